What follows belongs to an exercise in optimizing a design on an open flow for small area; a production flow would make more cautious choices. In this exercise RTL edits were held to simulation tests only and were not proved equivalent to the original. Order is by start time. A run may have started before the one above it ended, and the first run may already hold edits. Not every run is shown, and edits may drop behaviour that the tests do not exercise. No activity file was given, so power comes from the tool's default toggle rates.

$ cat flow/design.v
package utils_top;
parameter bit [7-1:0] OP_LUI    = 7'b0110111 ;  
parameter bit [7-1:0] OP_AUIPC  = 7'b0010111 ;  
parameter bit [7-1:0] OP_IMM    = 7'b0010011 ;  
parameter bit [7-1:0] OP_RR     = 7'b0110011 ;  
parameter bit [7-1:0] OP_FENCE  = 7'b0001111 ;  
parameter bit [7-1:0] OP_CSR    = 7'b1110011 ;  
parameter bit [7-1:0] OP_LOAD   = 7'b0000011 ;  
parameter bit [7-1:0] OP_STORE  = 7'b0100011 ;  
parameter bit [7-1:0] OP_JAL    = 7'b1101111 ;  
parameter bit [7-1:0] OP_JALR   = 7'b1100111 ;  
parameter bit [7-1:0] OP_BRANCH = 7'b1100011 ;  
parameter bit [4-1:0] ALU_ADD   = 4'b0000 ;  
parameter bit [4-1:0] ALU_SUB   = 4'b1000 ;  
parameter bit [4-1:0] ALU_AND   = 4'b0111 ;  
parameter bit [4-1:0] ALU_OR    = 4'b0110 ;  
parameter bit [4-1:0] ALU_XOR   = 4'b0100 ;  
parameter bit [4-1:0] ALU_SLT   = 4'b0010 ;  
parameter bit [4-1:0] ALU_SLTU  = 4'b0011 ;  
parameter bit [4-1:0] ALU_SRL   = 4'b0101 ;  
parameter bit [4-1:0] ALU_SRA   = 4'b1101 ;  
parameter bit [4-1:0] ALU_SLL   = 4'b0001 ;  
parameter bit [3-1:0] ALU_BEQ   =  3'b000 ;  
parameter bit [3-1:0] ALU_BNE   =  3'b001 ;  
parameter bit [3-1:0] ALU_BLT   =  3'b100 ;  
parameter bit [3-1:0] ALU_BGE   =  3'b101 ;  
parameter bit [3-1:0] ALU_BGEU  =  3'b111 ;  
parameter bit [3-1:0] ALU_ADDI  =  3'b000 ;  
parameter bit [4-1:0] ALU_SLLI  = 4'b0001 ;  
parameter bit [3-1:0] ALU_SLTI  =  3'b010 ;  
parameter bit [3-1:0] ALU_SLTIU =  3'b011 ;  
parameter bit [3-1:0] ALU_XORI  =  3'b100 ;  
parameter bit [4-1:0] ALU_SRLI  = 4'b0101 ;  
parameter bit [4-1:0] ALU_SRAI  = 4'b1101 ;  
parameter bit [3-1:0] ALU_ORI   =  3'b110 ;  
parameter bit [3-1:0] ALU_ANDI  =  3'b111 ;  
parameter bit [32-1:0] BUBBLE = 32'h33 ;  
endpackage
import utils_top::* ;  
module fetch_top #(
   parameter int INST_MEM_BYTE_ADD_W = 8  
)(
   input  logic [32-1:0] cfg_trap_hdlr_addr ,  
   input  logic [32-1:0] pc                 ,  
   output logic [32-1:0] pc_next            ,  
   output logic [32-1:0] id_inst            ,  
   input  logic          intrlock_bubble    ,  
   output logic          id_branch_taken    ,  
   output logic [32-1:0] id_branch_nt_pc    ,  
   input  logic          ex_branch_flush    ,  
   input  logic [32-1:0] ex_branch_pc       ,  
   input  logic          exc_main_addr_mis  ,  
   input  logic          exc_main_addr_oob  ,  
   output logic          exc_inst_addr_mis  ,  
   output logic          exc_inst_addr_oob  ,  
   output logic [32-1:0] mem_addr   ,  
   input  logic [32-1:0] mem_dat_out   
);
logic [07-1:0] opcode            ; 
logic [32-1:0] int_inst          ; 
logic [32-1:0] b_imm             ; 
logic [32-1:0] j_imm             ; 
logic [32-1:0] pc_p4             ; 
logic [32-1:0] pc_pb             ; 
logic [32-1:0] pc_pj             ; 
logic          jump2trap_cond    ; 
logic [32-1:0] pc_next_unmasked  ; 
assign opcode = int_inst[6:0] ; 
assign b_imm = { {20{int_inst[31]}} , int_inst[07] , int_inst[30:25] , int_inst[11:08] ,                           1'b0 } ; 
assign j_imm = { {12{int_inst[31]}} , int_inst[19:12] , int_inst[20] , int_inst[30:25] , int_inst[24:21] ,         1'b0 } ; 
assign pc_p4 = pc + 4 ; 
assign pc_pb = pc + b_imm ; 
assign pc_pj = pc + j_imm ;
assign id_branch_taken = opcode==OP_BRANCH & b_imm[31] ; 
assign id_branch_nt_pc = id_branch_taken ? pc_p4 : pc_pb ; 
assign pc_next_unmasked = ex_branch_flush ? ex_branch_pc       :  
                          intrlock_bubble ? pc                 :  
                          opcode==OP_JAL  ? pc_pj              :  
                          id_branch_taken ? pc_pb              :  
                                            pc_p4              ;  
assign pc_next = jump2trap_cond ? cfg_trap_hdlr_addr :  
                                  pc_next_unmasked   ;  
assign exc_inst_addr_mis = |(pc_next_unmasked[1:0]) ; 
assign exc_inst_addr_oob = |(pc_next_unmasked[32-1:INST_MEM_BYTE_ADD_W]) ; 
assign jump2trap_cond = exc_inst_addr_mis | exc_inst_addr_oob | exc_main_addr_mis | exc_main_addr_oob ; 
assign mem_addr = pc ; 
assign int_inst = ex_branch_flush ? BUBBLE      :
                                    mem_dat_out ; 
assign id_inst = int_inst ; 
endmodule
module decode_regfile #(
   parameter REGS_PTR_W =  5 ,  
   parameter REGS_NUM   = 32 ,  
   parameter REG_SIZE   = 32    
)(
   input  logic                  clk   ,  
   input  logic                  rst_n ,  
   input  logic                  we    ,  
   input  logic [REGS_PTR_W-1:0] wa    ,  
   input  logic [REG_SIZE  -1:0] wd    ,  
   input  logic [REGS_PTR_W-1:0] rs1   ,  
   input  logic [REGS_PTR_W-1:0] rs2   ,  
   output logic [REG_SIZE  -1:0] rd1   ,  
   output logic [REG_SIZE  -1:0] rd2      
);
logic [REGS_NUM-1:0][REG_SIZE-1:0] reg_array  ;  
logic [REGS_NUM-1:0]               reg_we_vec ;  
genvar REG_IDX ; 
generate
   for (REG_IDX=0; REG_IDX<REGS_NUM; REG_IDX++) begin: gen_regfile_loop
      assign reg_we_vec[REG_IDX] = we & (wa == REG_IDX[REGS_PTR_W-1:0]) & (REG_IDX!=0) ;  
      always_ff @(posedge clk) 
         if (!rst_n)  
            reg_array[REG_IDX] <= REG_SIZE'(0) ; 
         else if (reg_we_vec[REG_IDX])  
            reg_array[REG_IDX] <= wd ; 
   end
endgenerate
assign rd1 = reg_array[rs1] ; 
assign rd2 = reg_array[rs2] ; 
endmodule
import utils_top::* ;  
module decode_top ( 
   input  logic          clk             ,  
   input  logic          rst_n           ,  
   input  logic          ex_fwd_we       ,  
   input  logic [ 5-1:0] ex_fwd_dst      ,  
   input  logic [32-1:0] ex_fwd_dat      ,  
   input  logic          ma_fwd_we       ,  
   input  logic [ 5-1:0] ma_fwd_dst      ,  
   input  logic [32-1:0] ma_fwd_dat      ,  
   input  logic          if_branch_taken ,  
   input  logic [32-1:0] if_branch_nt_pc ,  
   output logic          ex_branch_taken ,  
   output logic [32-1:0] ex_branch_nt_pc ,  
   input  logic          ex_branch_flush ,  
   input  logic [32-1:0] wb_pc           ,  
   input  logic [32-1:0] wb_inst         ,  
   input  logic [32-1:0] wb_dat          ,  
   input  logic [32-1:0] if_inst         ,  
   input  logic [32-1:0] if_pc           ,  
   input  logic          ex_load         ,  
   output logic          intrlock_bubble ,  
   output logic [32-1:0] ex_inst         ,  
   output logic [32-1:0] ex_pc           ,  
   output logic [32-1:0] ex_dat_a        ,  
   output logic [32-1:0] ex_dat_b        ,  
   output logic [32-1:0] ex_rd2             
);
logic [32-1:0] inst           ;  
logic [32-1:0] i_imm          ;  
logic [32-1:0] s_imm          ;  
logic [32-1:0] b_imm          ;  
logic [32-1:0] u_imm          ;  
logic [32-1:0] j_imm          ;  
logic [ 7-1:0] opcode         ;  
logic [32-1:0] imm            ;  
logic          rgf_we         ;  
logic [05-1:0] rgf_wa         ;  
logic [32-1:0] rgf_wd         ;  
logic          rd1_re         ;  
logic          rd2_re         ;  
logic [05-1:0] rgf_rs1        ;  
logic [05-1:0] rgf_rs2        ;  
logic [32-1:0] rgf_rd1        ;  
logic [32-1:0] rgf_rd2        ;  
logic [32-1:0] fwd_rd1        ;  
logic [32-1:0] fwd_rd2        ;  
logic [32-1:0] wb_fwd_dat     ; 
logic [05-1:0] wb_fwd_dst     ; 
logic          wb_fwd_we      ; 
logic          fwd_rd1_ex_sel ;
logic          fwd_rd1_ma_sel ;
logic          fwd_rd1_wb_sel ;
logic          fwd_rd1_no_fwd ;  
logic          fwd_rd2_ex_sel ;
logic          fwd_rd2_ma_sel ;
logic          fwd_rd2_wb_sel ;
logic          fwd_rd2_no_fwd ;  
assign inst  = if_inst ; 
assign i_imm = { {21{inst[31]}}            , inst[30:25] , inst[24:21] ,               inst[20] } ; 
assign s_imm = { {21{inst[31]}}            , inst[30:25] , inst[11:08] ,               inst[07] } ; 
assign b_imm = { {20{inst[31]}} , inst[07] , inst[30:25] , inst[11:08] ,                   1'b0 } ; 
assign u_imm = { inst[31]                  , inst[30:20] , inst[19:12] ,                  12'b0 } ; 
assign j_imm = { {12{inst[31]}} , inst[19:12] , inst[20] , inst[30:25] , inst[24:21] ,     1'b0 } ; 
assign opcode = inst[6:0] ; 
always_comb begin
   case (opcode) 
      OP_LUI    : imm = u_imm ; 
      OP_AUIPC  : imm = u_imm ; 
      OP_STORE  : imm = s_imm ; 
      OP_JAL    : imm = j_imm ; 
      OP_BRANCH : imm = b_imm ; 
      default   : imm = i_imm ; 
   endcase
end
assign rgf_we  = ~(wb_inst[6:0]==OP_STORE | wb_inst[6:0]==OP_BRANCH) ; 
assign rgf_wa  = wb_inst[11:7] ; 
assign rgf_wd  = wb_dat        ; 
assign rgf_rs1 = inst[19:15]   ; 
assign rgf_rs2 = inst[24:20]   ; 
decode_regfile i_regfile (
   .clk   (clk     ),  
   .rst_n (rst_n   ),  
   .we    (rgf_we  ),  
   .wa    (rgf_wa  ),  
   .wd    (rgf_wd  ),  
   .rs1   (rgf_rs1 ),  
   .rs2   (rgf_rs2 ),  
   .rd1   (rgf_rd1 ),  
   .rd2   (rgf_rd2 )   
);
assign wb_fwd_we  = rgf_we ; 
assign wb_fwd_dst = rgf_wa ; 
assign wb_fwd_dat = rgf_wd ; 
assign rd1_re = opcode==OP_IMM | opcode==OP_RR | opcode==OP_LOAD | opcode==OP_STORE | opcode==OP_JALR | opcode==OP_BRANCH ; 
assign rd2_re =                  opcode==OP_RR                   | opcode==OP_STORE                   | opcode==OP_BRANCH ; 
assign fwd_rd1_ex_sel = ex_fwd_we & ex_fwd_dst!=5'h0 & rd1_re & ex_fwd_dst==rgf_rs1 ; 
assign fwd_rd1_ma_sel = ma_fwd_we & ma_fwd_dst!=5'h0 & rd1_re & ma_fwd_dst==rgf_rs1 & ~fwd_rd1_ex_sel ; 
assign fwd_rd1_wb_sel = wb_fwd_we & wb_fwd_dst!=5'h0 & rd1_re & wb_fwd_dst==rgf_rs1 & ~fwd_rd1_ex_sel & ~fwd_rd1_ma_sel ; 
assign fwd_rd1_no_fwd = ~fwd_rd1_ex_sel & ~fwd_rd1_ma_sel & ~fwd_rd1_wb_sel ;  
assign fwd_rd2_ex_sel = ex_fwd_we & ex_fwd_dst!=5'h0 & rd2_re & ex_fwd_dst==rgf_rs2 ; 
assign fwd_rd2_ma_sel = ma_fwd_we & ma_fwd_dst!=5'h0 & rd2_re & ma_fwd_dst==rgf_rs2 & ~fwd_rd2_ex_sel ; 
assign fwd_rd2_wb_sel = wb_fwd_we & wb_fwd_dst!=5'h0 & rd2_re & wb_fwd_dst==rgf_rs2 & ~fwd_rd2_ex_sel & ~fwd_rd2_ma_sel ; 
assign fwd_rd2_no_fwd = ~fwd_rd2_ex_sel & ~fwd_rd2_ma_sel & ~fwd_rd2_wb_sel ;  
assign fwd_rd1 = ({32{fwd_rd1_ex_sel}} & ex_fwd_dat) | ({32{fwd_rd1_ma_sel}} & ma_fwd_dat) | ({32{fwd_rd1_wb_sel}} & wb_fwd_dat) | ({32{fwd_rd1_no_fwd}} & rgf_rd1) ; 
assign fwd_rd2 = ({32{fwd_rd2_ex_sel}} & ex_fwd_dat) | ({32{fwd_rd2_ma_sel}} & ma_fwd_dat) | ({32{fwd_rd2_wb_sel}} & wb_fwd_dat) | ({32{fwd_rd2_no_fwd}} & rgf_rd2) ; 
assign intrlock_bubble = ex_load & (ex_fwd_dst!=5'h0) & ((rd1_re & ex_fwd_dst==rgf_rs1) | (rd2_re & ex_fwd_dst==rgf_rs2)) ; 
assign ex_inst   = ex_branch_flush | intrlock_bubble ? BUBBLE : inst ; 
assign ex_pc     = if_pc   ; 
assign ex_dat_a  = (opcode==OP_AUIPC) ? ex_pc : fwd_rd1 ;  
assign ex_dat_b  = (opcode==OP_RR | opcode==OP_BRANCH) ? fwd_rd2 : imm ; 
assign ex_rd2    = fwd_rd2 ; 
assign ex_branch_taken = if_branch_taken ; 
assign ex_branch_nt_pc = if_branch_nt_pc ; 
endmodule
import utils_top::* ;  
module execute_alu (
   input  logic [ 7-1:0] opcode ,  
   input  logic [ 3-1:0] funct3 ,  
   input  logic [ 1-1:0] funct7 ,  
   input  logic [32-1:0] a      ,  
   input  logic [32-1:0] b      ,  
   output logic [32-1:0] y         
);
logic [32-1:0] mask_stype        ; 
logic [32-1:0] mask_jtype        ;
logic [32-1:0] mask_rtype_add    ; 
logic [32-1:0] mask_rtype_sub    ; 
logic [32-1:0] mask_rtype_and    ; 
logic [32-1:0] mask_rtype_or     ; 
logic [32-1:0] mask_rtype_xor    ; 
logic [32-1:0] mask_rtype_slt    ; 
logic [32-1:0] mask_rtype_sltu   ; 
logic [32-1:0] mask_rtype_srl    ; 
logic [32-1:0] mask_rtype_sra    ; 
logic [32-1:0] mask_rtype_sll    ; 
logic [32-1:0] mask_rtype        ; 
logic [32-1:0] mask_btype_eq     ; 
logic [32-1:0] mask_btype_lt     ; 
logic [32-1:0] mask_btype_ltu    ; 
logic [32-1:0] mask_btype        ;
logic [32-1:0] mask_itype_add    ; 
logic [32-1:0] mask_itype_sll    ; 
logic [32-1:0] mask_itype_slt    ; 
logic [32-1:0] mask_itype_sltu   ; 
logic [32-1:0] mask_itype_xor    ; 
logic [32-1:0] mask_itype_srl    ; 
logic [32-1:0] mask_itype_sra    ; 
logic [32-1:0] mask_itype_or     ; 
logic [32-1:0] mask_itype_and    ; 
logic [32-1:0] mask_itype        ;
logic [32-1:0] mask_utype        ; 
logic [32-1:0] res_add           ;
logic [32-1:0] res_sub           ;
logic [32-1:0] res_and           ;
logic [32-1:0] res_or            ;
logic [32-1:0] res_xor           ;
logic [32-1:0] res_slt           ; 
logic [32-1:0] res_sltu          ; 
logic [32-1:0] res_sll           ; 
logic [32-1:0] res_srl           ; 
logic [32-1:0] res_sra           ; 
logic [32-1:0] res_rtype         ; 
logic [32-1:0] res_btype         ; 
logic [32-1:0] res_itype         ; 
logic [32-1:0] res_stype         ; 
logic [32-1:0] res_jtype         ; 
logic [32-1:0] res_utype         ; 
assign res_add  = a + b ; 
assign res_sub  = a - b ; 
assign res_and  = a & b ; 
assign res_or   = a | b ; 
assign res_xor  = a ^ b ; 
assign res_slt  = a[31] != b[31] ? (a[31] ? 1 : 0) : (res_sub[31] ? 1 : 0) ; 
assign res_sltu = a < b ? 1 : 0 ; 
assign res_sll  = a << b[4:0] ; 
assign res_srl  = a >> b[4:0] ; 
assign res_sra  = $signed(a) >> b[4:0] ; 
assign mask_rtype_add  = {32{{funct7, funct3}==ALU_ADD  }} ; 
assign mask_rtype_sub  = {32{{funct7, funct3}==ALU_SUB  }} ; 
assign mask_rtype_and  = {32{{funct7, funct3}==ALU_AND  }} ; 
assign mask_rtype_or   = {32{{funct7, funct3}==ALU_OR   }} ; 
assign mask_rtype_xor  = {32{{funct7, funct3}==ALU_XOR  }} ; 
assign mask_rtype_slt  = {32{{funct7, funct3}==ALU_SLT  }} ; 
assign mask_rtype_sltu = {32{{funct7, funct3}==ALU_SLTU }} ; 
assign mask_rtype_srl  = {32{{funct7, funct3}==ALU_SRL  }} ; 
assign mask_rtype_sra  = {32{{funct7, funct3}==ALU_SRA  }} ; 
assign mask_rtype_sll  = {32{{funct7, funct3}==ALU_SLL  }} ; 
assign mask_btype_ltu  = {32{funct3==ALU_BGEU}} ; 
assign mask_btype_lt   = {32{(funct3==ALU_BLT)|(funct3==ALU_BGE)}} ; 
assign mask_btype_eq   = {32{(funct3==ALU_BEQ)|(funct3==ALU_BNE)}} ; 
assign mask_itype_add  = {32{funct3==ALU_ADDI  }} ;  
assign mask_itype_slt  = {32{funct3==ALU_SLTI  }} ;
assign mask_itype_sltu = {32{funct3==ALU_SLTIU }} ;
assign mask_itype_xor  = {32{funct3==ALU_XORI  }} ;
assign mask_itype_or   = {32{funct3==ALU_ORI   }} ;
assign mask_itype_and  = {32{funct3==ALU_ANDI  }} ;
assign mask_itype_sll  = {32{{funct7, funct3}==ALU_SLLI }} ;
assign mask_itype_srl  = {32{{funct7, funct3}==ALU_SRLI }} ;
assign mask_itype_sra  = {32{{funct7, funct3}==ALU_SRAI }} ;
assign res_rtype = ( mask_rtype_add  & res_add  ) | 
                   ( mask_rtype_sub  & res_sub  ) | 
                   ( mask_rtype_and  & res_and  ) |
                   ( mask_rtype_or   & res_or   ) |
                   ( mask_rtype_xor  & res_xor  ) |
                   ( mask_rtype_slt  & res_slt  ) |
                   ( mask_rtype_sltu & res_sltu ) |
                   ( mask_rtype_sll  & res_sll  ) |
                   ( mask_rtype_srl  & res_srl  ) |
                   ( mask_rtype_sra  & res_sra  ) ;
assign res_btype = ( mask_btype_ltu  & res_sltu ) | 
                   ( mask_btype_lt   & res_slt  ) | 
                   ( mask_btype_eq   & res_xor  ) ;
assign res_itype = ( mask_itype_add  & res_add  ) | 
                   ( mask_itype_slt  & res_slt  ) | 
                   ( mask_itype_sltu & res_sltu ) | 
                   ( mask_itype_xor  & res_xor  ) |
                   ( mask_itype_or   & res_or   ) |
                   ( mask_itype_and  & res_and  ) |
                   ( mask_itype_sll  & res_sll  ) |
                   ( mask_itype_srl  & res_srl  ) |
                   ( mask_itype_sra  & res_sra  ) ;
assign res_stype = ( res_add ) ; 
assign res_jtype = ( res_add ) ; 
assign res_utype = ( res_add ) ; 
assign mask_rtype = {32{opcode==OP_RR}} ;
assign mask_jtype = {32{opcode==OP_JAL | opcode==OP_JALR}} ; 
assign mask_btype = {32{opcode==OP_BRANCH}} ;
assign mask_stype = {32{opcode==OP_STORE | opcode==OP_LOAD}} ; 
assign mask_itype = {32{opcode==OP_IMM}} ;
assign mask_utype = {32{(opcode==OP_LUI | opcode==OP_AUIPC)}} ;
assign y = ( mask_rtype & res_rtype ) | 
           ( mask_btype & res_btype ) | 
           ( mask_stype & res_stype ) | 
           ( mask_jtype & res_jtype ) | 
           ( mask_utype & res_utype ) | 
           ( mask_itype & res_itype ) ; 
endmodule
import utils_top::* ;  
module execute_branch_flush (
   input  logic          inst_branch , 
   input  logic          inst_jalr , 
   input  logic [32-1:0] alu_dat_out , 
   input  logic [ 3-1:0] funct3 , 
   input  logic          br_pred , 
   output logic          flush 
);
logic br_act ; 
assign br_act = funct3==ALU_BGEU | funct3==ALU_BGE ?    ~alu_dat_out[0] :  
                funct3==ALU_BLT                    ?     alu_dat_out[0] :  
                funct3==ALU_BEQ                    ? ~(|(alu_dat_out))  :  
                                                       |(alu_dat_out)   ;  
assign flush = inst_jalr | (inst_branch & (br_pred ^ br_act)) ;
endmodule
import utils_top::* ;  
module execute_top (
   input  logic [32-1:0] id_pc           ,  
   input  logic [32-1:0] id_inst         ,  
   input  logic [32-1:0] id_dat_a        ,  
   input  logic [32-1:0] id_dat_b        ,  
   input  logic [32-1:0] id_rd2          ,  
   output logic          id_fwd_we       ,  
   output logic [ 5-1:0] id_fwd_dst      ,  
   output logic [32-1:0] id_fwd_dat      ,  
   output logic          ex_load         ,  
   input  logic          id_branch_taken ,  
   input  logic [32-1:0] id_branch_nt_pc ,  
   output logic          ex_branch_flush ,  
   output logic [32-1:0] ex_branch_pc    ,  
   output logic [32-1:0] ma_inst         ,  
   output logic [32-1:0] ma_pc           ,  
   output logic [32-1:0] ma_dat          ,  
   output logic [32-1:0] ma_rd2             
);
logic inst_branch ;  
logic inst_jalr ;  
execute_alu i_alu (
   .opcode ( id_inst[ 6: 0] ) , 
   .funct3 ( id_inst[14:12] ) , 
   .funct7 ( id_inst[   30] ) ,
   .a      ( id_dat_a       ) , 
   .b      ( id_dat_b       ) , 
   .y      ( ma_dat         )   
);
assign inst_branch = id_inst[6:0]==OP_BRANCH ; 
assign inst_jalr = id_inst[6:0]==OP_JALR ; 
execute_branch_flush i_execute_branch_flush (
   .inst_branch ( inst_branch     ),
   .inst_jalr   ( inst_jalr       ),
   .alu_dat_out ( ma_dat          ),
   .funct3      ( id_inst[14:12]  ),
   .br_pred     ( id_branch_taken ),
   .flush       ( ex_branch_flush )
);
assign ex_branch_pc = inst_jalr ? ma_dat : id_branch_nt_pc ; 
assign id_fwd_we = ~(id_inst[6:0]==OP_STORE | id_inst[6:0]==OP_BRANCH) ; 
assign id_fwd_dst = id_inst[11:7] ; 
assign id_fwd_dat = id_inst[6:0]==OP_JAL | id_inst[6:0]==OP_JALR ? id_pc + 4 : ma_dat ; 
assign ex_load = id_inst[6:0]==OP_LOAD ; 
assign ma_rd2  = id_rd2  ; 
assign ma_inst = ex_branch_flush & inst_branch ? BUBBLE : id_inst ; 
assign ma_pc   = id_pc ; 
endmodule
import utils_top::* ;  
module memory_access_top #(
   parameter MAIN_MEM_BYTE_ADD_W = 8  
)(
   input  logic [32-1:0] ex_pc              ,  
   input  logic [32-1:0] ex_inst            ,  
   input  logic [32-1:0] ex_dat             ,  
   input  logic [32-1:0] ex_rd2             ,  
   output logic          id_fwd_we          ,  
   output logic [ 5-1:0] id_fwd_dst         ,  
   output logic [32-1:0] id_fwd_dat         ,  
   output logic [32-1:0] wb_dat             ,  
   output logic [32-1:0] wb_inst            ,  
   output logic [32-1:0] wb_pc              ,  
   output logic          exc_main_addr_mis  ,  
   output logic          exc_main_addr_oob  ,  
   output logic          mem_cs      ,  
   output logic          mem_wen     ,  
   output logic [32-1:0] mem_addr    ,  
   output logic [32-1:0] mem_dat_in  ,  
   input  logic [32-1:0] mem_dat_out   
);
logic [ 7-1:0] opcode       ; 
logic [ 3-1:0] f3           ; 
logic          mem_wen_int  ; 
logic          wb_sel_mem   ; 
logic          wb_sel_pc    ; 
logic [ 4-1:0] mem_byte_en  ;  
logic [32-1:0] mem_dat_mask ;  
assign opcode = ex_inst[6:0] ;
assign mem_wen_int = opcode==OP_STORE ;  
assign f3 = ex_inst[14:12] ; 
assign mem_byte_en = (f3==3'h0 | f3==3'h4) ? 4'b0001 :  
                     (f3==3'h1 | f3==3'h5) ? 4'b0011 :  
                                             4'b1111 ;  
genvar BYTE_IDX ; 
generate
   for (BYTE_IDX=0; BYTE_IDX<4; BYTE_IDX++) begin: gen_mask_loop
      assign mem_dat_mask[BYTE_IDX*8 +: 8] = {8{mem_byte_en[BYTE_IDX]}} ; 
   end
endgenerate
assign wb_sel_mem = opcode==OP_LOAD ; 
assign wb_sel_pc = opcode==OP_JAL | opcode==OP_JALR ; 
assign wb_dat = wb_sel_mem ? (mem_dat_out & mem_dat_mask) : wb_sel_pc ? (wb_pc + 4) : ex_dat ; 
assign wb_inst = exc_main_addr_mis | exc_main_addr_oob ? BUBBLE : ex_inst ; 
assign wb_pc = ex_pc ; 
assign mem_cs      = 1'b1 ; 
assign mem_wen     = mem_wen_int & ~(exc_main_addr_mis | exc_main_addr_oob) ; 
assign mem_addr    = ex_dat ; 
assign mem_dat_in  = ex_rd2 & mem_dat_mask ; 
assign id_fwd_we = ~(wb_inst[6:0]==OP_STORE | wb_inst[6:0]==OP_BRANCH) ; 
assign id_fwd_dst = wb_inst[11:7] ; 
assign id_fwd_dat = wb_sel_pc ? (wb_pc + 4) : wb_dat ; 
assign exc_main_addr_mis = (mem_wen_int | wb_sel_mem) & (|(mem_addr[1:0])) ; 
assign exc_main_addr_oob = (mem_wen_int | wb_sel_mem) & (|(mem_addr[32-1:MAIN_MEM_BYTE_ADD_W])) ; 
endmodule
module etcpu_mng_regs #(
   parameter int APB_ADD_W = 4 ,  
   parameter int APB_DAT_W = 32   
)(
   input  logic                  clk   ,
   input  logic                  rst_n ,
   output logic [32-1:0]         etcpu_mng_regs_cfg_trap_hdlr_addr        ,
   input  logic                  etcpu_mng_regs_exc_inst_addr_mis_hw_next ,
   input  logic                  etcpu_mng_regs_exc_inst_addr_oob_hw_next ,
   input  logic                  etcpu_mng_regs_exc_main_addr_mis_hw_next ,
   input  logic                  etcpu_mng_regs_exc_main_addr_oob_hw_next ,
   input  logic [32-1:0]         etcpu_mng_regs_epc_val_hw_next           ,
   input  logic                  etcpu_mng_regs_epc_val_hw_we             ,
   output logic                  etcpu_mng_regs___intr                    ,
   input  logic [APB_ADD_W-1:0]  paddr   ,
   input  logic [3-1:0]          pprot   ,
   input  logic                  psel    ,
   input  logic                  penable ,
   input  logic                  pwrite  ,
   input  logic [APB_DAT_W-1:0]  pwdata  ,
   input  logic [APB_DAT_W/8-1:0] pstrb  ,
   input  logic                  pwakeup ,
   output logic                  pready  ,
   output logic [APB_DAT_W-1:0]  prdata  ,
   output logic                  pslverr
);
logic [32-1:0] cfg_trap_hdlr_addr ;
logic [ 4-1:0] exc                ;  
logic [32-1:0] epc_val            ;
logic          addr_ok  ;
logic          wr_acc   ;
logic          wr_cfg   ;
logic          wr_exc   ;
logic [ 4-1:0] exc_set  ;
logic [ 4-1:0] exc_clr  ;
assign addr_ok = (paddr[1:0]==2'b00) & (paddr[APB_ADD_W-1:2] < 3) ;
assign wr_acc  = psel & penable & pwrite & addr_ok ;
assign wr_cfg  = wr_acc & (paddr[APB_ADD_W-1:2]==0) ;
assign wr_exc  = wr_acc & (paddr[APB_ADD_W-1:2]==1) ;
genvar BYTE_IDX ;
generate
   for (BYTE_IDX=0; BYTE_IDX<4; BYTE_IDX++) begin: gen_cfg_loop
      always_ff @(posedge clk)
         if (!rst_n)
            cfg_trap_hdlr_addr[BYTE_IDX*8 +: 8] <= 8'h0 ;
         else if (wr_cfg & pstrb[BYTE_IDX])
            cfg_trap_hdlr_addr[BYTE_IDX*8 +: 8] <= pwdata[BYTE_IDX*8 +: 8] ;
      assign exc_clr[BYTE_IDX] = wr_exc & pstrb[BYTE_IDX] & pwdata[BYTE_IDX*8] ;
   end
endgenerate
assign exc_set = { etcpu_mng_regs_exc_main_addr_oob_hw_next ,
                   etcpu_mng_regs_exc_main_addr_mis_hw_next ,
                   etcpu_mng_regs_exc_inst_addr_oob_hw_next ,
                   etcpu_mng_regs_exc_inst_addr_mis_hw_next } ;
always_ff @(posedge clk) if (!rst_n) exc <= 4'h0 ; else exc <= exc_set | (exc & ~exc_clr) ;
always_ff @(posedge clk) if (!rst_n) epc_val <= 32'h0 ; else if (etcpu_mng_regs_epc_val_hw_we) epc_val <= etcpu_mng_regs_epc_val_hw_next ;
assign etcpu_mng_regs_cfg_trap_hdlr_addr = cfg_trap_hdlr_addr ;
assign etcpu_mng_regs___intr             = |exc_set ;  
assign pready  = 1'b1 ;
assign pslverr = psel & penable & ~addr_ok ;
always_comb begin
   prdata = '0 ;
   if (psel & ~pwrite & addr_ok) begin
      case (paddr[APB_ADD_W-1:2])
         0       : prdata = cfg_trap_hdlr_addr ;
         1       : prdata = {7'h0, exc[3], 7'h0, exc[2], 7'h0, exc[1], 7'h0, exc[0]} ;
         default : prdata = epc_val ;
      endcase
   end
end
endmodule
module etcpu_top #(
   parameter  int INST_MEM_BYTE_ADD_W =  8 ,  
   parameter  int MAIN_MEM_BYTE_ADD_W =  8 ,  
   parameter  int APB_ADD_W           =  4 ,  
   parameter  int APB_DAT_W           = 32 ,  
   localparam int APB_STRB_W     = int'(APB_DAT_W/8)    
)(
   input  logic                  clk                ,  
   input  logic                  rst_n              ,  
   input  logic [APB_ADD_W -1:0] mng_apb4_s_paddr   ,
   input  logic [3         -1:0] mng_apb4_s_pprot   , 
   input  logic                  mng_apb4_s_psel    ,
   input  logic                  mng_apb4_s_penable ,
   input  logic                  mng_apb4_s_pwrite  ,
   input  logic [APB_DAT_W -1:0] mng_apb4_s_pwdata  ,
   input  logic [APB_STRB_W-1:0] mng_apb4_s_pstrb   ,
   input  logic                  mng_apb4_s_pwakeup ,
   output logic                  mng_apb4_s_pready  ,
   output logic [APB_DAT_W -1:0] mng_apb4_s_prdata  ,
   output logic                  mng_apb4_s_pslverr ,
   output logic                  exc_evnt_agg       ,  
   output logic                  main_mem_cs        ,  
   output logic                  main_mem_wen       ,  
   output logic [32-1:0]         main_mem_addr      ,  
   output logic [32-1:0]         main_mem_dat_in    ,  
   input  logic [32-1:0]         main_mem_dat_out   ,  
   output logic [32-1:0]         inst_mem_addr      ,  
   input  logic [32-1:0]         inst_mem_dat_out      
);
logic [32-1:0] cfg_trap_hdlr_addr      ;
logic          exc_inst_addr_mis       ; 
logic          exc_inst_addr_oob       ;
logic          exc_main_addr_mis       ;
logic          exc_main_addr_oob       ;
logic [32-1:0] pc_next                 ; 
logic [32-1:0] if2id_inst_next         ; 
logic [32-1:0] ma2wb_pc_next           ; 
logic [32-1:0] ma2wb_inst_next         ;
logic [32-1:0] ma2wb_dat_next          ;
logic [32-1:0] id2ex_pc_next           ; 
logic [32-1:0] id2ex_inst_next         ; 
logic [32-1:0] id2ex_dat_a_next        ;
logic [32-1:0] id2ex_dat_b_next        ;
logic [32-1:0] id2ex_rd2_next          ;
logic [32-1:0] ex2ma_pc_next           ; 
logic [32-1:0] ex2ma_inst_next         ;
logic [32-1:0] ex2ma_rd2_next          ;
logic [32-1:0] ex2ma_dat_next          ;
logic [32-1:0] ex2id_fwd_dat           ;
logic [05-1:0] ex2id_fwd_dst           ;
logic          ex2id_fwd_we            ;
logic [32-1:0] ma2id_fwd_dat           ;
logic [05-1:0] ma2id_fwd_dst           ;
logic          ma2id_fwd_we            ;
logic          ex_load                 ;
logic          intrlock_bubble         ;
logic          branch_flush            ;
logic [32-1:0] branch_flush_pc         ;
logic          if2id_branch_taken_next ; 
logic [32-1:0] if2id_branch_nt_pc_next ; 
logic          id2ex_branch_taken_next ; 
logic [32-1:0] id2ex_branch_nt_pc_next ; 
logic [32-1:0] pc                 ; 
logic [32-1:0] if2id_pc           ; 
logic [32-1:0] if2id_inst         ; 
logic [32-1:0] ma2wb_pc           ; 
logic [32-1:0] ma2wb_inst         ;
logic [32-1:0] ma2wb_dat          ;
logic [32-1:0] id2ex_inst         ; 
logic [32-1:0] id2ex_dat_a        ;
logic [32-1:0] id2ex_dat_b        ;
logic [32-1:0] id2ex_rd2          ;
logic [32-1:0] id2ex_pc           ; 
logic [32-1:0] ex2ma_inst         ;
logic [32-1:0] ex2ma_rd2          ;
logic [32-1:0] ex2ma_dat          ;
logic [32-1:0] ex2ma_pc           ; 
logic          if2id_branch_taken ; 
logic [32-1:0] if2id_branch_nt_pc ; 
logic          id2ex_branch_taken ; 
logic [32-1:0] id2ex_branch_nt_pc ; 
fetch_top #(.INST_MEM_BYTE_ADD_W(INST_MEM_BYTE_ADD_W)) i_fetch_top (
   .cfg_trap_hdlr_addr (cfg_trap_hdlr_addr      ),  
   .pc                 (pc                      ),  
   .pc_next            (pc_next                 ),  
   .id_inst            (if2id_inst_next         ),  
   .intrlock_bubble    (intrlock_bubble         ),  
   .id_branch_taken    (if2id_branch_taken_next ),
   .id_branch_nt_pc    (if2id_branch_nt_pc_next ),
   .ex_branch_flush    (branch_flush            ),
   .ex_branch_pc       (branch_flush_pc         ),
   .exc_main_addr_mis  (exc_main_addr_mis       ),  
   .exc_main_addr_oob  (exc_main_addr_oob       ),  
   .exc_inst_addr_mis  (exc_inst_addr_mis       ),  
   .exc_inst_addr_oob  (exc_inst_addr_oob       ),  
   .mem_addr          (inst_mem_addr           ),  
   .mem_dat_out       (inst_mem_dat_out        )   
);
decode_top i_decode_top (
   .clk             (clk                     ),  
   .rst_n           (rst_n                   ),  
   .ex_fwd_we       (ex2id_fwd_we            ),  
   .ex_fwd_dst      (ex2id_fwd_dst           ),  
   .ex_fwd_dat      (ex2id_fwd_dat           ),  
   .ma_fwd_we       (ma2id_fwd_we            ),  
   .ma_fwd_dst      (ma2id_fwd_dst           ),  
   .ma_fwd_dat      (ma2id_fwd_dat           ),  
   .wb_pc           (ma2wb_pc                ),  
   .wb_inst         (ma2wb_inst              ),  
   .wb_dat          (ma2wb_dat               ),  
   .if_pc           (if2id_pc                ),  
   .if_inst         (if2id_inst              ),  
   .ex_load         (ex_load                 ),  
   .intrlock_bubble (intrlock_bubble         ),  
   .if_branch_taken (if2id_branch_taken      ),
   .if_branch_nt_pc (if2id_branch_nt_pc      ),
   .ex_branch_taken (id2ex_branch_taken_next ),
   .ex_branch_nt_pc (id2ex_branch_nt_pc_next ),
   .ex_branch_flush (branch_flush            ),
   .ex_pc           (id2ex_pc_next           ),  
   .ex_inst         (id2ex_inst_next         ),  
   .ex_dat_a        (id2ex_dat_a_next        ),  
   .ex_dat_b        (id2ex_dat_b_next        ),  
   .ex_rd2          (id2ex_rd2_next          )   
);
execute_top i_execute_top (
   .id_pc           (id2ex_pc           ),  
   .id_inst         (id2ex_inst         ),  
   .id_dat_a        (id2ex_dat_a        ),  
   .id_dat_b        (id2ex_dat_b        ),  
   .id_rd2          (id2ex_rd2          ),  
   .id_fwd_we       (ex2id_fwd_we       ),  
   .id_fwd_dst      (ex2id_fwd_dst      ),  
   .id_fwd_dat      (ex2id_fwd_dat      ),  
   .ex_load         (ex_load            ),  
   .id_branch_taken (id2ex_branch_taken ),
   .id_branch_nt_pc (id2ex_branch_nt_pc ),
   .ex_branch_flush (branch_flush       ),
   .ex_branch_pc    (branch_flush_pc    ),
   .ma_pc           (ex2ma_pc_next      ),  
   .ma_inst         (ex2ma_inst_next    ),  
   .ma_dat          (ex2ma_dat_next     ),  
   .ma_rd2          (ex2ma_rd2_next     )   
);
memory_access_top #(.MAIN_MEM_BYTE_ADD_W(MAIN_MEM_BYTE_ADD_W)) i_memory_access_top (
   .ex_pc             (ex2ma_pc         ),  
   .ex_inst           (ex2ma_inst       ),  
   .ex_dat            (ex2ma_dat        ),  
   .ex_rd2            (ex2ma_rd2        ),  
   .wb_dat            (ma2wb_dat_next   ),  
   .wb_inst           (ma2wb_inst_next  ),  
   .wb_pc             (ma2wb_pc_next    ),  
   .id_fwd_we         (ma2id_fwd_we     ),  
   .id_fwd_dst        (ma2id_fwd_dst    ),  
   .id_fwd_dat        (ma2id_fwd_dat    ),  
   .exc_main_addr_mis (exc_main_addr_mis),  
   .exc_main_addr_oob (exc_main_addr_oob),  
   .mem_cs            (main_mem_cs      ),  
   .mem_wen           (main_mem_wen     ),  
   .mem_addr          (main_mem_addr    ),  
   .mem_dat_in        (main_mem_dat_in  ),  
   .mem_dat_out       (main_mem_dat_out )   
);
always_ff @(posedge clk) if (!rst_n) pc                 <=    0 ;                                                       else pc <= 32'(pc_next[INST_MEM_BYTE_ADD_W-1:0])   ; 
always_ff @(posedge clk) if (!rst_n) if2id_pc           <=    0 ;                                                       else if2id_pc           <= pc                      ; 
always_ff @(posedge clk) if (!rst_n) if2id_inst         <=    0 ;  else if (intrlock_bubble) if2id_inst <= if2id_inst ; else if2id_inst         <= if2id_inst_next         ; 
always_ff @(posedge clk) if (!rst_n) if2id_branch_taken <= 1'b0 ;                                                       else if2id_branch_taken <= if2id_branch_taken_next ; 
always_ff @(posedge clk) if (!rst_n) if2id_branch_nt_pc <=    0 ;                                                       else if2id_branch_nt_pc <= if2id_branch_nt_pc_next ; 
always_ff @(posedge clk) if (!rst_n) id2ex_inst         <=    0 ;                                                       else id2ex_inst         <= id2ex_inst_next         ; 
always_ff @(posedge clk) if (!rst_n) id2ex_dat_a        <=    0 ;                                                       else id2ex_dat_a        <= id2ex_dat_a_next        ; 
always_ff @(posedge clk) if (!rst_n) id2ex_dat_b        <=    0 ;                                                       else id2ex_dat_b        <= id2ex_dat_b_next        ; 
always_ff @(posedge clk) if (!rst_n) id2ex_rd2          <=    0 ;                                                       else id2ex_rd2          <= id2ex_rd2_next          ; 
always_ff @(posedge clk) if (!rst_n) id2ex_pc           <=    0 ;                                                       else id2ex_pc           <= id2ex_pc_next           ; 
always_ff @(posedge clk) if (!rst_n) id2ex_branch_taken <= 1'b0 ;                                                       else id2ex_branch_taken <= id2ex_branch_taken_next ; 
always_ff @(posedge clk) if (!rst_n) id2ex_branch_nt_pc <=    0 ;                                                       else id2ex_branch_nt_pc <= id2ex_branch_nt_pc_next ; 
always_ff @(posedge clk) if (!rst_n) ex2ma_pc           <=    0 ;                                                       else ex2ma_pc           <= ex2ma_pc_next           ; 
always_ff @(posedge clk) if (!rst_n) ex2ma_inst         <=    0 ;                                                       else ex2ma_inst         <= ex2ma_inst_next         ; 
always_ff @(posedge clk) if (!rst_n) ex2ma_rd2          <=    0 ;                                                       else ex2ma_rd2          <= ex2ma_rd2_next          ; 
always_ff @(posedge clk) if (!rst_n) ex2ma_dat          <=    0 ;                                                       else ex2ma_dat          <= ex2ma_dat_next          ; 
always_ff @(posedge clk) if (!rst_n) ma2wb_pc           <=    0 ;                                                       else ma2wb_pc           <= ma2wb_pc_next           ; 
always_ff @(posedge clk) if (!rst_n) ma2wb_inst         <=    0 ;                                                       else ma2wb_inst         <= ma2wb_inst_next         ; 
always_ff @(posedge clk) if (!rst_n) ma2wb_dat          <=    0 ;                                                       else ma2wb_dat          <= ma2wb_dat_next          ; 
etcpu_mng_regs i_etcpu_mng_regs ( 
   .clk   (clk   ),
   .rst_n (rst_n ),
   .etcpu_mng_regs_cfg_trap_hdlr_addr        (cfg_trap_hdlr_addr ),  
   .etcpu_mng_regs_exc_inst_addr_mis_hw_next (exc_inst_addr_mis  ),  
   .etcpu_mng_regs_exc_inst_addr_oob_hw_next (exc_inst_addr_oob  ),  
   .etcpu_mng_regs_exc_main_addr_mis_hw_next (exc_main_addr_mis  ),  
   .etcpu_mng_regs_exc_main_addr_oob_hw_next (exc_main_addr_oob  ),  
   .etcpu_mng_regs_epc_val_hw_next           (pc                 ),  
   .etcpu_mng_regs_epc_val_hw_we             (exc_evnt_agg       ),  
   .etcpu_mng_regs___intr                    (exc_evnt_agg       ),  
   .paddr   (mng_apb4_s_paddr   ),
   .pprot   (mng_apb4_s_pprot   ),
   .psel    (mng_apb4_s_psel    ),
   .penable (mng_apb4_s_penable ),
   .pwrite  (mng_apb4_s_pwrite  ),
   .pwdata  (mng_apb4_s_pwdata  ),
   .pstrb   (mng_apb4_s_pstrb   ),
   .pwakeup (mng_apb4_s_pwakeup ),
   .pready  (mng_apb4_s_pready  ),
   .prdata  (mng_apb4_s_prdata  ),
   .pslverr (mng_apb4_s_pslverr )
);
endmodule
$ cat flow/run.sh
#!/bin/bash
# synth_recipe.tcl (not shown) runs the flow's synth.tcl, then flattens the netlist and writes it again
# the make line also repeats each setting of config.mk as NAME=value (left out here)
make -C /OpenROAD-flow-scripts/flow DESIGN_CONFIG=/design/flow/config.mk WORK_HOME=/design/flow/orfs CLKGATE_MAP_FILE= SYNTH_SCRIPT=/design/flow/synth_recipe.tcl finish
$ cat flow/config.mk
export PLATFORM = sky130hd
export DESIGN_NAME = etcpu_top
export DESIGN_NICKNAME = etcpu_top
export VERILOG_FILES = /design/flow/design.v
export SDC_FILE = /design/flow/constraint.sdc
export NUM_CORES = 4
export LEC_CHECK = 0
export CAP_MARGIN = 20
export CORE_MARGIN = 2
export CORE_UTILIZATION = 40
export SLEW_MARGIN = 20
$ cat flow/constraint.sdc
create_clock -name core_clock -period 15.0 [get_ports {clk}]
set_input_delay 3.0000 -clock core_clock [delete_from_list [all_inputs] [get_ports {clk}]]
set_output_delay 3.0000 -clock core_clock [all_outputs]
set_load 0.01 [all_outputs]
==> results.ini, run 1 <==
[synth]
synth_ff_type=dfxtp_1
synth_xor_area_frac=0.009318
synthArstFlopShare=0
ys_types=109
muxShareOfSynthArea=0.2116
synth_edf_count=0
synth_compound_area_frac=0.1580
synth_top_family_by_area=multiplexers
ys_seq_area_frac=0.3574
syn_area_um2=78020
ys_warn_count=4
synth-simple-area-share=0.1907
synthAdderAreaFrac=0.01973
synth_cells=9108
synth_seq_cells=1393
postSynthAreaPerCell_um2=8.566

[flow_run]
max_cap_viol_count=0

[final_layout]
nets=9068
areaGrowthSynthToFinish_pct=11.99
nFillCells=18570
drive_gt1_frac=0.1527

[timing]
period_share=0.9696
setup_slack_ns=0.4562
setup_violations=0
grt_setup_unrepaired=false
maxSlewHeadroom=0.1504
fin_setup_tns_ns=0
clock_skew_ns=0.05598
layout_min_cycle_time_ns=14.54
slew_violations=0
fin_hold_ws_ns=0.4175
worstMarginPinSlew_ns=1.261
fmax_ghz=0.06876
finalHoldViolCount=0

[clock_network]
clock-root-buffer=clkbuf_16
path_clk_slew_ns=0.06
cts_buffer_depth=3
cts_made_buffers=154
cts_tree=yes
htreeDepth=4
ctsHoldBuffers=0
numClockSinks=1393
clk_latency_ns=0.87

[detailed_routing]
drc_errors=0
wl_per_cell_um=27.92
drtPass1Iterations=9
drt-initial-drc-count=9332
routed_wl_um=321200
vias=71620
drtAntennaViolNets=0
viasPerCell=6.225

[global_routing]
grt_antenna_before_repair=15
gr-total-overflow=0
grt_pass1_vias=68880
grt_pass1_wl_um=466600
grt_max_degree=212
grt_usage=0.3151

[hold_path]
holdPathStages=1
min_path_type=reg -> reg
min-delay-start=if2id_branch_nt_pc[22]
hold_end=id2ex_branch_nt_pc[22]

[floorplan]
row_count=162
die_h_um=445.6
num_io_pins=246
initial_core_util=0.4014
die_area_um2=198600
design.core.area_um2=194400
die_w_um=445.6

[critical_path]
critPathRequiredTime_ns=12.00
crit_type=reg -> out
rrSetupSlack_ns=4.23
critPathArrivalTime_ns=11.54
start_kind=flip-flop
r2r_cells=42
end_kind=output pin
timing.rr.start=id2ex_dat_a[9]
cp_max_fo=10
rr_endpoint=pc[0]
cpMaxStageDelayCell=dfxtp_1
crit_top_cell=ha_1
cpPeakStageDelay_ns=0.65

[power_and_ir_drop]
p_per_area_nw_per_um2=94.25
irDropWorstVdd_uv=137.4
p_leak_uw=0.02915

[run_status]
outcome=timing/DRC/antenna clean

[placement]
gp_congestion=1.002
place_ws_ns=0.8379
dp.final_hpwl_um=206800
port_buffers=215

placed cells by master (no fill, tap or decap), types with 29 or more instances in the layout:
cell,n
nand2_1,2300
dfxtp_1,1360
a21oi_1,1311
mux4_2,604
nor2_1,453
buf_4,223
clkdlybuf4s50_1,214
and2_1,178
clkbuf_16,156
mux2i_1,148
o21ai_0,140
inv_1,123
mux2_2,113
ha_1,112
nand3_1,97
nor3_1,85
and3_1,85
o22ai_1,79
a22o_1,72
a211oi_1,67
a31oi_1,55
xnor2_1,54
a22oi_1,47
nor4_1,43
clkbuf_1,43
nand4_1,38
nand2b_1,37
nor2_4,32
a21o_1,29
xor2_1,29
flip-flops by register name (all words and copies together), names as in the netlist, 29 cells and up:
signal / count
ex2ma_dat: 32
ex2ma_rd2: 32
i_decode_top.i_regfile.reg_array: 992
i_etcpu_mng_regs.cfg_trap_hdlr_addr: 32
id2ex_branch_nt_pc: 30
id2ex_dat_a: 32
id2ex_dat_b: 32
id2ex_rd2: 32
if2id_branch_nt_pc: 29
if2id_inst: 32
ma2wb_dat: 32
power breakdown:
group | leakage, uW | switching (uW) | total (uW) | internal, uW
logic | 0.0154 | 377 | 570 | 192
registers | 0.0113 | 42.7 | 3770 | 3720
clock network | 0.00253 | 1670 | 3900 | 2230
cell type report:
class                      count  area [um2]  area share
antenna                        5       12.51   0.0001432
clock buffer                 226        4437     0.05078
multi-input combinational   6712       46580      0.5332
clock inverter                52       711.9    0.008149
sequential                  1393       27960      0.3200
tap                         2542        3181     0.03640
timing repair buffer         446        3995     0.04573
inverter                     128       488.0    0.005585
cells in the mapped netlist, drive strengths merged, types with 38 or more instances:
master  instances  area (um2)
xnor2          54       473.0
a211oi         72       555.5
nand2        2329        8745
and3           85       531.8
mux2          123        1400
o21ai         155       779.5
a21oi        1316        6590
ha            115        1439
a22o           72       630.6
nand3         102       520.5
nor2          487        1828
clkbuf        651        2464
nor3           92       465.5
and2          182        1139
inv           125       469.2
a31oi          56       356.6
mux4          605       13630
mux2i         148        1481
o22ai          79       494.2
a22oi          47       352.8
nor4           52       331.6
dfxtp        1393       27890
buf           248        1202
nand4          38       237.7
logic make-up (layout without fill, tap and decap cells):
group                    Yosys count  after routing
multiplexers                     876            876
flip-flops                      1393           1393
AND/OR/NAND/NOR                 3515           3515
AO/OA/AOI/OAI                   2092           2092
buffers and inverters           1027            852
XOR/XNOR                          83             83
adder cells (fa/ha/maj)          120            120
other                              2             31
metrics by stage:
step	std cells	power, uW	utilization	area, um2
after CTS	11500	8252	0.4488	87250
after global routing	11500	8447	0.4494	87370
after global placement	11220	4398	0.4221	82050
final	11500	8234	0.4495	87370
after detailed placement	11220	4399	0.4223	82080
after floorplan	9132	4197	-	78110
per-layer routing:
| layer | vias to the layer above | track usage | part of all wire | wire length [um] |
|---|---|---|---|---|
| li1 | 31600 | - | - | - |
| met1 | 34900 | 0.3931 | 0.37 | 120200 |
| met2 | 4029 | 0.5011 | 0.46 | 147400 |
| met3 | 1084 | 0.06250 | 0.096 | 30830 |
| met4 | 6 | 0.1948 | 0.071 | 22690 |
| met5 | - | 0 | 0.00011 | 36 |
worst max path at each step:
stage | from | depth (start not counted) | end
finish | id2ex_dat_a[9] | 41 | exc_evnt_agg
global placement | id2ex_dat_a[5] | 36 | exc_evnt_agg
CTS | id2ex_dat_a[8] | 42 | exc_evnt_agg
detailed placement | id2ex_dat_a[11] | 41 | exc_evnt_agg
global route | id2ex_dat_a[2] | 42 | exc_evnt_agg
floorplan | id2ex_dat_b[3] | 46 | exc_evnt_agg
what timing repair did:
action	CTS	global route
setup endpoints to repair	1	1
pin swaps	0	1
resized for setup	4	34
gates cloned	0	0
buffers inserted	0	1
worst max-delay path, delay by kind of cell, from the launching register on:
family	cells	cell delay, ns
DFF	1	0.65
adders and majority gates	5	1.63
buffers and inverters	4	0.89
AOI/OAI and AO/OA	18	4.18
and+or+nand+nor	14	3.33
==> run 2, diff against run 1 <==
==> flow/design.v (replaced) <==
module decode_regfile (
   input  logic          clk    ,
   input  logic          rst_n  ,
   input  logic [ 5-1:0] wa     ,
   input  logic [32-1:0] wd     ,
   input  logic [ 5-1:0] rs1    ,
   input  logic          rf1_en ,  
   input  logic [ 3-1:0] fw1    ,  
   input  logic [ 5-1:0] rs2    ,
   input  logic          rf2_en ,
   input  logic [ 3-1:0] fw2    ,
   input  logic [32-1:0] ex_dat ,
   input  logic [32-1:0] ma_dat ,
   output logic [32-1:0] rd1    ,
   output logic [32-1:0] rd2
);
logic [31:1][32-1:0] rf ;
logic [32-1:0]       wdr ;
logic [31:1]         we ;
logic [31:1]         s1, s2 ;
assign wdr = wd & {32{rst_n}} ;
genvar i ;
generate
   for (i=1; i<32; i++) begin: gen_rf
      assign we[i] = ~rst_n | (wa == i[4:0]) ;
      assign s1[i] = rf1_en & (rs1 == i[4:0]) ;
      assign s2[i] = rf2_en & (rs2 == i[4:0]) ;
      always_ff @(posedge clk)
         if (we[i]) rf[i] <= wdr ;
   end
endgenerate
always_comb begin
   rd1 = ({32{fw1[0]}} & ex_dat) | ({32{fw1[1]}} & ma_dat) | ({32{fw1[2]}} & wd) ;
   rd2 = ({32{fw2[0]}} & ex_dat) | ({32{fw2[1]}} & ma_dat) | ({32{fw2[2]}} & wd) ;
   for (int k=1; k<32; k++) begin
      rd1 = rd1 | ({32{s1[k]}} & rf[k]) ;
      rd2 = rd2 | ({32{s2[k]}} & rf[k]) ;
   end
end
endmodule
module execute_alu (
   input  logic [ 4-1:0] op ,
   input  logic [32-1:0] a  ,
   input  logic [32-1:0] b  ,
   output logic [32-1:0] y
);
logic          op_add, op_sub, op_and, op_or, op_xor, op_slt, op_sltu, op_sll, op_srl ;
logic          sub_mode ;
logic [34-1:0] sum ;
logic          lt_u, lt_s ;
logic [32-1:0] sh_in, sh_out, sh_res ;
assign op_add  = op == 4'd1 ;
assign op_sub  = op == 4'd2 ;
assign op_and  = op == 4'd3 ;
assign op_or   = op == 4'd4 ;
assign op_xor  = op == 4'd5 ;
assign op_slt  = op == 4'd6 ;
assign op_sltu = op == 4'd7 ;
assign op_sll  = op == 4'd8 ;
assign op_srl  = op == 4'd9 ;
assign sub_mode = op_sub | op_slt | op_sltu ;
assign sum  = {1'b0, a, 1'b1} + {1'b0, b ^ {32{sub_mode}}, sub_mode} ;
assign lt_u = ~sum[33] ;
assign lt_s = (a[31] ^ b[31]) ? a[31] : sum[32] ;
genvar i ;
generate
   for (i=0; i<32; i++) begin: gen_rev
      assign sh_in[i]  = op_sll ? a[31-i] : a[i] ;
      assign sh_res[i] = op_sll ? sh_out[31-i] : sh_out[i] ;
   end
endgenerate
assign sh_out = sh_in >> b[4:0] ;
assign y = ({32{op_add | op_sub}} & sum[32:1])          |
           ({32{op_and}}          & (a & b))            |
           ({32{op_or }}          & (a | b))            |
           ({32{op_xor}}          & (a ^ b))            |
           ({32{op_sll | op_srl}} & sh_res)             |
           {31'b0, (op_slt & lt_s) | (op_sltu & lt_u)} ;
endmodule
module etcpu_mng_regs #(
   parameter int APB_ADD_W = 4 ,  
   parameter int APB_DAT_W = 32   
)(
   input  logic                  clk   ,
   input  logic                  rst_n ,
   output logic [32-1:0]         etcpu_mng_regs_cfg_trap_hdlr_addr        ,
   input  logic                  etcpu_mng_regs_exc_inst_addr_mis_hw_next ,
   input  logic                  etcpu_mng_regs_exc_inst_addr_oob_hw_next ,
   input  logic                  etcpu_mng_regs_exc_main_addr_mis_hw_next ,
   input  logic                  etcpu_mng_regs_exc_main_addr_oob_hw_next ,
   input  logic [ 8-1:0]         etcpu_mng_regs_epc_val_hw_next           ,
   input  logic                  etcpu_mng_regs_epc_val_hw_we             ,
   output logic                  etcpu_mng_regs___intr                    ,
   input  logic [APB_ADD_W-1:0]  paddr   ,
   input  logic [3-1:0]          pprot   ,
   input  logic                  psel    ,
   input  logic                  penable ,
   input  logic                  pwrite  ,
   input  logic [APB_DAT_W-1:0]  pwdata  ,
   input  logic [APB_DAT_W/8-1:0] pstrb  ,
   input  logic                  pwakeup ,
   output logic                  pready  ,
   output logic [APB_DAT_W-1:0]  prdata  ,
   output logic                  pslverr
);
logic [32-1:0] cfg_trap_hdlr_addr ;
logic [ 4-1:0] exc                ;  
logic [ 8-1:0] epc_val            ;  
logic          addr_ok  ;
logic          wr_acc   ;
logic          wr_cfg   ;
logic          wr_exc   ;
logic [ 4-1:0] exc_set  ;
logic [ 4-1:0] exc_clr  ;
assign addr_ok = (paddr[1:0]==2'b00) & (paddr[APB_ADD_W-1:2] < 3) ;
assign wr_acc  = psel & penable & pwrite & addr_ok ;
assign wr_cfg  = wr_acc & (paddr[APB_ADD_W-1:2]==0) ;
assign wr_exc  = wr_acc & (paddr[APB_ADD_W-1:2]==1) ;
genvar BYTE_IDX ;
generate
   for (BYTE_IDX=0; BYTE_IDX<4; BYTE_IDX++) begin: gen_cfg_loop
      always_ff @(posedge clk)
         if (!rst_n)
            cfg_trap_hdlr_addr[BYTE_IDX*8 +: 8] <= 8'h0 ;
         else if (wr_cfg & pstrb[BYTE_IDX])
            cfg_trap_hdlr_addr[BYTE_IDX*8 +: 8] <= pwdata[BYTE_IDX*8 +: 8] ;
      assign exc_clr[BYTE_IDX] = wr_exc & pstrb[BYTE_IDX] & pwdata[BYTE_IDX*8] ;
   end
endgenerate
assign exc_set = { etcpu_mng_regs_exc_main_addr_oob_hw_next ,
                   etcpu_mng_regs_exc_main_addr_mis_hw_next ,
                   etcpu_mng_regs_exc_inst_addr_oob_hw_next ,
                   etcpu_mng_regs_exc_inst_addr_mis_hw_next } ;
always_ff @(posedge clk) if (!rst_n) exc <= 4'h0 ; else exc <= exc_set | (exc & ~exc_clr) ;
always_ff @(posedge clk) if (!rst_n) epc_val <= 8'h0 ; else if (etcpu_mng_regs_epc_val_hw_we) epc_val <= etcpu_mng_regs_epc_val_hw_next ;
assign etcpu_mng_regs_cfg_trap_hdlr_addr = cfg_trap_hdlr_addr ;
assign etcpu_mng_regs___intr             = |exc_set ;  
assign pready  = 1'b1 ;
assign pslverr = psel & penable & ~addr_ok ;
always_comb begin
   prdata = '0 ;
   if (psel & ~pwrite & addr_ok) begin
      case (paddr[APB_ADD_W-1:2])
         0       : prdata = cfg_trap_hdlr_addr ;
         1       : prdata = {7'h0, exc[3], 7'h0, exc[2], 7'h0, exc[1], 7'h0, exc[0]} ;
         default : prdata = {24'h0, epc_val} ;
      endcase
   end
end
endmodule
module etcpu_top #(
   parameter  int INST_MEM_BYTE_ADD_W =  8 ,  
   parameter  int MAIN_MEM_BYTE_ADD_W =  8 ,  
   parameter  int APB_ADD_W           =  4 ,  
   parameter  int APB_DAT_W           = 32 ,  
   localparam int APB_STRB_W     = int'(APB_DAT_W/8)    
)(
   input  logic                  clk                ,  
   input  logic                  rst_n              ,  
   input  logic [APB_ADD_W -1:0] mng_apb4_s_paddr   ,
   input  logic [3         -1:0] mng_apb4_s_pprot   ,
   input  logic                  mng_apb4_s_psel    ,
   input  logic                  mng_apb4_s_penable ,
   input  logic                  mng_apb4_s_pwrite  ,
   input  logic [APB_DAT_W -1:0] mng_apb4_s_pwdata  ,
   input  logic [APB_STRB_W-1:0] mng_apb4_s_pstrb   ,
   input  logic                  mng_apb4_s_pwakeup ,
   output logic                  mng_apb4_s_pready  ,
   output logic [APB_DAT_W -1:0] mng_apb4_s_prdata  ,
   output logic                  mng_apb4_s_pslverr ,
   output logic                  exc_evnt_agg       ,  
   output logic                  main_mem_cs        ,  
   output logic                  main_mem_wen       ,  
   output logic [32-1:0]         main_mem_addr      ,  
   output logic [32-1:0]         main_mem_dat_in    ,  
   input  logic [32-1:0]         main_mem_dat_out   ,  
   output logic [32-1:0]         inst_mem_addr      ,  
   input  logic [32-1:0]         inst_mem_dat_out      
);
localparam logic [6:0] OP_LUI    = 7'b0110111 ;
localparam logic [6:0] OP_AUIPC  = 7'b0010111 ;
localparam logic [6:0] OP_IMM    = 7'b0010011 ;
localparam logic [6:0] OP_RR     = 7'b0110011 ;
localparam logic [6:0] OP_LOAD   = 7'b0000011 ;
localparam logic [6:0] OP_STORE  = 7'b0100011 ;
localparam logic [6:0] OP_JAL    = 7'b1101111 ;
localparam logic [6:0] OP_JALR   = 7'b1100111 ;
localparam logic [6:0] OP_BRANCH = 7'b1100011 ;
localparam logic [3:0] A_ZERO = 4'd0 , A_ADD = 4'd1 , A_SUB = 4'd2 , A_AND = 4'd3 , A_OR  = 4'd4 ,
                       A_XOR  = 4'd5 , A_SLT = 4'd6 , A_SLTU = 4'd7, A_SLL = 4'd8 , A_SRL = 4'd9 ;
logic [ 8-1:0] pc          ;
logic [32-1:0] if2id_inst  ;
logic [ 8-1:0] if2id_pc    ;
logic          if2id_taken ;
logic [ 9-1:0] if2id_ntpc  ;  
logic [ 4-1:0] id2ex_op    ;  
logic          id2ex_br    ;  
logic          id2ex_pinv  ;  
logic          id2ex_jalr  ;
logic          id2ex_jal   ;  
logic          id2ex_ld    ;
logic          id2ex_st    ;
logic [ 2-1:0] id2ex_msk   ;  
logic [ 5-1:0] id2ex_dst   ;  
logic [ 9-1:0] id2ex_pc4   ;
logic [ 9-1:0] id2ex_ntpc  ;
logic [32-1:0] id2ex_a     ;
logic [32-1:0] id2ex_b     ;
logic [32-1:0] id2ex_rd2   ;
logic [32-1:0] ex2ma_dat   ;
logic [32-1:0] ex2ma_rd2   ;
logic [ 9-1:0] ex2ma_pc4   ;
logic          ex2ma_ld    ;
logic          ex2ma_st    ;
logic          ex2ma_jal   ;
logic [ 2-1:0] ex2ma_msk   ;
logic [ 5-1:0] ex2ma_dst   ;
logic [32-1:0] ma2wb_dat   ;
logic [ 5-1:0] ma2wb_dst   ;
logic [32-1:0] cfg_trap_hdlr_addr ;
logic          exc_inst_addr_mis , exc_inst_addr_oob ;
logic          exc_main_addr_mis , exc_main_addr_oob ;
logic          flush      ;
logic [ 9-1:0] flush_pc   ;  
logic          bubble     ;
logic [32-1:0] y          ;  
logic [32-1:0] ex_fwd_dat ;
logic [32-1:0] wb_dat     ;
logic [ 5-1:0] wb_dst     ;
logic [32-1:0] finst ;
logic          f_jal, f_taken ;
logic [ 9-1:0] p4, pb, pj ;     
logic [ 9-1:0] pb_sum, pj_sum ;
logic [ 5-1:0] bhi ;
logic [13-1:0] jhi ;
logic [ 9-1:0] pcnu ;
logic          trap ;
assign finst   = flush ? 32'h00000033 : inst_mem_dat_out ;
assign f_jal   = finst[6:0] == OP_JAL ;
assign f_taken = finst[6:0] == OP_BRANCH & finst[31] ;
assign p4 = {1'b0, pc} + 9'd4 ;
assign bhi    = {finst[31], finst[7], finst[30:28]} ;
assign pb_sum = {1'b0, pc} + {1'b0, finst[27:25], finst[11:8], 1'b0} ;
assign pb     = {~((bhi == 5'h00 & ~pb_sum[8]) | (bhi == 5'h1f & pb_sum[8])), pb_sum[7:0]} ;
assign jhi    = {finst[31], finst[19:12], finst[20], finst[30:28]} ;
assign pj_sum = {1'b0, pc} + {1'b0, finst[27:21], 1'b0} ;
assign pj     = {~((jhi == 13'h0000 & ~pj_sum[8]) | (jhi == 13'h1fff & pj_sum[8])), pj_sum[7:0]} ;
assign pcnu = flush   ? flush_pc      :
              bubble  ? {1'b0, pc}    :
              f_jal   ? pj            :
              f_taken ? pb            :
                        p4            ;
assign exc_inst_addr_mis = |pcnu[1:0] ;
assign exc_inst_addr_oob = pcnu[8] ;
assign trap = exc_inst_addr_mis | exc_inst_addr_oob | exc_main_addr_mis | exc_main_addr_oob ;
assign inst_mem_addr = {24'h0, pc} ;
always_ff @(posedge clk)
   if (!rst_n) begin
      pc          <= 8'h0 ;
      if2id_inst  <= 32'h0 ;
      if2id_pc    <= 8'h0 ;
      if2id_taken <= 1'b0 ;
      if2id_ntpc  <= 9'h0 ;
   end else begin
      pc          <= trap ? cfg_trap_hdlr_addr[7:0] : pcnu[7:0] ;
      if (!bubble) if2id_inst <= finst ;
      if2id_pc    <= pc ;
      if2id_taken <= f_taken ;
      if2id_ntpc  <= f_taken ? p4 : pb ;
   end
logic [32-1:0] inst ;
logic [ 7-1:0] opcode ;
logic [ 3-1:0] f3 ;
logic          is_lui, is_auipc, is_imm, is_rr, is_load, is_store, is_jal, is_jalr, is_branch ;
logic          rd1_re, rd2_re ;
logic [ 5-1:0] rs1, rs2 ;
logic [ 5-1:0] ex_dst, ma_dst ;
logic          ex1, ma1, wb1, ex2, ma2, wb2 ;
logic [32-1:0] imm ;
logic [32-1:0] rd1, rd2 ;
logic [ 4-1:0] alu_op ;
logic          kill ;
assign inst   = if2id_inst ;
assign opcode = inst[6:0] ;
assign f3     = inst[14:12] ;
assign rs1    = inst[19:15] ;
assign rs2    = inst[24:20] ;
assign is_lui    = opcode == OP_LUI    ;
assign is_auipc  = opcode == OP_AUIPC  ;
assign is_imm    = opcode == OP_IMM    ;
assign is_rr     = opcode == OP_RR     ;
assign is_load   = opcode == OP_LOAD   ;
assign is_store  = opcode == OP_STORE  ;
assign is_jal    = opcode == OP_JAL    ;
assign is_jalr   = opcode == OP_JALR   ;
assign is_branch = opcode == OP_BRANCH ;
assign rd1_re = is_imm | is_rr | is_load | is_store | is_jalr | is_branch ;
assign rd2_re =          is_rr           | is_store           | is_branch ;
assign ex_dst = id2ex_dst ;
assign ma_dst = wb_dst    ;
assign ex1 = rd1_re & (ex_dst    != 5'h0) & (ex_dst    == rs1) ;
assign ma1 = rd1_re & (ma_dst    != 5'h0) & (ma_dst    == rs1) & ~ex1 ;
assign wb1 = rd1_re & (ma2wb_dst != 5'h0) & (ma2wb_dst == rs1) & ~ex1 & ~ma1 ;
assign ex2 = rd2_re & (ex_dst    != 5'h0) & (ex_dst    == rs2) ;
assign ma2 = rd2_re & (ma_dst    != 5'h0) & (ma_dst    == rs2) & ~ex2 ;
assign wb2 = rd2_re & (ma2wb_dst != 5'h0) & (ma2wb_dst == rs2) & ~ex2 & ~ma2 ;
assign bubble = id2ex_ld & (ex1 | ex2) ;
assign kill   = flush | bubble ;
decode_regfile i_regfile (
   .clk    (clk                                  ),
   .rst_n  (rst_n                                ),
   .wa     (ma2wb_dst                            ),
   .wd     (ma2wb_dat                            ),
   .rs1    (rs1                                  ),
   .rf1_en (~(ex1 | ma1 | wb1) & ~is_auipc       ),
   .fw1    ({wb1, ma1, ex1}                      ),
   .rs2    (rs2                                  ),
   .rf2_en (~(ex2 | ma2 | wb2)                   ),
   .fw2    ({wb2, ma2, ex2}                      ),
   .ex_dat (ex_fwd_dat                           ),
   .ma_dat (wb_dat                               ),
   .rd1    (rd1                                  ),
   .rd2    (rd2                                  )
);
always_comb begin
   case (opcode)
      OP_LUI, OP_AUIPC : imm = {inst[31:12], 12'b0} ;
      OP_STORE         : imm = {{21{inst[31]}}, inst[30:25], inst[11:7]} ;
      OP_JAL           : imm = {{12{inst[31]}}, inst[19:12], inst[20], inst[30:21], 1'b0} ;
      OP_BRANCH        : imm = {{20{inst[31]}}, inst[7], inst[30:25], inst[11:8], 1'b0} ;
      default          : imm = {{21{inst[31]}}, inst[30:20]} ;
   endcase
end
always_comb begin
   alu_op = A_ZERO ;
   if (is_rr) begin
      case ({inst[30], f3})
         4'b0000 : alu_op = A_ADD  ;
         4'b1000 : alu_op = A_SUB  ;
         4'b0111 : alu_op = A_AND  ;
         4'b0110 : alu_op = A_OR   ;
         4'b0100 : alu_op = A_XOR  ;
         4'b0010 : alu_op = A_SLT  ;
         4'b0011 : alu_op = A_SLTU ;
         4'b0101 : alu_op = A_SRL  ;
         4'b1101 : alu_op = A_SRL  ;  
         4'b0001 : alu_op = A_SLL  ;
         default : alu_op = A_ZERO ;
      endcase
   end else if (is_imm) begin
      case (f3)
         3'b000  : alu_op = A_ADD  ;
         3'b010  : alu_op = A_SLT  ;
         3'b011  : alu_op = A_SLTU ;
         3'b100  : alu_op = A_XOR  ;
         3'b110  : alu_op = A_OR   ;
         3'b111  : alu_op = A_AND  ;
         3'b001  : alu_op = inst[30] ? A_ZERO : A_SLL ;
         default : alu_op = A_SRL  ;
      endcase
   end else if (is_branch) begin
      case (f3)
         3'b111         : alu_op = A_SLTU ;
         3'b100, 3'b101 : alu_op = A_SLT  ;
         3'b000, 3'b001 : alu_op = A_XOR  ;
         default        : alu_op = A_ZERO ;
      endcase
   end else if (is_load | is_store | is_jal | is_jalr | is_lui | is_auipc) begin
      alu_op = A_ADD ;
   end
end
always_ff @(posedge clk)
   if (!rst_n) begin
      id2ex_op   <= A_ZERO ;
      id2ex_br   <= 1'b0 ;
      id2ex_pinv <= 1'b0 ;
      id2ex_jalr <= 1'b0 ;
      id2ex_jal  <= 1'b0 ;
      id2ex_ld   <= 1'b0 ;
      id2ex_st   <= 1'b0 ;
      id2ex_msk  <= 2'b0 ;
      id2ex_dst  <= 5'h0 ;
      id2ex_pc4  <= 9'h0 ;
      id2ex_ntpc <= 9'h0 ;
      id2ex_a    <= 32'h0 ;
      id2ex_b    <= 32'h0 ;
      id2ex_rd2  <= 32'h0 ;
   end else begin
      id2ex_op   <= kill ? A_ADD : alu_op ;  
      id2ex_br   <= ~kill & is_branch ;
      id2ex_pinv <= if2id_taken ^ (f3 == 3'b111 | f3 == 3'b101 | f3 == 3'b000) ;
      id2ex_jalr <= ~kill & is_jalr ;
      id2ex_jal  <= ~kill & (is_jal | is_jalr) ;
      id2ex_ld   <= ~kill & is_load ;
      id2ex_st   <= ~kill & is_store ;
      id2ex_msk  <= kill ? 2'b00 : {f3[1], f3[1:0] != 2'b00} ;
      id2ex_dst  <= (kill | is_store | is_branch) ? 5'h0 : inst[11:7] ;
      id2ex_pc4  <= {1'b0, if2id_pc} + 9'd4 ;
      id2ex_ntpc <= if2id_ntpc ;
      id2ex_a    <= rd1 | {24'h0, if2id_pc & {8{is_auipc}}} ;
      id2ex_b    <= (is_rr | is_branch) ? rd2 : imm ;
      id2ex_rd2  <= rd2 ;
   end
execute_alu i_alu (
   .op (id2ex_op ),
   .a  (id2ex_a  ),
   .b  (id2ex_b  ),
   .y  (y        )
);
assign flush      = id2ex_jalr | (id2ex_br & (id2ex_pinv ^ (|y))) ;
assign flush_pc   = id2ex_jalr ? {|y[31:8], y[7:0]} : id2ex_ntpc ;
assign ex_fwd_dat = id2ex_jal ? {23'h0, id2ex_pc4} : y ;
always_ff @(posedge clk)
   if (!rst_n) begin
      ex2ma_dat <= 32'h0 ;
      ex2ma_rd2 <= 32'h0 ;
      ex2ma_pc4 <= 9'h0 ;
      ex2ma_ld  <= 1'b0 ;
      ex2ma_st  <= 1'b0 ;
      ex2ma_jal <= 1'b0 ;
      ex2ma_msk <= 2'b0 ;
      ex2ma_dst <= 5'h0 ;
   end else begin
      ex2ma_dat <= y ;
      ex2ma_rd2 <= id2ex_rd2 ;
      ex2ma_pc4 <= id2ex_pc4 ;
      ex2ma_ld  <= id2ex_ld ;
      ex2ma_st  <= id2ex_st ;
      ex2ma_jal <= id2ex_jal ;
      ex2ma_msk <= (flush & id2ex_br) ? 2'b00 : id2ex_msk ;  
      ex2ma_dst <= id2ex_dst ;
   end
logic          lsu   ;
logic          exc_m ;
logic [32-1:0] mask  ;
assign lsu   = ex2ma_ld | ex2ma_st ;
assign exc_main_addr_mis = lsu & (|ex2ma_dat[1:0]) ;
assign exc_main_addr_oob = lsu & (|ex2ma_dat[31:8]) ;
assign exc_m = exc_main_addr_mis | exc_main_addr_oob ;
assign mask  = {{16{ex2ma_msk[1]}}, {8{ex2ma_msk[0]}}, 8'hff} ;
assign wb_dat = ex2ma_ld  ? (main_mem_dat_out & mask) :
                ex2ma_jal ? {23'h0, ex2ma_pc4}        :
                            ex2ma_dat                 ;
assign wb_dst = exc_m ? 5'h0 : ex2ma_dst ;
assign main_mem_cs     = 1'b1 ;
assign main_mem_wen    = ex2ma_st & ~exc_m ;
assign main_mem_addr   = ex2ma_dat ;
assign main_mem_dat_in = ex2ma_rd2 & mask ;
always_ff @(posedge clk)
   if (!rst_n) begin
      ma2wb_dat <= 32'h0 ;
      ma2wb_dst <= 5'h0 ;
   end else begin
      ma2wb_dat <= wb_dat ;
      ma2wb_dst <= wb_dst ;
   end
etcpu_mng_regs i_etcpu_mng_regs (
   .clk   (clk   ),
   .rst_n (rst_n ),
   .etcpu_mng_regs_cfg_trap_hdlr_addr        (cfg_trap_hdlr_addr ),
   .etcpu_mng_regs_exc_inst_addr_mis_hw_next (exc_inst_addr_mis  ),
   .etcpu_mng_regs_exc_inst_addr_oob_hw_next (exc_inst_addr_oob  ),
   .etcpu_mng_regs_exc_main_addr_mis_hw_next (exc_main_addr_mis  ),
   .etcpu_mng_regs_exc_main_addr_oob_hw_next (exc_main_addr_oob  ),
   .etcpu_mng_regs_epc_val_hw_next           (pc                 ),
   .etcpu_mng_regs_epc_val_hw_we             (exc_evnt_agg       ),
   .etcpu_mng_regs___intr                    (exc_evnt_agg       ),
   .paddr   (mng_apb4_s_paddr   ),
   .pprot   (mng_apb4_s_pprot   ),
   .psel    (mng_apb4_s_psel    ),
   .penable (mng_apb4_s_penable ),
   .pwrite  (mng_apb4_s_pwrite  ),
   .pwdata  (mng_apb4_s_pwdata  ),
   .pstrb   (mng_apb4_s_pstrb   ),
   .pwakeup (mng_apb4_s_pwakeup ),
   .pready  (mng_apb4_s_pready  ),
   .prdata  (mng_apb4_s_prdata  ),
   .pslverr (mng_apb4_s_pslverr )
);
endmodule
==> results.ini, run 2 <==
[run_status]
outcome=complete, but fails checks
so.violations=capacitance limit

[critical_path]
cp_max_fo=15
crit_top_cell=buf_4
crit_type=reg -> out
crit_start=id2ex_op[2]
end_kind=output pin
rr_endpoint=pc[7]
r2r_cells=32
critPathRequiredTime_ns=12.00
timing.rr.start=id2ex_op[2]
cpPeakStageDelay_ns=0.86
start_kind=flip-flop
cpMaxStageDelayCell=nor4_1
crit_path_end=exc_evnt_agg
rrSetupSlack_ns=4.51
critPathArrivalTime_ns=11.29

[placement]
placedCellCount=7607
dp.final_hpwl_um=207400
place_area_um2=69910
gp_congestion=1.028
port_buffers=215

[global_routing]
top_usage_layer=met2
gr-total-overflow=0
met3_usage=0.1860
grt_max_degree=119
use_met1=0.4813
grt_pass1_wl_um=452300
grt_util_met2=0.5707
grt_pass1_vias=54080
grt_antenna_before_repair=26
grt_usage=0.4002

[final_layout]
layout_common_cells=edfxtp_1 (992), a22oi_1 (490), dfxtp_1 (354)
final_cells=7888
regMostFlops=i_regfile.rf
postLayoutCoreUtil=0.4672
nets=5904
final_common_cell=edfxtp_1
areaGrowthSynthToFinish_pct=16.31
largest_reg_flops=992
fin_area_um2=74760
drive_gt1_frac=0.1065

[timing]
worstMarginPinSlew_ns=1.502
slew_violations=2
grt_setup_unrepaired=false
maxSlewHeadroom=-0.009043
fin_setup_tns_ns=0
period_share=0.9529
fmax_ghz=0.06996
finalHoldViolCount=0
clock_skew_ns=0.05222
layout_min_cycle_time_ns=14.29
setup_violations=0

[clock_network]
cts_buffer_depth=3
ctsHoldBuffers=0
cts_made_buffers=144
clk_latency_ns=0.82
htreeDepth=4
cts_tree=yes
cts_resized=0
post_cts_buffers=0
path_clk_slew_ns=0.06
clock-root-buffer=clkbuf_16
numClockSinks=1347

[detailed_routing]
wl_per_cell_um=43.00
routed_wl_um=339200
drtPass1Iterations=14
drt-initial-drc-count=12400
viasPerCell=7.475
drtAntennaViolNets=0
vias=58960
drc_errors=0

[floorplan]
die_area_um2=163900
row_count=147
design.core.area_um2=160000
num_io_pins=246
die_w_um=404.9
die_h_um=404.9
initial_core_util=0.4017

[flow_run]
max_cap_viol_count=2

[power_and_ir_drop]
p_per_area_nw_per_um2=116.3
irDropWorstVdd_uv=131.5
power.total_uw=8693
p_leak_uw=0.02623

[synth]
ys_seq_area_frac=0.5740
yosys.area.top_type=edfxtp_1
yosysTopAreaCellShare=0.4635
ys_types=94
synthTopCellsByArea=edfxtp_1 (46%), dfxtp_1 (11%), a22oi_1 (5.7%)
postSynthAreaPerCell_um2=11.69
ys_warn_count=3
synthTopCellsByCount=edfxtp_1 (992), a22oi_1 (490), nor2_1 (358)
syn_area_um2=64270
synthArstFlopShare=0
synth_ff_type=edfxtp_1
synth_cells=5500
synth_most_common_cell=edfxtp_1
synth_seq_cells=1347
synth_edf_count=992

[hold_path]
min_path_type=reg -> reg

## run 2: cell count changes in the layout (fill, tap and decap cells not counted), sizes merged, moves of 52 or more
| cell | previous run | this run |
|---|---|---|
| o22ai | 79 | 17 |
| mux4 | 605 | 6 |
| mux2 | 123 | 15 |
| dfxtp | 1393 | 355 |
| a222oi | 3 | 55 |
| edfxtp | 0 | 992 |
| a22oi | 47 | 490 |
| and2 | 182 | 248 |
| nand4 | 38 | 183 |
| a21oi | 1316 | 173 |
| a221oi | 31 | 281 |
| nand2 | 2329 | 204 |
| a22o | 72 | 276 |
| nor2 | 487 | 359 |
## run 2: cell families after synthesis
kind of cell	share of synthesized area
fa+ha+maj	0.02437
mux	0.02684
buf+inv	0.03432
other cells	0.0001168
xor+xnor	0.01254
flops	0.5740
compound gates	0.2062
simple gates	0.1215
## run 2: metrics by stage
step                      hold WS, ns  setup WS (ns)
after CTS                      0.4318         0.9812
after global routing           0.4436         0.2288
after floorplan                0.4104          4.031
final                          0.4292         0.7067
after global placement         0.4136          1.735
after detailed placement       0.4199          1.859
## run 2: worst min path at each step
| stage | end | from | cells after the start |
|---|---|---|---|
| floorplan | id2ex_pc4[2] | if2id_pc[2] | 1 |
| detailed placement | ex2ma_rd2[5] | id2ex_rd2[5] | 1 |
| global placement | ex2ma_rd2[27] | id2ex_rd2[27] | 1 |
| finish | id2ex_ntpc[7] | if2id_ntpc[7] | 1 |
| global route | id2ex_ntpc[4] | if2id_ntpc[4] | 1 |
| CTS | ex2ma_rd2[5] | id2ex_rd2[5] | 1 |
## run 2: routing by layer
metal  vias to the layer above  wire length, um
met5                         -              343
met4                        30            30450
met3                      1907            56890
met2                      6141           136700
met1                     28590           114900
li1                      22300                -
## run 2: layout make-up
class,instances,area (um2)
diodes,17,42.54
clock buffers,192,3956
clock inverters,72,788.3
fillers,14460,85260
inverters,98,372.9
multi-input cells,3641,26230
flip-flops and latches,1347,36900
well taps,2086,2610
repair buffers,435,3861
## run 2: worst max-delay path: cells and delay by family (launching register included)
family                     cells  cell delay, ns
adders and majority gates      2            0.63
buffers and inverters          5            1.44
xor gates and xnor gates       1            0.16
AOI/OAI and AO/OA             10            2.81
DFF                            1            0.64
and+or+nand+nor               16            4.83
## run 2: power breakdown
| group | internal (uW) | switching, uW | total [uW] |
|---|---|---|---|
| clock network | 2050 | 1580 | 3630 |
| registers | 4130 | 133 | 4260 |
| logic | 212 | 585 | 798 |
| total | 6390 | 2300 | 8690 |
==> run 3, diff against run 2 <==
--- a/flow/design.v
+++ b/flow/design.v
@@ -238,10 +238,10 @@
 assign finst   = flush ? 32'h00000033 : inst_mem_dat_out ;
-assign f_jal   = finst[6:0] == OP_JAL ;
-assign f_taken = finst[6:0] == OP_BRANCH & finst[31] ;
+assign f_jal   = inst_mem_dat_out[6:0] == OP_JAL ;
+assign f_taken = inst_mem_dat_out[6:0] == OP_BRANCH & inst_mem_dat_out[31] ;
 assign p4 = {1'b0, pc} + 9'd4 ;
-assign bhi    = {finst[31], finst[7], finst[30:28]} ;
-assign pb_sum = {1'b0, pc} + {1'b0, finst[27:25], finst[11:8], 1'b0} ;
+assign bhi    = {inst_mem_dat_out[31], inst_mem_dat_out[7], inst_mem_dat_out[30:28]} ;
+assign pb_sum = {1'b0, pc} + {1'b0, inst_mem_dat_out[27:25], inst_mem_dat_out[11:8], 1'b0} ;
 assign pb     = {~((bhi == 5'h00 & ~pb_sum[8]) | (bhi == 5'h1f & pb_sum[8])), pb_sum[7:0]} ;
-assign jhi    = {finst[31], finst[19:12], finst[20], finst[30:28]} ;
-assign pj_sum = {1'b0, pc} + {1'b0, finst[27:21], 1'b0} ;
+assign jhi    = {inst_mem_dat_out[31], inst_mem_dat_out[19:12], inst_mem_dat_out[20], inst_mem_dat_out[30:28]} ;
+assign pj_sum = {1'b0, pc} + {1'b0, inst_mem_dat_out[27:21], 1'b0} ;
 assign pj     = {~((jhi == 13'h0000 & ~pj_sum[8]) | (jhi == 13'h1fff & pj_sum[8])), pj_sum[7:0]} ;
@@ -267,4 +267,4 @@
       if2id_pc    <= pc ;
-      if2id_taken <= f_taken ;
-      if2id_ntpc  <= f_taken ? p4 : pb ;
+      if2id_taken <= ~flush & f_taken ;
+      if2id_ntpc  <= flush ? {1'b0, pc} : f_taken ? p4 : pb ;
    end
==> results.ini, run 3 <==
[run_status]
outcome=timing/DRC/antenna clean

[floorplan]
die_w_um=405.9
initial_core_util=0.4028
num_io_pins=246
design.core.area_um2=160400
die_h_um=405.9
row_count=147
die_area_um2=164700

[synth]
syn_area_um2=64600
ys_seq_area_frac=0.5711
synthTopCellsByArea=edfxtp_1 (46%), dfxtp_1 (11%), a22oi_1 (4.6%)
synthTopCellsByCount=edfxtp_1 (992), a22oi_1 (397), nor2_1 (363)
synth_most_common_cell=edfxtp_1
ys_types=98
synth_seq_cells=1347
synth_cells=5552
synth_edf_count=992
yosysTopAreaCellShare=0.4611
yosys.area.top_type=edfxtp_1
ys_warn_count=3
postSynthAreaPerCell_um2=11.64
synth_ff_type=edfxtp_1
synthArstFlopShare=0

[detailed_routing]
routed_wl_um=333600
drt-initial-drc-count=12020
drtPass1Iterations=12
drtAntennaViolNets=0
viasPerCell=7.382
vias=58840
drc_errors=0
wl_per_cell_um=41.85

[global_routing]
grt_pass1_wl_um=444600
grt_max_degree=98
grt_antenna_before_repair=19
grt_usage=0.3918
grt_pass1_vias=54100
gr-total-overflow=0

[clock_network]
cts_resized=0
clk_latency_ns=0.82
htreeDepth=4
cts_tree=yes
cts_made_buffers=141
clock-root-buffer=clkbuf_16
post_cts_buffers=0
path_clk_slew_ns=0.06
ctsHoldBuffers=0
cts_buffer_depth=3
numClockSinks=1347

[timing]
fmax_ghz=0.07618
fin_setup_tns_ns=0
finalHoldViolCount=0
period_share=0.8751
setup_violations=0
maxSlewHeadroom=0.1086
worstMarginPinSlew_ns=1.327
layout_min_cycle_time_ns=13.13
slew_violations=0
fin_hold_ws_ns=0.4294
grt_setup_unrepaired=false
clock_skew_ns=0.03938

[final_layout]
largest_reg_flops=992
regMostFlops=i_regfile.rf
drive_gt1_frac=0.1035
multi_input_area_um2=26420
seq_area_um2=36900
layout_common_cells=edfxtp_1 (992), a22oi_1 (397), dfxtp_1 (353)
areaGrowthSynthToFinish_pct=15.53
final_common_cell=edfxtp_1
nets=5913
nFillCells=14430

[power_and_ir_drop]
p_per_area_nw_per_um2=115.8
irDropWorstVdd_uv=92.40
power.total_uw=8641
p_leak_uw=0.02627

[critical_path]
start_kind=flip-flop
cp_cell_sequence=nor2b_1, nand2_2, xnor2_1, ha_1, nand2_1, o21ai_0, a211oi_1, a211oi_1, nor4_1, nor4b_1, o311ai_0, nor3b_1, and2_1, a311oi_2, a311oi_4, buf_4, mux2_4, nand2_1, clkdlybuf4s50_1
critPathArrivalTime_ns=10.13
cp_top_family=simple AND/OR/NAND/NOR gates
cp_max_fo=61
r2r_cells=21
end_kind=output pin
crit_buf_inv=2
critPathRequiredTime_ns=12.00
crit_type=reg -> out
cpPeakStageDelay_ns=0.96
cpMaxStageDelayCell=nor3b_1
path_depth=19

[placement]
gp_congestion=1.042
port_buffers=215
dp.final_hpwl_um=196400

[flow_run]
max_cap_viol_count=0

[hold_path]
min_path_type=reg -> reg
holdPathStages=1

[run 3: cell types whose count changed after synthesis, moves of 12 or more]
cell | before | now
buf_1 | 59 | 47
a222oi_1 | 55 | 41
o21ai_0 | 174 | 153
and2_1 | 247 | 210
nand2_1 | 204 | 296
nor3_1 | 121 | 107
mux2_2 | 12 | 32
a21oi_1 | 172 | 190
a221oi_1 | 280 | 337
a22oi_1 | 490 | 397
mux2i_1 | 142 | 129
nor4_1 | 55 | 29
a221o_1 | 10 | 24
[run 3: per-layer routing]
metal / part of all wire / global-route usage / vias up / wire length (um)
met5: 0.0022 / 0.02409 / - / 738
met4: 0.094 / 0.2684 / 30 / 31450
met3: 0.17 / 0.1971 / 1836 / 57840
met2: 0.39 / 0.5461 / 6094 / 131400
met1: 0.34 / 0.4670 / 28520 / 112100
li1: - / - / 22370 / -
[run 3: logic make-up after synthesis]
logic type      share of synthesized area
fa+ha+maj                         0.02425
other cells                     0.0001163
simple gates                       0.1221
buf+inv                           0.03477
flops                              0.5711
compound gates                     0.2045
mux                               0.03054
xor+xnor                          0.01261
[run 3: final cells by class]
cell class,count,share of cell area
multi-input combinational,3686,0.3540
timing repair buffer,403,0.04780
sequential,1347,0.4944
inverter,97,0.004946
tap,2160,0.03621
clock buffer,191,0.05338
clock inverter,66,0.008500
antenna,21,0.0007041
[run 3: path summary, 6_finish.rpt]
path	slack, ns	end	startpoint
worst max-delay path	1.87	exc_evnt_agg	id2ex_op[1]
worst min-delay path	0.43	ex2ma_rd2[11]	id2ex_rd2[11]
worst max register to register	5.96	flip-flop	id2ex_op[1]
worst min register to register	0.43	ex2ma_rd2[11]	id2ex_rd2[11]
[run 3: report_power, final]
group          internal, uW  switching, uW  leakage [uW]  total, uW
Sequential             4130            134        0.0131       4270
Clock                  2010           1550       0.00227       3560
Combinational           216            591        0.0109        807
Total                  6360           2280        0.0263       8640
[run 3: through the flow]
step / util / area [um2] / cells / worst slack, ns
after floorplan: - / 64690 / 5576 / 6.644
after global placement: 0.4360 / 69920 / 7691 / 3.142
after detailed placement: 0.4360 / 69930 / 7691 / 3.163
after CTS: 0.4648 / 74550 / 7948 / 2.243
after global routing: 0.4651 / 74590 / 7953 / 1.858
final: 0.4653 / 74630 / 7971 / 1.873
==> run 4, diff against run 3 <==
--- a/flow/design.v
+++ b/flow/design.v
@@ -46,7 +46,3 @@
 );
-logic          op_add, op_sub, op_and, op_or, op_xor, op_slt, op_sltu, op_sll, op_srl ;
-logic          sub_mode ;
-logic [34-1:0] sum ;
-logic          lt_u, lt_s ;
-logic [32-1:0] sh_in, sh_out, sh_res ;
+logic op_add, op_sub, op_and, op_or, op_xor, op_slt, op_sltu, op_sll, op_srl ;
 assign op_add  = op == 4'd1 ;
@@ -60,11 +56,33 @@
 assign op_srl  = op == 4'd9 ;
+logic sub_mode ;
+logic [31:0] bb, p, g, c, sum ;
+logic [8:0] C ;
+logic lt_u, lt_s ;
 assign sub_mode = op_sub | op_slt | op_sltu ;
-assign sum  = {1'b0, a, 1'b1} + {1'b0, b ^ {32{sub_mode}}, sub_mode} ;
-assign lt_u = ~sum[33] ;
-assign lt_s = (a[31] ^ b[31]) ? a[31] : sum[32] ;
-genvar i ;
+assign bb = b ^ {32{sub_mode}} ;
+assign p  = a ^ bb ;
+assign g  = a & bb ;
+assign C[0] = sub_mode ;
+genvar k, i ;
+generate
+   for (k=0; k<8; k++) begin: gen_blk
+      logic [4:0] gg, pp ;
+      assign gg[0] = 1'b0 ;
+      assign pp[0] = 1'b1 ;
+      for (i=0; i<4; i++) begin: gen_bit
+         assign gg[i+1]   = g[4*k+i] | (p[4*k+i] & gg[i]) ;
+         assign pp[i+1]   = p[4*k+i] & pp[i] ;
+         assign c[4*k+i]  = gg[i] | (pp[i] & C[k]) ;
+      end
+      assign C[k+1] = gg[4] | (pp[4] & C[k]) ;
+   end
+endgenerate
+assign sum  = p ^ c ;
+assign lt_u = ~C[8] ;
+assign lt_s = (a[31] ^ b[31]) ? a[31] : sum[31] ;
+logic [31:0] sh_in, sh_out, sh_rev ;
 generate
    for (i=0; i<32; i++) begin: gen_rev
-      assign sh_in[i]  = op_sll ? a[31-i] : a[i] ;
-      assign sh_res[i] = op_sll ? sh_out[31-i] : sh_out[i] ;
+      assign sh_in[i]  = (op_sll & a[31-i]) | (~op_sll & a[i]) ;
+      assign sh_rev[i] = sh_out[31-i] ;
    end
@@ -72,7 +90,6 @@
 assign sh_out = sh_in >> b[4:0] ;
-assign y = ({32{op_add | op_sub}} & sum[32:1])          |
-           ({32{op_and}}          & (a & b))            |
-           ({32{op_or }}          & (a | b))            |
-           ({32{op_xor}}          & (a ^ b))            |
-           ({32{op_sll | op_srl}} & sh_res)             |
+assign y = ({32{op_add | op_sub}} & sum)  |
+           ({32{op_xor | op_or }} & p)    |
+           ({32{op_and | op_or }} & g)    |
+           ({32{op_srl}} & sh_out) | ({32{op_sll}} & sh_rev) |
            {31'b0, (op_slt & lt_s) | (op_sltu & lt_u)} ;
@@ -202,3 +219,3 @@
 logic          id2ex_st    ;
-logic [ 2-1:0] id2ex_msk   ;  
+logic [ 3-1:0] id2ex_msk   ;  
 logic [ 5-1:0] id2ex_dst   ;  
@@ -215,3 +232,3 @@
 logic          ex2ma_jal   ;
-logic [ 2-1:0] ex2ma_msk   ;
+logic [ 3-1:0] ex2ma_msk   ;
 logic [ 5-1:0] ex2ma_dst   ;
@@ -258,14 +275,14 @@
    if (!rst_n) begin
-      pc          <= 8'h0 ;
-      if2id_inst  <= 32'h0 ;
-      if2id_pc    <= 8'h0 ;
-      if2id_taken <= 1'b0 ;
-      if2id_ntpc  <= 9'h0 ;
+      pc                <= 8'h0 ;
+      if2id_inst[11:0]  <= 12'h0 ;
    end else begin
-      pc          <= trap ? cfg_trap_hdlr_addr[7:0] : pcnu[7:0] ;
-      if (!bubble) if2id_inst <= finst ;
-      if2id_pc    <= pc ;
-      if2id_taken <= ~flush & f_taken ;
-      if2id_ntpc  <= flush ? {1'b0, pc} : f_taken ? p4 : pb ;
+      pc                <= trap ? cfg_trap_hdlr_addr[7:0] : pcnu[7:0] ;
+      if (!bubble) if2id_inst[11:0] <= finst[11:0] ;
    end
+always_ff @(posedge clk) begin
+   if (!bubble) if2id_inst[31:12] <= finst[31:12] ;
+   if2id_pc    <= pc ;
+   if2id_taken <= ~flush & f_taken ;
+   if2id_ntpc  <= flush ? {1'b0, pc} : f_taken ? p4 : pb ;
+end
 logic [32-1:0] inst ;
@@ -333,40 +350,31 @@
 end
-always_comb begin
-   alu_op = A_ZERO ;
-   if (is_rr) begin
-      case ({inst[30], f3})
-         4'b0000 : alu_op = A_ADD  ;
-         4'b1000 : alu_op = A_SUB  ;
-         4'b0111 : alu_op = A_AND  ;
-         4'b0110 : alu_op = A_OR   ;
-         4'b0100 : alu_op = A_XOR  ;
-         4'b0010 : alu_op = A_SLT  ;
-         4'b0011 : alu_op = A_SLTU ;
-         4'b0101 : alu_op = A_SRL  ;
-         4'b1101 : alu_op = A_SRL  ;  
-         4'b0001 : alu_op = A_SLL  ;
-         default : alu_op = A_ZERO ;
-      endcase
-   end else if (is_imm) begin
-      case (f3)
-         3'b000  : alu_op = A_ADD  ;
-         3'b010  : alu_op = A_SLT  ;
-         3'b011  : alu_op = A_SLTU ;
-         3'b100  : alu_op = A_XOR  ;
-         3'b110  : alu_op = A_OR   ;
-         3'b111  : alu_op = A_AND  ;
-         3'b001  : alu_op = inst[30] ? A_ZERO : A_SLL ;
-         default : alu_op = A_SRL  ;
-      endcase
-   end else if (is_branch) begin
-      case (f3)
-         3'b111         : alu_op = A_SLTU ;
-         3'b100, 3'b101 : alu_op = A_SLT  ;
-         3'b000, 3'b001 : alu_op = A_XOR  ;
-         default        : alu_op = A_ZERO ;
-      endcase
-   end else if (is_load | is_store | is_jal | is_jalr | is_lui | is_auipc) begin
-      alu_op = A_ADD ;
-   end
-end
+logic [ 4-1:0] fn ;
+logic [ 4-1:0] rr_op, imm_op, br_op ;
+assign fn     = {inst[30], f3} ;
+assign rr_op  = (fn == 4'b0000)                   ? A_ADD  :
+                (fn == 4'b1000)                   ? A_SUB  :
+                (fn == 4'b0111)                   ? A_AND  :
+                (fn == 4'b0110)                   ? A_OR   :
+                (fn == 4'b0100)                   ? A_XOR  :
+                (fn == 4'b0010)                   ? A_SLT  :
+                (fn == 4'b0011)                   ? A_SLTU :
+                (fn[2:0] == 3'b101)               ? A_SRL  :  
+                (fn == 4'b0001)                   ? A_SLL  :
+                                                    A_ZERO ;
+assign imm_op = (f3 == 3'b000)                    ? A_ADD  :
+                (f3 == 3'b010)                    ? A_SLT  :
+                (f3 == 3'b011)                    ? A_SLTU :
+                (f3 == 3'b100)                    ? A_XOR  :
+                (f3 == 3'b110)                    ? A_OR   :
+                (f3 == 3'b111)                    ? A_AND  :
+                (f3 == 3'b001)                    ? (inst[30] ? A_ZERO : A_SLL) :
+                                                    A_SRL  ;
+assign br_op  = (f3 == 3'b111)                    ? A_SLTU :
+                (f3 == 3'b100 | f3 == 3'b101)     ? A_SLT  :
+                (f3 == 3'b000 | f3 == 3'b001)     ? A_XOR  :
+                                                    A_ZERO ;
+assign alu_op = is_rr     ? rr_op  :
+                is_imm    ? imm_op :
+                is_branch ? br_op  :
+                (is_load | is_store | is_jal | is_jalr | is_lui | is_auipc) ? A_ADD : A_ZERO ;
 always_ff @(posedge clk)
@@ -375,3 +383,2 @@
       id2ex_br   <= 1'b0 ;
-      id2ex_pinv <= 1'b0 ;
       id2ex_jalr <= 1'b0 ;
@@ -380,9 +387,4 @@
       id2ex_st   <= 1'b0 ;
-      id2ex_msk  <= 2'b0 ;
       id2ex_dst  <= 5'h0 ;
-      id2ex_pc4  <= 9'h0 ;
-      id2ex_ntpc <= 9'h0 ;
-      id2ex_a    <= 32'h0 ;
-      id2ex_b    <= 32'h0 ;
-      id2ex_rd2  <= 32'h0 ;
+      id2ex_msk  <= 3'b000 ;
    end else begin
@@ -390,3 +392,2 @@
       id2ex_br   <= ~kill & is_branch ;
-      id2ex_pinv <= if2id_taken ^ (f3 == 3'b111 | f3 == 3'b101 | f3 == 3'b000) ;
       id2ex_jalr <= ~kill & is_jalr ;
@@ -395,10 +396,13 @@
       id2ex_st   <= ~kill & is_store ;
-      id2ex_msk  <= kill ? 2'b00 : {f3[1], f3[1:0] != 2'b00} ;
       id2ex_dst  <= (kill | is_store | is_branch) ? 5'h0 : inst[11:7] ;
-      id2ex_pc4  <= {1'b0, if2id_pc} + 9'd4 ;
-      id2ex_ntpc <= if2id_ntpc ;
-      id2ex_a    <= rd1 | {24'h0, if2id_pc & {8{is_auipc}}} ;
-      id2ex_b    <= (is_rr | is_branch) ? rd2 : imm ;
-      id2ex_rd2  <= rd2 ;
+      id2ex_msk  <= kill ? 3'b001 : {f3[1], f3[1:0] != 2'b00, 1'b1} ;
    end
+always_ff @(posedge clk) begin
+   id2ex_rd2  <= rd2 ;
+   id2ex_pinv <= if2id_taken ^ (f3 == 3'b111 | f3 == 3'b101 | f3 == 3'b000) ;
+   id2ex_pc4  <= {1'b0, if2id_pc} + 9'd4 ;
+   id2ex_ntpc <= if2id_ntpc ;
+   id2ex_a    <= rd1 | {24'h0, if2id_pc & {8{is_auipc}}} ;
+   id2ex_b    <= (is_rr | is_branch) ? rd2 : imm ;
+end
 execute_alu i_alu (
@@ -415,4 +419,3 @@
       ex2ma_dat <= 32'h0 ;
-      ex2ma_rd2 <= 32'h0 ;
-      ex2ma_pc4 <= 9'h0 ;
+      ex2ma_msk <= 3'b000 ;
       ex2ma_ld  <= 1'b0 ;
@@ -420,3 +423,2 @@
       ex2ma_jal <= 1'b0 ;
-      ex2ma_msk <= 2'b0 ;
       ex2ma_dst <= 5'h0 ;
@@ -424,4 +426,3 @@
       ex2ma_dat <= y ;
-      ex2ma_rd2 <= id2ex_rd2 ;
-      ex2ma_pc4 <= id2ex_pc4 ;
+      ex2ma_msk <= (flush & id2ex_br) ? 3'b001 : id2ex_msk ;  
       ex2ma_ld  <= id2ex_ld ;
@@ -429,5 +430,8 @@
       ex2ma_jal <= id2ex_jal ;
-      ex2ma_msk <= (flush & id2ex_br) ? 2'b00 : id2ex_msk ;  
       ex2ma_dst <= id2ex_dst ;
    end
+always_ff @(posedge clk) begin
+   ex2ma_pc4 <= id2ex_pc4 ;
+   ex2ma_rd2 <= id2ex_rd2 ;
+end
 logic          lsu   ;
@@ -439,3 +443,3 @@
 assign exc_m = exc_main_addr_mis | exc_main_addr_oob ;
-assign mask  = {{16{ex2ma_msk[1]}}, {8{ex2ma_msk[0]}}, 8'hff} ;
+assign mask  = {{16{ex2ma_msk[2]}}, {8{ex2ma_msk[1]}}, {8{ex2ma_msk[0]}}} ;
 assign wb_dat = ex2ma_ld  ? (main_mem_dat_out & mask) :
@@ -450,8 +454,7 @@
    if (!rst_n) begin
-      ma2wb_dat <= 32'h0 ;
       ma2wb_dst <= 5'h0 ;
    end else begin
-      ma2wb_dat <= wb_dat ;
       ma2wb_dst <= wb_dst ;
    end
+always_ff @(posedge clk) ma2wb_dat <= wb_dat ;
 etcpu_mng_regs i_etcpu_mng_regs (
==> flow/flow/run.sh (new file) <==
#!/bin/bash
# Own layout flow: the standard flow (standard.sh) with these changes:
#  1. Synthesis is the standard one (same Yosys script, registers mapped by
#     dfflibmap before ABC as usual), but ABC maps the combinational logic
#     with flow/abc_area.script, an area-recovering variant of ORFS's
#     abc_speed.script (delay relaxation instead of buffering/upsizing).
#  2. The port buffers inserted by global placement use
#     sky130_fd_sc_hd__buf_1. Every input and output port still gets one.
#  3. CTS runs with sink clusters of up to 20 flops within 100 um and
#     without dummy loads; the tree is still built from the root, so every
#     register gets its clock through buffers.
# Everything else (floorplan, power grid, taps, placement, routing) is the
# standard flow. All tool logs stay in orfs/logs; standard.sh's own output
# goes to standard.log.
set -o pipefail
W=$(pwd)
cp standard.sh standard.sh.log
rm -rf "$W/scripts_area"
cp -r "$FLOW_HOME/scripts" "$W/scripts_area"
cp "$W/flow/abc_area.script" "$W/scripts_area/abc_speed.script"
export SCRIPTS_DIR="$W/scripts_area"
export BUFFER_PORTS_ARGS="-buffer_cell sky130_fd_sc_hd__buf_1"
export CTS_ARGS="-sink_clustering_enable -repair_clock_nets -sink_clustering_size 20 -sink_clustering_max_diameter 100 -dont_use_dummy_load"
bash standard.sh > "$W/standard.log" 2>&1
rc=$?
grep -h "abc -script" -r "$W/orfs/logs" 2>/dev/null | head -1 | cut -c1-200 >> "$W/standard.log"
exit $rc
==> flow/flow/abc_area.script (new file) <==
&get -n
&st
&dch
&nf -R 1000 -p
&st
&syn2
&if -g -K 6
&synch2
&nf -R 1000 -p
&st
&syn2
&if -g -K 6
&synch2
&nf -R 1000 -p
&st
&dch -f
&nf -R 1000 -p -a
&put
topo
stime -c
==> flow/standard.sh (new file) <==
#!/bin/bash
# synth_recipe.tcl (not shown) runs the flow's synth.tcl, then flattens the netlist and writes it again
# the make line also repeats each setting of config.mk as NAME=value (left out here)
make -C /OpenROAD-flow-scripts/flow DESIGN_CONFIG=/design/flow/config.mk WORK_HOME=/design/flow/orfs CLKGATE_MAP_FILE= SYNTH_SCRIPT=/design/flow/synth_recipe.tcl "${@:-finish}"
--- a/flow/config.mk
+++ b/flow/config.mk
@@ -7,5 +7,8 @@
 export LEC_CHECK = 0
-export CAP_MARGIN = 20
+export CAP_MARGIN = 35
 export CORE_MARGIN = 2
-export CORE_UTILIZATION = 40
+export CORE_UTILIZATION = 35
+export CTS_CLUSTER_DIAMETER = 100
+export CTS_CLUSTER_SIZE = 20
+export PLACE_DENSITY = 0.5
 export SLEW_MARGIN = 20
removed: flow/run.sh
==> results.ini, run 4 <==
[detailed_routing]
routed_wl_um=328700
drc_errors=0
drtAntennaViolNets=0
viasPerCell=7.222
wl_per_cell_um=44.96
drt-initial-drc-count=12150
drtPass1Iterations=13
vias=52800

[synth]
synth_ff_type=edfxtp_1
synth_cells=4559
synth_edf_count=1012
synthTopCellsByArea=edfxtp_1 (52%), dfxtp_1 (11%), a22oi_1 (4.5%)
postSynthAreaPerCell_um2=12.75
yosysTopAreaCellShare=0.5226
synthTopCellsByCount=edfxtp_1 (1012), nand2_1 (367), a22oi_1 (345)
ys_seq_area_frac=0.6372
ys_warn_count=3
yosys.area.top_type=edfxtp_1
synthArstFlopShare=0
synth_seq_cells=1345
syn_area_um2=58150
synth_most_common_cell=edfxtp_1
ys_types=68

[final_layout]
layout_common_cells=edfxtp_1 (1012), nand2_1 (367), a22oi_1 (345)
nets=5282
drive_gt1_frac=0.08918
final_common_cell=edfxtp_1
regMostFlops=i_regfile.rf
final_cells=7311
largest_reg_flops=992
areaGrowthSynthToFinish_pct=14.98
postLayoutCoreUtil=0.4052

[critical_path]
crit_type=reg -> out
rr_endpoint=i_etcpu_mng_regs.epc_val[2]
path_depth=29
cpPeakStageDelay_ns=0.73
crit_buf_inv=6
r2r_cells=30
cpMaxStageDelayCell=or4_1
cp_top_family=simple AND/OR/NAND/NOR gates
critPathArrivalTime_ns=9.89
crit_path_end=exc_evnt_agg
start_kind=flip-flop
rrSetupSlack_ns=5.69
cp_max_fo=36
critPathRequiredTime_ns=12.00
crit_start=id2ex_op[0]
end_kind=output pin
timing.rr.start=id2ex_op[0]
crit_top_cell=buf_4

[floorplan]
die_w_um=411.6
die_h_um=411.6
row_count=149
initial_core_util=0.3524
design.core.area_um2=165000
num_io_pins=246
die_area_um2=169400

[placement]
port_buffers=215
gp_congestion=0.9820
place_ws_ns=2.939
dp.final_hpwl_um=204800
placedCellCount=7214

[timing]
setup_violations=0
period_share=0.8596
slew_violations=0
grt_setup_unrepaired=false
worstMarginPinSlew_ns=1.118
fin_setup_tns_ns=0
finalHoldViolCount=0
layout_min_cycle_time_ns=12.89
setup_slack_ns=2.106
clock_skew_ns=0.1287
maxSlewHeadroom=0.2550
fmax_ghz=0.07755
fin_hold_ws_ns=0.3223

[clock_network]
ctsHoldBuffers=0
clk_latency_ns=0.77
cts_made_buffers=79
numClockSinks=1345
path_clk_slew_ns=0.09
cts_tree=yes
post_cts_buffers=0
cts_buffer_depth=3
clock-root-buffer=clkbuf_16
cts_resized=0
htreeDepth=3

[global_routing]
grt_pass1_vias=48650
gr-total-overflow=0
grt_max_degree=83
grt_pass1_wl_um=431800
grt_usage=0.3748
grt_antenna_before_repair=39

[hold_path]
min_path_type=reg -> reg

[run_status]
outcome=timing/DRC/antenna clean

[power_and_ir_drop]
irDropWorstVdd_uv=78.21
switchingPower_uw=2086
intPower_uw=5344
p_clk_frac=0.297
p_leak_uw=0.02266
power_frac_seq=0.582
p_comb_frac=0.121
p_per_area_nw_per_um2=111.1
swShare=0.2808

[flow_run]
max_cap_viol_count=0

[run 4: layout make-up]
cell class / instances / area (um2)
sequential: 1345 / 37060
fill: 15540 / 98130
timing repair buffer: 477 / 3198
tap: 2189 / 2739
multi-input combinational: 3182 / 21750
clock buffer: 79 / 1977
inverter: 30 / 112.6
antenna: 9 / 22.52
[run 4: metal layers]
layer  up-vias  share of wire  track usage
li1      20020              -            -
met1     26110           0.35       0.4638
met2      5134           0.41       0.5346
met3      1498           0.16       0.1548
met4        36          0.082       0.2464
met5         -        0.00077            0
[run 4: kinds of logic after synthesis]
logic type / Yosys count / synth area share
XOR/XNOR: 91 / 0.01371
multiplexers: 41 / 0.007682
AND/OR/NAND/NOR: 1434 / 0.1227
adder cells (fa/ha/maj): 54 / 0.01278
flip-flops: 1345 / 0.6372
other: 2 / 0.0001291
buffers and inverters: 56 / 0.005293
AO/OA/AOI/OAI: 1536 / 0.2005
[run 4: power by group through the flow]
stage | Clock, uW | Sequential (uW) | Combinational, uW
after global routing | 2320 | 4340 | 901
after global placement | 0 | 4410 | 818
after CTS | 2200 | 4320 | 839
after floorplan | 0 | 4350 | 380
final | 2210 | 4320 | 898
after detailed placement | 0 | 4400 | 838
[run 4: worst min-delay path by stage]
stage / startpoint / end / slack (ns) / cells past startpoint
2_1_floorplan: id2ex_rd2[0] / ex2ma_rd2[0] / 0.31 / 0
3_3_place_gp: id2ex_rd2[14] / ex2ma_rd2[14] / 0.31 / 0
6_report: id2ex_rd2[20] / ex2ma_rd2[20] / 0.32 / 0
4_1_cts: id2ex_rd2[20] / ex2ma_rd2[20] / 0.32 / 0
5_1_grt: id2ex_rd2[8] / ex2ma_rd2[8] / 0.32 / 0
3_5_place_dp: id2ex_rd2[14] / ex2ma_rd2[14] / 0.31 / 0
[run 4: per-stage QoR]
step	area [um2]	power, uW
after floorplan	58240	4728
after global placement	64150	5224
after detailed placement	64730	5239
after CTS	66710	7355
after global routing	66840	7564
final	66860	7430
==> run 5, diff against run 4 <==
--- a/flow/design.v
+++ b/flow/design.v
@@ -17,6 +17,4 @@
 logic [31:1][32-1:0] rf ;
-logic [32-1:0]       wdr ;
-logic [31:1]         we ;
+logic [31:1]         ld, hold ;
 logic [31:1]         s1, s2 ;
-assign wdr = wd & {32{rst_n}} ;
 genvar i ;
@@ -24,3 +22,4 @@
    for (i=1; i<32; i++) begin: gen_rf
-      assign we[i] = ~rst_n | (wa == i[4:0]) ;
+      assign ld[i]   = rst_n & (wa == i[4:0]) ;
+      assign hold[i] = rst_n & (wa != i[4:0]) ;
       assign s1[i] = rf1_en & (rs1 == i[4:0]) ;
@@ -28,3 +27,3 @@
       always_ff @(posedge clk)
-         if (we[i]) rf[i] <= wdr ;
+         rf[i] <= (rf[i] & {32{hold[i]}}) | (wd & {32{ld[i]}}) ;
    end
--- a/flow/config.mk
+++ b/flow/config.mk
@@ -9,6 +9,6 @@
 export CORE_MARGIN = 2
-export CORE_UTILIZATION = 35
+export CORE_UTILIZATION = 30
 export CTS_CLUSTER_DIAMETER = 100
 export CTS_CLUSTER_SIZE = 20
-export PLACE_DENSITY = 0.5
+export PLACE_DENSITY = 0.45
 export SLEW_MARGIN = 20
==> results.ini, run 5 <==
[clock_network]
cts_resized=0
cts_buffer_depth=3
ctsHoldBuffers=0
cts_tree=yes
htreeDepth=3
clock-root-buffer=clkbuf_16
cts_made_buffers=80
clk_latency_ns=0.80
numClockSinks=1345
path_clk_slew_ns=0.08
post_cts_buffers=0

[placement]
placedCellCount=8565
gp_congestion=0.9979
place_area_um2=64220
port_buffers=215
place_ws_ns=1.862
dp.final_hpwl_um=242700

[global_routing]
grt_max_degree=69
grt_pass1_vias=58050
grt_antenna_before_repair=49
grt_pass1_wl_um=540800
grt_usage=0.4100
gr-total-overflow=0

[synth]
synthTopCellsByCount=dfxtp_1 (1325), a22o_1 (1120), nand2_1 (441)
ys_types=63
synth_cells=5562
yosysTopAreaCellShare=0.4667
synthTopCellsByArea=dfxtp_1 (47%), a22o_1 (17%), a222oi_1 (4.9%)
yosys.area.top_type=dfxtp_1
synth_ff_type=dfxtp_1
synth_seq_cells=1345
ys_warn_count=3
postSynthAreaPerCell_um2=10.22
syn_area_um2=56830
synth_edf_count=20
synth_most_common_cell=dfxtp_1
ys_seq_area_frac=0.4773
synthArstFlopShare=0

[timing]
fmax_ghz=0.07302
fin_setup_tns_ns=0
setup_violations=0
layout_min_cycle_time_ns=13.70
slew_violations=0
setup_slack_ns=1.305
worstMarginPinSlew_ns=1.179
period_share=0.9130
finalHoldViolCount=0
grt_setup_unrepaired=false
clock_skew_ns=0.08222
maxSlewHeadroom=0.2139

[critical_path]
rr_endpoint=pc[7]
rrSetupSlack_ns=4.68
end_kind=output pin
cpPeakStageDelay_ns=0.72
critPathRequiredTime_ns=12.00
crit_start=id2ex_op[2]
cpMaxStageDelayCell=or4_1
cp_max_fo=40
start_kind=flip-flop
crit_type=reg -> out
critPathArrivalTime_ns=10.70
r2r_cells=34
timing.rr.start=id2ex_op[2]

[power_and_ir_drop]
p_leak_uw=0.02375
p_per_area_nw_per_um2=96.55
irDropWorstVdd_uv=86.75

[floorplan]
design.core.area_um2=188000
die_h_um=439.2
row_count=159
initial_core_util=0.3023
num_io_pins=246
die_area_um2=192900
die_w_um=439.2

[final_layout]
final_cells=8716
fin_area_um2=66760
seq_area_um2=27130
drive_gt1_frac=0.08913
postLayoutCoreUtil=0.3551
areaGrowthSynthToFinish_pct=17.46
final_common_cell=dfxtp_1
nFillCells=19040
regMostFlops=i_regfile.rf
layout_common_cells=dfxtp_1 (1321), a22o_1 (1120), nand2_1 (441)
nets=6340
largest_reg_flops=992
multi_input_area_um2=30450

[run_status]
outcome=timing/DRC/antenna clean

[hold_path]
min-delay-start=id2ex_rd2[15]
holdPathStages=0
min_path_type=reg -> reg
hold_end=ex2ma_rd2[15]

[detailed_routing]
drtPass1Iterations=14
viasPerCell=7.485
vias=65240
drtAntennaViolNets=0
wl_per_cell_um=47.45
drc_errors=0
routed_wl_um=413600
drt-initial-drc-count=14730

[flow_run]
max_cap_viol_count=0

==> run 5: changes by cell type in the layout (fill, tap and decap cells not counted), sizes merged, moves of 22 or more <==
cell,before,now
a222oi,239,280
o21ai,191,165
a21boi,2,24
a22o,151,1120
edfxtp,1012,20
nor3,43,67
a221oi,170,134
nand2,367,441
buf,476,526
a2111oi,7,31
diode,9,50
dfxtp,333,1325
==> run 5: final cells by class <==
type                       instances  area share
multi-input combinational       4181      0.4562
antenna                           50    0.001874
timing repair buffer             531     0.05689
tap                             2495     0.04676
inverter                          34    0.001912
clock buffer                      80     0.02999
sequential                      1345      0.4064
==> run 5: report_power, final <==
part,leakage [uW],internal [uW],switching (uW),total [uW]
logic,0.0119,104,406,510
clock network,0.000986,950,1350,2300
registers,0.0109,3600,32.7,3640
total,0.0238,4660,1790,6450
==> run 5: worst max-delay path by stage <==
stage                   endpoint  slack, ns
finish              exc_evnt_agg       1.30
global route        exc_evnt_agg       0.46
CTS                 exc_evnt_agg       1.04
detailed placement  exc_evnt_agg       1.86
global placement    exc_evnt_agg       1.95
floorplan           exc_evnt_agg       3.20
==> run 5: worst max-delay path, delay by kind of cell (launching register included) <==
family	cells	cell delay, ns
and+or+nand+nor	14	3.57
buffers and inverters	6	1.56
AOI/OAI and AO/OA	8	2.71
DFF	1	0.58
xor gates and xnor gates	3	0.71
adders and majority gates	2	0.76
==> run 5: stage by stage <==
stage               total power, uW  hold WS [ns]
CTS                            6366        0.3043
floorplan                      3876        0.3096
finish                         6445        0.2970
global route                   6522        0.3327
detailed placement             4173        0.3121
global placement               4163        0.3105
==> run 5: kinds of logic (layout without fill, tap and decap cells) <==
kind of cell,count (synthesis),in the layout,share of synthesized area
flip-flops,1345,1345,0.4773
other,2,76,0.0001321
multiplexers,40,40,0.007706
AO/OA/AOI/OAI,2488,2488,0.3566
XOR/XNOR,91,91,0.01402
AND/OR/NAND/NOR,1482,1482,0.1255
buffers and inverters,60,645,0.005680
adder cells (fa/ha/maj),54,54,0.01308
==> run 5: routing by layer <==
layer	share of wire	global-route usage	vias to the layer above
met5	0.0015	0.008685	-
met4	0.096	0.3040	45
met3	0.16	0.1878	2030
met2	0.38	0.5355	6990
met1	0.37	0.5188	31940
li1	-	-	24240
==> run 6, diff against run 5 <==
--- a/flow/design.v
+++ b/flow/design.v
@@ -17,4 +17,6 @@
 logic [31:1][32-1:0] rf ;
-logic [31:1]         ld, hold ;
+logic [32-1:0]       wdr ;
+logic [31:1]         we ;
 logic [31:1]         s1, s2 ;
+assign wdr = wd & {32{rst_n}} ;
 genvar i ;
@@ -22,4 +24,3 @@
    for (i=1; i<32; i++) begin: gen_rf
-      assign ld[i]   = rst_n & (wa == i[4:0]) ;
-      assign hold[i] = rst_n & (wa != i[4:0]) ;
+      assign we[i] = ~rst_n | (wa == i[4:0]) ;
       assign s1[i] = rf1_en & (rs1 == i[4:0]) ;
@@ -27,3 +28,3 @@
       always_ff @(posedge clk)
-         rf[i] <= (rf[i] & {32{hold[i]}}) | (wd & {32{ld[i]}}) ;
+         if (we[i]) rf[i] <= wdr ;
    end
--- a/flow/config.mk
+++ b/flow/config.mk
@@ -7,8 +7,8 @@
 export LEC_CHECK = 0
-export CAP_MARGIN = 35
+export CAP_MARGIN = 27
 export CORE_MARGIN = 2
-export CORE_UTILIZATION = 30
+export CORE_UTILIZATION = 35
 export CTS_CLUSTER_DIAMETER = 100
 export CTS_CLUSTER_SIZE = 20
-export PLACE_DENSITY = 0.45
+export PLACE_DENSITY = 0.5
 export SLEW_MARGIN = 20
==> results.ini, run 6 <==
[run_status]
outcome=timing/DRC/antenna clean

[critical_path]
critPathRequiredTime_ns=12.00
cp_max_fo=36
start_kind=flip-flop
critPathArrivalTime_ns=10.03
crit_type=reg -> out
cpMaxStageDelayCell=or4_1
cpPeakStageDelay_ns=0.73
cp_top_family=compound AO/OA/AOI/OAI gates
crit_buf_inv=6
end_kind=output pin
crit_top_cell=buf_4

[placement]
gp_congestion=0.9820
place_area_um2=64310
placedCellCount=7191
dp.final_hpwl_um=199800
port_buffers=215

[final_layout]
largest_reg_flops=992
regMostFlops=i_regfile.rf
nets=5253
nFillCells=15620
final_cells=7289
drive_gt1_frac=0.08419
layout_common_cells=edfxtp_1 (1012), nand2_1 (367), a22oi_1 (345)
areaGrowthSynthToFinish_pct=14.14
final_common_cell=edfxtp_1
fin_area_um2=66370

[synth]
ys_types=68
synthTopCellsByArea=edfxtp_1 (52%), dfxtp_1 (11%), a22oi_1 (4.5%)
synthTopCellsByCount=edfxtp_1 (1012), nand2_1 (367), a22oi_1 (345)
ys_seq_area_frac=0.6372
synth_most_common_cell=edfxtp_1
synthArstFlopShare=0
yosysTopAreaCellShare=0.5226
yosys.area.top_type=edfxtp_1
synth_cells=4559
ys_warn_count=3
postSynthAreaPerCell_um2=12.75
synth_ff_type=edfxtp_1
synth_edf_count=1012
synth_seq_cells=1345
syn_area_um2=58150

[power_and_ir_drop]
irDropWorstVdd_uv=80.81
p_leak_uw=0.02242
power.total_uw=7420
p_per_area_nw_per_um2=111.8

[clock_network]
clk_latency_ns=0.76
ctsHoldBuffers=0
numClockSinks=1345
cts_tree=yes
cts_made_buffers=80
htreeDepth=3
cts_buffer_depth=3
cts_resized=0
post_cts_buffers=0
clock-root-buffer=clkbuf_16
path_clk_slew_ns=0.08

[timing]
clock_skew_ns=0.1198
worstMarginPinSlew_ns=1.251
fin_hold_ws_ns=0.3269
fmax_ghz=0.07677
fin_setup_tns_ns=0
period_share=0.8684
finalHoldViolCount=0
maxSlewHeadroom=0.1642
setup_violations=0
layout_min_cycle_time_ns=13.03
slew_violations=0
grt_setup_unrepaired=false

[detailed_routing]
viasPerCell=7.246
drt-initial-drc-count=12150
vias=52810
wl_per_cell_um=44.94
routed_wl_um=327600
drc_errors=0
drtPass1Iterations=13
drtAntennaViolNets=0

[floorplan]
die_area_um2=169400
die_w_um=411.6
design.core.area_um2=165000
initial_core_util=0.3524
die_h_um=411.6
num_io_pins=246
row_count=149

[global_routing]
grt_pass1_wl_um=430300
grt_antenna_before_repair=32
grt_usage=0.3733
grt_max_degree=83
grt_pass1_vias=48540
gr-total-overflow=0

[flow_run]
max_cap_viol_count=0

[hold_path]
min_path_type=reg -> reg

-- run 6: final cells by class --
cell class	count	area (um2)	share of cell area
multi-input cells	3182	21760	0.3278
inverters	30	112.6	0.001697
clock buffers	80	2002	0.03016
well taps	2189	2739	0.04127
diodes	16	40.04	0.0006032
repair buffers	447	2663	0.04012
flip-flops and latches	1345	37060	0.5583
-- run 6: cell families (layout without fill, tap and decap cells) --
logic type / count (synthesis) / in the layout / share of synthesized area
compound gates: 1536 / 1536 / 0.2005
xor+xnor: 91 / 91 / 0.01371
fa+ha+maj: 54 / 54 / 0.01278
buf+inv: 56 / 557 / 0.005293
flops: 1345 / 1345 / 0.6372
mux: 41 / 41 / 0.007682
other cells: 2 / 42 / 0.0001291
simple gates: 1434 / 1434 / 0.1227
-- run 6: power by group --
group / total (uW) / switching, uW / internal (uW)
registers: 4330 / 148 / 4180
logic: 883 / 665 / 218
clock network: 2210 / 1260 / 949
-- run 6: path summary, 6_finish.rpt --
path	from	end	slack (ns)	depth (start not counted)
worst min register to register	id2ex_rd2[23]	ex2ma_rd2[23]	0.33	0
worst max register to register	id2ex_op[0]	i_etcpu_mng_regs.epc_val[2]	5.57	30
worst max-delay path	id2ex_op[0]	exc_evnt_agg	1.97	29
worst min-delay path	id2ex_rd2[23]	ex2ma_rd2[23]	0.33	0
-- run 6: worst register-to-register path, delay by kind of cell (launching register included) --
family,cells,cell delay (ns)
and+or+nand+nor,12,3.01
buffers and inverters,5,1.83
DFF,1,0.61
xor gates and xnor gates,2,0.30
AOI/OAI and AO/OA,9,2.82
adders and majority gates,2,0.77
-- run 6: stage by stage --
stage / setup slack (ns) / utilization
after detailed placement: 2.856 / 0.3898
final: 1.973 / 0.4023
after CTS: 2.079 / 0.4019
after floorplan: 1.705 / -
after global routing: 1.270 / 0.4020
after global placement: 2.884 / 0.3888
-- run 6: metal layers --
| metal | wire [um] | share of wire | GRT usage |
|---|---|---|---|
| met5 | 510 | 0.0016 | 0.005653 |
| met4 | 27930 | 0.085 | 0.2497 |
| met3 | 51260 | 0.16 | 0.1543 |
| met2 | 132700 | 0.41 | 0.5276 |
| met1 | 115200 | 0.35 | 0.4638 |
==> run 7, diff against run 6 <==
--- a/flow/design.v
+++ b/flow/design.v
@@ -17,6 +17,4 @@
 logic [31:1][32-1:0] rf ;
-logic [32-1:0]       wdr ;
-logic [31:1]         we ;
+logic [31:1]         ld, hold ;
 logic [31:1]         s1, s2 ;
-assign wdr = wd & {32{rst_n}} ;
 genvar i ;
@@ -24,3 +22,4 @@
    for (i=1; i<32; i++) begin: gen_rf
-      assign we[i] = ~rst_n | (wa == i[4:0]) ;
+      assign ld[i]   = rst_n & (wa == i[4:0]) ;
+      assign hold[i] = rst_n & (wa != i[4:0]) ;
       assign s1[i] = rf1_en & (rs1 == i[4:0]) ;
@@ -28,3 +27,3 @@
       always_ff @(posedge clk)
-         if (we[i]) rf[i] <= wdr ;
+         rf[i] <= (rf[i] & {32{hold[i]}}) | (wd & {32{ld[i]}}) ;
    end
--- a/flow/config.mk
+++ b/flow/config.mk
@@ -9,6 +9,6 @@
 export CORE_MARGIN = 2
-export CORE_UTILIZATION = 35
+export CORE_UTILIZATION = 30
 export CTS_CLUSTER_DIAMETER = 100
 export CTS_CLUSTER_SIZE = 20
-export PLACE_DENSITY = 0.5
+export PLACE_DENSITY = 0.45
 export SLEW_MARGIN = 20
==> results.ini, run 7 <==
[flow_run]
max_cap_viol_count=0

[final_layout]
seq_area_um2=27130
regMostFlops=i_regfile.rf
layout_common_cells=dfxtp_1 (1321), a22o_1 (1120), nand2_1 (441)
nets=6299
drive_gt1_frac=0.08320
final_common_cell=dfxtp_1
fin_area_um2=65950
largest_reg_flops=992
areaGrowthSynthToFinish_pct=16.05
nFillCells=19080
multi_input_area_um2=30460

[timing]
fin_hold_ws_ns=0.3096
fmax_ghz=0.07038
worstMarginPinSlew_ns=1.251
layout_min_cycle_time_ns=14.21
finalHoldViolCount=0
fin_setup_tns_ns=0
grt_setup_unrepaired=false
period_share=0.9473
setup_slack_ns=0.7911
maxSlewHeadroom=0.1662
setup_violations=0
slew_violations=0
clock_skew_ns=0.06105

[synth]
synth_cells=5562
synth_seq_cells=1345
ys_warn_count=3
yosysTopAreaCellShare=0.4667
syn_area_um2=56830
synth_compound_area_frac=0.3566
ys_types=63
synth_edf_count=20
synth_ff_type=dfxtp_1
synthTopCellsByCount=dfxtp_1 (1325), a22o_1 (1120), nand2_1 (441)
ys_seq_area_frac=0.4773
yosys.area.top_type=dfxtp_1
synth_most_common_cell=dfxtp_1
synthArstFlopShare=0
synthAdderAreaFrac=0.01308
muxShareOfSynthArea=0.007706
postSynthAreaPerCell_um2=10.22
synth_top_family_by_area=compound AO/OA/AOI/OAI gates
synth_xor_area_frac=0.01402
synthTopCellsByArea=dfxtp_1 (47%), a22o_1 (17%), a222oi_1 (4.9%)
synth-simple-area-share=0.1255

[placement]
dp.final_hpwl_um=236300
gp_congestion=0.9979
place_ws_ns=1.836
port_buffers=215
place_area_um2=63710

[detailed_routing]
wl_per_cell_um=47.56
routed_wl_um=413100
vias=65080
viasPerCell=7.493
drtPass1Iterations=13
drtAntennaViolNets=0
drc_errors=0
drt-initial-drc-count=14930

[clock_network]
cts_resized=0
htreeDepth=3
cts_made_buffers=79
clk_latency_ns=0.79
post_cts_buffers=0
ctsHoldBuffers=0
numClockSinks=1345
cts_tree=yes
clock-root-buffer=clkbuf_16
path_clk_slew_ns=0.08
cts_buffer_depth=3

[global_routing]
grt_usage=0.4105
use_met1=0.5207
grt_util_met2=0.5388
met3_usage=0.1829
grt_pass1_vias=57610
grt_antenna_before_repair=41
gr-total-overflow=0
grt_max_degree=69
top_usage_layer=met2
grt_pass1_wl_um=541100

[critical_path]
crit_buf_inv=4
crit_type=reg -> out
end_kind=output pin
cpPeakStageDelay_ns=0.76
critPathArrivalTime_ns=11.21
cpMaxStageDelayCell=o31ai_1
start_kind=flip-flop
cp_top_family=simple AND/OR/NAND/NOR gates
critPathRequiredTime_ns=12.00
cp_max_fo=40
crit_top_cell=nand2_1

[floorplan]
die_h_um=439.2
num_io_pins=246
initial_core_util=0.3023
row_count=159
die_area_um2=192900
die_w_um=439.2
design.core.area_um2=188000

[hold_path]
min_path_type=reg -> reg

[power_and_ir_drop]
irDropWorstVdd_uv=102.1
p_leak_uw=0.02337
p_per_area_nw_per_um2=97.32
power.total_uw=6418

[run_status]
outcome=timing/DRC/antenna clean

[run 7: cell types whose count changed in the layout (fill, tap and decap cells not counted), sizes merged, moves of 20 or more]
| cell | before | now |
|---|---|---|
| a21boi | 2 | 24 |
| o21ai | 191 | 165 |
| dfxtp | 333 | 1325 |
| o22ai | 35 | 15 |
| a222oi | 239 | 280 |
| a22o | 151 | 1120 |
| nor3 | 43 | 67 |
| a221oi | 170 | 134 |
| edfxtp | 1012 | 20 |
| buf | 446 | 489 |
| a21oi | 200 | 180 |
| diode | 16 | 60 |
| nand2 | 367 | 441 |
| a2111oi | 7 | 31 |
[run 7: worst paths after layout]
path,startpoint,endpoint,slack (ns),cells past startpoint
worst max-delay path,id2ex_op[2],exc_evnt_agg,0.79,32
worst min-delay path,id2ex_rd2[1],ex2ma_rd2[1],0.31,0
worst max register to register,id2ex_op[2],pc[7],4.14,33
worst min register to register,id2ex_rd2[1],ex2ma_rd2[1],0.31,0
[run 7: metal layers]
layer	share of wire	up-vias
met2	0.38	6904
met3	0.16	2038
met1	0.37	31950
met5	0.00070	-
met4	0.095	30
li1	-	24150
[run 7: per-stage QoR]
step | utilization | instances
6_report | 0.3508 | 8685
5_1_grt | 0.3503 | 8646
4_1_cts | 0.3494 | 8618
3_5_place_dp | 0.3389 | 8539
3_3_place_gp | 0.3382 | 8530
2_1_floorplan | - | 5586
[run 7: power by group]
part / total [uW] / internal [uW] / switching (uW)
Sequential: 3640 / 3600 / 33.3
Clock: 2290 / 939 / 1350
Combinational: 495 / 92.2 / 403
Total: 6420 / 4640 / 1780
[run 7: logic make-up after synthesis]
family,count (synthesis)
and+or+nand+nor,1482
muxes,40
adders and majority gates,54
AOI/OAI and AO/OA,2488
DFF,1345
buffers and inverters,60
other,2
xor gates and xnor gates,91
[run 7: final cells by class]
| type | instances | area share |
|---|---|---|
| multi-input cells | 4181 | 0.4618 |
| flip-flops and latches | 1345 | 0.4114 |
| well taps | 2495 | 0.04733 |
| repair buffers | 491 | 0.04534 |
| clock buffers | 79 | 0.02997 |
| diodes | 60 | 0.002276 |
| inverters | 34 | 0.001935 |

-- re-timing with driven ports --
The results above use ideal ports. As a check the final layouts listed here were re-extracted and re-timed, cells and wires unchanged.
Step 1 assumes that a clkbuf_16 drives the clock port and a buf_2 every other input.
Step 2 moves the port delays by t, midway between the first and last clock arrival at a register: inputs arrive t later, outputs are due t later. That takes back most of the time a late clock gives input paths.
a / b / c = ideal ports / drivers / drivers and shift; a / b = the first two.
| run | t, ns | setup WS [ns] | latest minus earliest clock arrival (ns) | worst slew at a driven data input, ns | pins driven straight from the clock port |
|---|---|---|---|---|---|
| run 1 | 0.924 | 0.456 / 0.370 / 1.294 | 0.060 / 0.060 | 0.09 | 1 |
| run 2 | 0.870 | 0.707 / 0.627 / 1.497 | 0.056 / 0.056 | 0.07 | 1 |
| run 3 | 0.885 | 1.873 / 1.790 / 2.675 | 0.044 / 0.044 | 0.08 | 1 |
| run 4 | 0.794 | 2.106 / 2.019 / 2.814 | 0.129 / 0.129 | 0.06 | 1 |
| run 5 | 0.847 | 1.305 / 1.214 / 2.061 | 0.083 / 0.083 | 0.06 | 1 |
| run 6 | 0.797 | 1.973 / 1.882 / 2.680 | 0.131 / 0.131 | 0.06 | 1 |
| run 7 | 0.847 | 0.791 / 0.699 / 1.546 | 0.076 / 0.076 | 0.06 | 1 |
